This design comes from an exercise in tuning for small area on the open sky130 flow, not from production work. Where RTL was checked, it was by simulation tests only, not by an equivalence proof against the original. The runs stand in the order in which they began. Some may have run side by side, so a run need not build on the results above it, and the first need not be the original design. Not every run is shown, and edits may drop behaviour that the tests do not exercise. Only the layout flow was run in run 2; the RTL was not checked for function there. The clock cells of runs 5 to 12 come from the design's own scripts or RTL, not from TritonCTS. No driver is modelled on the clock port, so clock power and skew are understated where the tree is cut down; a real chip needs a root buffer or a tree.

==> flow/run.sh <==
#!/bin/bash
# synth_recipe.tcl (not shown) runs the flow's synth.tcl, then flattens the netlist and writes it again
# the make line also repeats each setting of config.mk as NAME=value (left out here)
make -C /OpenROAD-flow-scripts/flow DESIGN_CONFIG=/design/flow/config.mk WORK_HOME=/design/flow/orfs CLKGATE_MAP_FILE= SYNTH_SCRIPT=/design/flow/synth_recipe.tcl finish
==> flow/config.mk <==
export PLATFORM = sky130hd
export DESIGN_NAME = LEDRGBCtrl
export DESIGN_NICKNAME = LEDRGBCtrl
export VERILOG_FILES = /design/flow/design.v
export SDC_FILE = /design/flow/constraint.sdc
export NUM_CORES = 4
export LEC_CHECK = 0
export CAP_MARGIN = 20
export CORE_MARGIN = 2
export CORE_UTILIZATION = 40
export PLACE_DENSITY = 0.6
export SLEW_MARGIN = 20
==> flow/constraint.sdc <==
create_clock -name core_clock -period 6.0 [get_ports {CLK}]
set_input_delay 1.2000 -clock core_clock [delete_from_list [all_inputs] [get_ports {CLK}]]
set_output_delay 1.2000 -clock core_clock [all_outputs]
set_load 0.01 [all_outputs]
==> flow/design.v <==
module PWM
#(
    parameter PWMWidth = 16
)
(
    input   wire                    CLK,
    input   wire                    nRST,
    output  wire                    OUT,
    input   wire    [PWMWidth-1:0]  PWMUpData,
    input   wire    [PWMWidth-1:0]  PWMConData
);
    reg     [PWMWidth-1:0]  PWMCount;
    always@( posedge CLK or negedge nRST ) begin
        if( !nRST )begin
            PWMCount    <=  0;
            end
        else if ( PWMCount >= PWMUpData )begin
            PWMCount    <=  0;
            end
        else begin
            PWMCount    <=  PWMCount + 1'b1;
            end
    end
    assign  OUT = ( PWMCount <= PWMConData ) ? 1'b0 : 1'b1;
endmodule
module LEDRGBCtrl
(
    input   wire    CLK,
    input   wire    nRST,
    output  wire    [2:0]    LEDs
);
    reg [31:0]  Count_LED;
    always@( posedge CLK or negedge nRST ) begin
        if ( !nRST ) begin
            Count_LED     <=  32'd0;
        end
        else if ( Count_LED >= 32'd768000 )begin
            Count_LED     <=  32'd0;
        end
        else begin
            Count_LED     <=  Count_LED + 1'b1;
        end
    end
    wire    [31:0]  PWM_RData;
    wire    [31:0]  PWM_GData;
    wire    [31:0]  PWM_BData;
    assign  PWM_RData[31:0]   = ( Count_LED <= 32'd256000 ) ? Count_LED[31:0] : 
                                (( Count_LED > 32'd256000)&&( Count_LED <= 32'd512000 )) ? ( 32'd512000 - Count_LED[31:0] ) : 32'b0;
    assign  PWM_GData[31:0]   = (( Count_LED >= 32'd256000 )&&( Count_LED <= 32'd512000 )) ? ( Count_LED[31:0] - 32'd256000 ) : 
                                ( Count_LED > 32'd512000 ) ? ( 32'd768000 - Count_LED[31:0] ) : 32'b0;
    assign  PWM_BData[31:0]   = ( Count_LED <= 32'd256000 ) ? ( 32'd256000 - Count_LED[31:0] ) : 
                                ( Count_LED > 32'd512000 ) ? ( Count_LED[31:0] - 32'd512000 ) : 32'b0;
    PWM
    #(
       .PWMWidth( 16 )
    )
    R_PWM
    (
        .CLK        (   CLK         ),
        .nRST       (   nRST        ),
        .OUT        (   LEDs[0]     ),
        .PWMUpData  (   16'd1000    ),
        .PWMConData (   PWM_RData[23:8]   )
    );
    PWM
    #(
       .PWMWidth( 16 )
    )
    G_PWM
    (
        .CLK        (   CLK         ),
        .nRST       (   nRST        ),
        .OUT        (   LEDs[1]     ),
        .PWMUpData  (   16'd1000    ),
        .PWMConData (   PWM_GData[23:8]   )
    );
    PWM
    #(
       .PWMWidth( 16 )
    )
    B_PWM
    (
        .CLK        (   CLK         ),
        .nRST       (   nRST        ),
        .OUT        (   LEDs[2]     ),
        .PWMUpData  (   16'd1000    ),
        .PWMConData (   PWM_BData[23:8]   )
    );
endmodule
==> flow_summary.json, run 1 <==
{
  "async_reset_ff_share_pct": 100.0,
  "worst_ep_required_time_ns": 4.80,
  "avgSynthCellArea_um2": 8.822,
  "floorplan.die.width_um": 125.0,
  "critical_path.endpoint_type": "output port",
  "cts_sinks": 80,
  "power.combinational.fraction_pct": 5.0,
  "synth-seq-cells": 80,
  "fp.coreArea_um2": 14420,
  "critPathBufInv": 4,
  "final_sum_of_negative_setup_slack_ns": 0,
  "floorplan.die.height_um": 125.0,
  "via_count_of_the_first_global_routing_pass": 4699,
  "timing.slew.headroom_pct": 43.18,
  "finalWeightedCongestion": 0.9261,
  "detail_route_antenna_nets": 0,
  "final_max_slew_viol_count": 0,
  "reg2reg_from": "Count_LED[9]",
  "setup_violations": 0,
  "synth-edff-count": 0,
  "critPathMaxFanout": 20,
  "overflow": 0,
  "max-clock-path-buffers": 2,
  "holdCritStartpoint": "G_PWM.PWMCount[0]",
  "hold_path_end": "G_PWM.PWMCount[0]",
  "vdd.ir_drop.worst_mv": 0.1372,
  "fin_nets": 768,
  "netlist_instances": 664,
  "r2r_end": "Count_LED[17]",
  "synth_warnings": 2,
  "rsz0062_at_grt": "no",
  "synth.cell_area_um2": 5858,
  "maxCapViolCount": 0,
  "synthDominantAreaCellType": "sky130_fd_sc_hd__dfrtp_1",
  "post-route-drc-count": 0,
  "power.switching_mw": 0.2550,
  "ff_latch_area_um2": 2004,
  "yosysTopAreaCellShare_pct": 34.17,
  "reg2reg_depth": 6,
  "drt-total-wl_um": 14700,
  "place_area_um2": 6201,
  "max_freq_mhz": 173.4,
  "p_seq_share_pct": 48.2,
  "nFillCells": 1379,
  "final_worst_path_cycle_share_pct": 96.11,
  "timing.hold.worst.class": "flop to flop",
  "worst_ep_arrival_time_ns": 4.57,
  "grt_first_pass_wirelength_um": 23740,
  "place.port_buffers": 4,
  "initialDrtViolationCount": 388,
  "path_cells": "inv_1, buf_4, ha_1, and3b_1, nand3_1, o211ai_4, buf_4, mux2_2, mux2i_1, ha_1, a21o_1, a21oi_1, o311ai_0, o21a_1, clkdlybuf4s50_1",
  "vias_per_cell": 5.628,
  "grt_start_max_net_pins": 81,
  "ios": 5,
  "dieArea_um2": 15630,
  "drive_gt1_share_pct": 7.813,
  "period_minus_slack_ns": 5.766,
  "netlist-cell-type-count": 68,
  "number_of_buffers_inserted_during_clock_tree_synthesis": 9,
  "starting_density_pct": 40.61,
  "hold_viol": 0,
  "total_power_mw": 1.159,
  "reg_to_reg_slack_setup_ns": 3.88,
  "postLayoutCellArea_um2": 6574,
  "p_per_area_nw_per_um2": 176.4,
  "ys_dominant_reg_cell": "sky130_fd_sc_hd__dfrtp_1",
  "status": "complete, no violations",
  "crit_path_top_delay_cell": "sky130_fd_sc_hd__dfrtp_2",
  "place.detailed.hpwl_um": 10670,
  "leakage_nw": 2.796,
  "synth.yosys.seq_area_share_pct": 34.17,
  "setup.worst_path.start_class": "flop",
  "clk_latency_ns": 0.35,
  "area_growth_syn_to_layout_pct": 12.22,
  "cts_root_buffer": "sky130_fd_sc_hd__clkbuf_16",
  "htreeDepth": 3,
  "crit_path_max_incr_delay_ns": 0.50,
  "multi_input_area_um2": 3746,
  "grt_util_all_layers_pct": 18.77,
  "number_of_antenna_repair_diodes": 0,
  "tightestPinTransition_ns": 0.8466,
  "ys_top_cells_by_area": "sky130_fd_sc_hd__dfrtp_1, sky130_fd_sc_hd__ha_1, sky130_fd_sc_hd__nor2_1, sky130_fd_sc_hd__xnor2_1, sky130_fd_sc_hd__xor2_1",
  "crit_family": "buffers and inverters",
  "path_clk_slew_ns": 0.06,
  "cp_num_cells": 15,
  "hold_path_depth": 1,
  "switching_share_pct": 21.99,
  "route.vias.total": 4998,
  "detail_route.wl_per_cell_um": 16.55,
  "path_class": "flop to output port",
  "p_clk_share_pct": 46.9,
  "antenna_found_initial": 0,
  "std_cell_rows": 44,
  "p_int_mw": 0.9043,
  "tritoncts": "done",
  "clock_skew_ns": 0.005275,
  "detailedRoute.firstPassIterationCount": 6
}
[Yosys cell counts, drive strengths merged, types with 2 or more instances]
| master | count |
|---|---|
| a211oi | 5 |
| a21boi | 6 |
| a21o | 16 |
| a21oi | 36 |
| a221oi | 2 |
| a22o | 3 |
| a22oi | 5 |
| a311oi | 2 |
| a31o | 2 |
| a31oi | 2 |
| and2 | 2 |
| and3 | 8 |
| and3b | 2 |
| and4 | 3 |
| buf | 18 |
| clkbuf | 13 |
| dfrtp | 80 |
| ha | 66 |
| inv | 25 |
| nand2 | 40 |
| nand2b | 2 |
| nand3 | 28 |
| nand4 | 27 |
| nand4b | 2 |
| nor2 | 83 |
| nor2b | 6 |
| nor3 | 16 |
| nor4 | 7 |
| o2111ai | 2 |
| o211ai | 6 |
| o21a | 4 |
| o21ai | 43 |
| o21ba | 2 |
| o21bai | 3 |
| o221ai | 4 |
| o22ai | 8 |
| o2bb2ai | 3 |
| o31ai | 7 |
| or3 | 8 |
| or4 | 3 |
| xnor2 | 27 |
| xor2 | 23 |
[power groups by stage]
stage / Clock, mW / Sequential, mW / Combinational [mW]
after global placement: 0 / 0.568 / 0.0556
after floorplan: 0 / 0.564 / 0.0378
after global routing: 0.578 / 0.559 / 0.0679
final: 0.543 / 0.558 / 0.0577
after detailed placement: 0 / 0.568 / 0.0578
after CTS: 0.554 / 0.558 / 0.0577
[area by class of cell]
cell class              count  area share, %
multi-input cells         557          56.99
flip-flops and latches     80          30.49
clock buffers              12          3.750
well taps                 184          3.502
repair buffers             26          3.140
inverters                  26          1.485
clock inverters             3         0.6471
[metal layers]
layer	up-vias	track usage, %	part of all wire [%]
met2	148	30.18	47
met5	-	0	0
met3	31	2.995	5.4
met4	0	7.386	2.7
li1	2455	-	-
met1	2364	25.47	45
[logic make-up after synthesis]
family	synth area share, %
buf+inv	4.165
flops	34.17
xor+xnor	7.475
mux	0.3631
other cells	0.06401
fa+ha+maj	14.10
compound gates	19.03
simple gates	20.63
[metrics by stage]
| step | std cells | worst slack (ns) | util [%] | hold WS (ns) |
|---|---|---|---|---|
| after CTS | 880 | 0.06207 | 44.99 | 0.5163 |
| final | 888 | 0.2336 | 45.58 | 0.5113 |
| after global routing | 888 | 0.01495 | 45.58 | 0.5522 |
| after global placement | 865 | 0.6172 | 42.99 | 0.5006 |
| after floorplan | 693 | 1.529 | - | 0.4737 |
| after detailed placement | 865 | 0.4755 | 42.99 | 0.5084 |
[cells in the final DEF, fill, tap and decap left out, types with 4 or more instances in the layout]
cell / instances
sky130_fd_sc_hd__a21oi_1: 35
sky130_fd_sc_hd__dfrtp_1: 78
sky130_fd_sc_hd__o221ai_1: 4
sky130_fd_sc_hd__a21boi_0: 5
sky130_fd_sc_hd__or3_1: 8
sky130_fd_sc_hd__o22ai_1: 8
sky130_fd_sc_hd__o31ai_1: 6
sky130_fd_sc_hd__nor2b_1: 6
sky130_fd_sc_hd__o21a_1: 4
sky130_fd_sc_hd__nor4_1: 6
sky130_fd_sc_hd__nor2_1: 82
sky130_fd_sc_hd__a211oi_1: 4
sky130_fd_sc_hd__and3_1: 8
sky130_fd_sc_hd__o21ai_0: 37
sky130_fd_sc_hd__clkbuf_16: 9
sky130_fd_sc_hd__o211ai_1: 5
sky130_fd_sc_hd__o21ai_1: 6
sky130_fd_sc_hd__a22oi_1: 5
sky130_fd_sc_hd__xnor2_1: 27
sky130_fd_sc_hd__conb_1: 30
sky130_fd_sc_hd__xor2_1: 23
sky130_fd_sc_hd__buf_4: 22
sky130_fd_sc_hd__nand4_1: 27
sky130_fd_sc_hd__nand3_1: 28
sky130_fd_sc_hd__inv_1: 25
sky130_fd_sc_hd__nor3_1: 15
sky130_fd_sc_hd__a21o_1: 16
sky130_fd_sc_hd__ha_1: 66
sky130_fd_sc_hd__nand2_1: 40
[worst max path at each step]
stage	from	to	slack, ns
2_1_floorplan	Count_LED[12]	LEDs[1]	1.53
3_3_place_gp	Count_LED[13]	LEDs[1]	0.62
3_5_place_dp	Count_LED[13]	LEDs[1]	0.48
4_1_cts	Count_LED[13]	LEDs[1]	0.06
5_1_grt	Count_LED[6]	LEDs[2]	0.01
6_report	Count_LED[12]	LEDs[1]	0.23
[timing repair]
action / CTS / global route
endpoints found under the setup margin: 0 / 3
hold buffers: 0 / 0
buffers inserted: 0 / 7
resized for setup: 0 / 4
[worst reg2reg max path, stage by stage, from the launching register on]
cell	delay [ns]
sky130_fd_sc_hd__dfrtp_1	0.65
sky130_fd_sc_hd__nand2_1	0.14
sky130_fd_sc_hd__nor4_1	0.53
sky130_fd_sc_hd__and3_1	0.32
sky130_fd_sc_hd__nand4_1	0.13
sky130_fd_sc_hd__xor2_1	0.15
sky130_fd_sc_hd__nor2_1	0.06
[flip-flops by register name, indices dropped and copies added (netlist names)]
signal and cells:
B_PWM.PWMCount 16, Count_LED 32, G_PWM.PWMCount 16, R_PWM.PWMCount 16
==> run 2: changes to the inputs <==
==> flow/design.v (replaced) <==
module PWM
(
    input   wire    [1:0]   s,
    input   wire    [9:0]   T,
    input   wire    [9:0]   M,
    input   wire            y,
    output  reg     [2:0]   OUT
);
    wire [10:0] uc;
    wire [10:0] dc;
    assign uc[0] = ~y;
    assign dc[0] = 1'b1;
    genvar i;
    generate
        for (i = 0; i < 10; i = i + 1) begin : g_cmp
            assign uc[i+1] = (T[i] & ~M[i]) | (uc[i] & (T[i] | ~M[i]));
            assign dc[i+1] = (T[i] &  M[i]) | (dc[i] & (T[i] |  M[i]));
        end
    endgenerate
    wire        up   = uc[10];
    wire        dn   = dc[10];
    wire        zero = (|T[9:4]) | T[2];                     
    always @(*) begin
        case (s)
            2'b01:   OUT = {dn,   zero, up  };    
            2'b11:   OUT = {zero, up,   dn  };    
            2'b10:   OUT = {up,   dn,   zero};    
            default: OUT = {1'b0, zero, zero};    
        endcase
    end
endmodule
module LEDRGBCtrl
(
    input   wire    CLK,
    input   wire    nRST,
    output  wire    [2:0]    LEDs
);
    localparam [1:0] S3 = 2'b00, S0 = 2'b01, S1 = 2'b11, S2 = 2'b10;
    reg [1:0]   s;
    reg [9:0]   M;
    reg [7:0]   n;
    reg [9:0]   T;
    wire [8:0]  nc;
    wire [10:0] mc;
    wire [10:0] tc;
    assign nc[0] = 1'b1;
    assign mc[0] = nc[8];
    assign tc[0] = 1'b1;
    genvar i;
    generate
        for (i = 0; i < 8; i = i + 1) begin : g_n
            assign nc[i+1] = nc[i] & n[i];
        end
        for (i = 0; i < 10; i = i + 1) begin : g_mt
            assign mc[i+1] = mc[i] & M[i];
            assign tc[i+1] = tc[i] & T[i];
        end
    endgenerate
    wire        y     = nc[8];                               
    wire        m_end = y & (&M[9:4]) & M[1] & M[0];         
    wire        t_end = (&T[9:4]) & T[1] & T[0];             
    wire        is3   = (s == S3);
    always @(posedge CLK or negedge nRST) begin
        if (!nRST) begin
            s <= S3;
            T <= 10'd11;
        end else begin
            case (s)
                S3:      s <= S0;
                S0:      s <= m_end ? S1 : S0;
                S1:      s <= m_end ? S2 : S1;
                default: s <= m_end ? S3 : S2;
            endcase
            T <= t_end ? 10'd11 : (T ^ tc[9:0]);
        end
    end
    always @(posedge CLK) begin
        n <= is3 ? 8'd0 : (n ^ nc[7:0]);
        M <= (is3 | m_end) ? 10'd12 : (M ^ mc[9:0]);
    end
    PWM u_pwm
    (
        .s      (   s       ),
        .T      (   T       ),
        .M      (   M       ),
        .y      (   y       ),
        .OUT    (   LEDs    )
    );
endmodule
==> run 2 against run 1 <==
Compared with the run above:
- routed wire length decreased by 78%
- sequential share of layout area increased by 5.1 points
- core utilization increased by 0.70 points
- still clean
- highest routed layer unchanged
==> flow_summary.json, run 2 <==
{
  "number_of_antenna_repair_diodes": 0,
  "fin_util_pct": 46.27,
  "avgSynthCellArea_um2": 9.973,
  "ctsHoldBuffers": 0,
  "critPathMaxFanout": 3,
  "place.detailed.hpwl_um": 2462,
  "path_class": "flop to output port",
  "yosysTopAreaCellShare_pct": 21.25,
  "detail_route_antenna_nets": 0,
  "drt-total-wl_um": 3171,
  "ys_dominant_reg_cell": "sky130_fd_sc_hd__dfxtp_1",
  "route.met3.wl_um": 114,
  "clock_skew_ns": 0.003858,
  "synth_warnings": 2,
  "route.vias.total": 1220,
  "netlist-cell-type-count": 46,
  "reg.largest.list": "M: 10 flops, T: 10 flops, n: 8 flops",
  "status": "complete, no violations",
  "initialDrtViolationCount": 90,
  "final_max_slew_viol_count": 0,
  "path_clk_slew_ns": 0.06,
  "max_freq_mhz": 209.6,
  "worst_ep_required_time_ns": 4.80,
  "synth-edff-count": 0,
  "hold_viol": 0,
  "floorplan.die.height_um": 69.11,
  "maxCapViolCount": 0,
  "synthDominantAreaCellType": "sky130_fd_sc_hd__dfxtp_1",
  "place.port_buffers": 4,
  "rsz0062_at_grt": "no",
  "max-clock-path-buffers": 2,
  "cts_sinks": 30,
  "ys_top_cells_by_area": "sky130_fd_sc_hd__dfxtp_1, sky130_fd_sc_hd__ha_1, sky130_fd_sc_hd__dfrtp_1, sky130_fd_sc_hd__and2_1, sky130_fd_sc_hd__dfstp_2",
  "starting_density_pct": 42.08,
  "drive_gt1_share_pct": 11.80,
  "setup.worst_path.start_class": "flop",
  "setup_violations": 0,
  "highest_layer": "met4",
  "vias_per_cell": 5.351,
  "timing.hold.worst.class": "flop to flop",
  "dieArea_um2": 4776,
  "area_growth_syn_to_layout_pct": 9.963,
  "timing.critical_path.from": "n[0]",
  "htreeDepth": 2,
  "synth.cell_area_um2": 1695,
  "fp.coreArea_um2": 4029,
  "grt_first_pass_wirelength_um": 5520,
  "final_sum_of_negative_setup_slack_ns": 0,
  "wl_met1_um": 1517,
  "post-route-drc-count": 0,
  "timing.slew.headroom_pct": 64.56,
  "synth.most_common_cell": "sky130_fd_sc_hd__ha_1",
  "grt_util_all_layers_pct": 14.53,
  "detail_route.wl_per_cell_um": 13.91,
  "tritoncts": "done",
  "worst_ep_arrival_time_ns": 3.57,
  "overflow": 0,
  "via_count_of_the_first_global_routing_pass": 1155,
  "critical_path.endpoint_type": "output port",
  "grt_start_max_net_pins": 13,
  "async_reset_ff_share_pct": 40.00,
  "cts_root_buffer": "sky130_fd_sc_hd__clkbuf_8",
  "fin_nets": 204,
  "layout_common_cells": "sky130_fd_sc_hd__ha_1, sky130_fd_sc_hd__dfxtp_1, sky130_fd_sc_hd__nor2_1, sky130_fd_sc_hd__and2_1, sky130_fd_sc_hd__dfrtp_1",
  "ios": 5,
  "r2r_end": "M[9]",
  "holdCritStartpoint": "n[0]",
  "final_worst_path_cycle_share_pct": 79.52,
  "std_cell_rows": 23,
  "floorplan.die.width_um": 69.11,
  "number_of_gates_resized_after_cts": 0,
  "dr_wl_met2_um": 1493,
  "finalWeightedCongestion": 0.7689,
  "antenna_found_initial": 0,
  "synth-seq-cells": 30,
  "detailedRoute.firstPassIterationCount": 4,
  "layout_commonest_cell": "sky130_fd_sc_hd__ha_1",
  "crit_path_end": "LEDs[2]",
  "number_of_buffers_inserted_during_clock_tree_synthesis": 5,
  "reg2reg_depth": 18,
  "period_minus_slack_ns": 4.771,
  "reg2reg_from": "n[0]",
  "netlist_instances": 170,
  "clk_latency_ns": 0.27,
  "synth.yosys.seq_area_share_pct": 39.19,
  "tightestPinTransition_ns": 0.5300,
  "netlist_top_cells_count": "sky130_fd_sc_hd__ha_1, sky130_fd_sc_hd__dfxtp_1, sky130_fd_sc_hd__nor2_1",
  "cts.repair_timing.setup_buffer_count": 0,
  "reg_to_reg_slack_setup_ns": 2.33
}
==> run 2: stage by stage <==
step / worst slack, ns / cells / hold WS, ns / instance area [um2]
global placement: 1.584 / 221 / 0.4052 / 1788
global route: 1.045 / 228 / 0.4500 / 1864
CTS: 1.193 / 228 / 0.4236 / 1864
finish: 1.229 / 228 / 0.4210 / 1864
detailed placement: 1.503 / 221 / 0.4152 / 1788
floorplan: 2.129 / 170 / 0.3992 / 1695
==> run 2: worst min-delay path by stage <==
stage,to,slack [ns],cells after the start
after floorplan,n[0],0.40,1
after global placement,n[0],0.41,1
after detailed placement,n[0],0.42,1
after CTS,n[0],0.42,1
after global routing,n[0],0.45,1
final,n[0],0.42,1
==> run 2: critical path, cell delays in order (launching register included) <==
cell and delay (ns):
sky130_fd_sc_hd__dfxtp_1 0.31, sky130_fd_sc_hd__ha_1 0.20, sky130_fd_sc_hd__ha_1 0.18, sky130_fd_sc_hd__ha_1 0.18
sky130_fd_sc_hd__ha_1 0.17, sky130_fd_sc_hd__ha_1 0.18, sky130_fd_sc_hd__ha_1 0.19, sky130_fd_sc_hd__ha_1 0.23
sky130_fd_sc_hd__maj3_2 0.34, sky130_fd_sc_hd__a2111oi_4 0.33, sky130_fd_sc_hd__o31a_2 0.18, sky130_fd_sc_hd__nor4bb_1 0.07
sky130_fd_sc_hd__o31ai_2 0.17, sky130_fd_sc_hd__clkdlybuf4s50_1 0.57
==> run 2: area by class of cell <==
class,instances,area (um2)
fillers,393,2165
multi-input cells,126,975.9
flip-flops and latches,30,664.4
clock buffers,7,76.32
well taps,50,62.56
repair buffers,5,47.55
inverters,10,37.54
==> run 2: layer usage <==
layer	GRT usage, %	vias up
met5	0	-
met1	18.82	575
met2	23.18	21
met4	4.575	0
li1	-	618
met3	4.386	6
==> run 2: cell families after synthesis <==
family,Yosys count,share of synthesized area [%]
and+or+nand+nor,67,22.95
adders and majority gates,26,18.97
buffers and inverters,14,3.248
AOI/OAI and AO/OA,31,14.61
DFF,30,39.19
xor gates and xnor gates,2,1.033
Power of run 2 is not shown: the default activity estimate is doubtful for this run.
==> run 3: changes to the inputs <==
--- a/flow/design.v
+++ b/flow/design.v
@@ -42,7 +42,9 @@
     reg [9:0]   T;
-    wire [8:0]  nc;
+    wire        is3   = (s == S3);
+    wire        nz    = ~|n[6:0];
+    wire        y     = n[7] & nz;                           
+    wire        n_fb  = (n[7] ^ n[5] ^ n[4] ^ n[3] ^ nz) & ~is3;
     wire [10:0] mc;
     wire [10:0] tc;
-    assign nc[0] = 1'b1;
-    assign mc[0] = nc[8];
+    assign mc[0] = y;
     assign tc[0] = 1'b1;
@@ -50,5 +52,2 @@
     generate
-        for (i = 0; i < 8; i = i + 1) begin : g_n
-            assign nc[i+1] = nc[i] & n[i];
-        end
         for (i = 0; i < 10; i = i + 1) begin : g_mt
@@ -58,6 +57,4 @@
     endgenerate
-    wire        y     = nc[8];                               
     wire        m_end = y & (&M[9:4]) & M[1] & M[0];         
     wire        t_end = (&T[9:4]) & T[1] & T[0];             
-    wire        is3   = (s == S3);
     always @(posedge CLK or negedge nRST) begin
@@ -65,2 +62,3 @@
             s <= S3;
+            n <= 8'd0;
             T <= 10'd11;
@@ -73,2 +71,3 @@
             endcase
+            n <= {n[6:0], n_fb};
             T <= t_end ? 10'd11 : (T ^ tc[9:0]);
@@ -77,3 +76,2 @@
     always @(posedge CLK) begin
-        n <= is3 ? 8'd0 : (n ^ nc[7:0]);
         M <= (is3 | m_end) ? 10'd12 : (M ^ mc[9:0]);
--- a/flow/config.mk
+++ b/flow/config.mk
@@ -10,2 +10,4 @@
 export CORE_UTILIZATION = 40
+export CTS_CLUSTER_DIAMETER = 500
+export CTS_CLUSTER_SIZE = 40
 export PLACE_DENSITY = 0.6
==> run 3 against run 2 <==
Compared with the run above:
- still clean
- synthesized cell count fell by 8.8%
- via count fell by 2.5%
- maximum frequency rose by 25%
- worst setup slack improved by 0.95 ns
- critical endpoint is now LEDs[0]
- core utilization fell by 0.70 points
==> flow_summary.json, run 3 <==
{
  "status": "complete, no violations",
  "floorplan.die.height_um": 67.48,
  "detailedRoute.firstPassIterationCount": 4,
  "overflow": 0,
  "reg.largest.list": "M: 10 flops, T: 10 flops, n: 8 flops",
  "setup.worst_path.start_class": "flop",
  "synth-seq-cells": 30,
  "critical_path.endpoint_type": "output port",
  "finalWeightedCongestion": 0.8617,
  "place.detailed.hpwl_um": 2285,
  "floorplan.die.width_um": 67.48,
  "area_growth_syn_to_layout_pct": 11.49,
  "path_clk_slew_ns": 0.06,
  "layout_common_cells": "sky130_fd_sc_hd__dfrtp_1, sky130_fd_sc_hd__ha_1, sky130_fd_sc_hd__and2_1, sky130_fd_sc_hd__nand2b_1",
  "hold_viol": 0,
  "ys_top_cells_by_area": "sky130_fd_sc_hd__dfrtp_1, sky130_fd_sc_hd__ha_1, sky130_fd_sc_hd__dfxtp_1, sky130_fd_sc_hd__and2_1, sky130_fd_sc_hd__dfstp_2",
  "grt_util_all_layers_pct": 16.00,
  "antenna_found_initial": 0,
  "cts_sinks": 30,
  "path_class": "flop to output port",
  "route.vias.total": 1189,
  "grt_first_pass_wirelength_um": 5244,
  "ctsHoldBuffers": 0,
  "timing.slew.headroom_pct": 39.43,
  "netlist_top_cells_count": "sky130_fd_sc_hd__dfrtp_1, sky130_fd_sc_hd__ha_1, sky130_fd_sc_hd__and2_1",
  "vias_per_cell": 5.479,
  "clock_skew_ns": 0.008939,
  "period_minus_slack_ns": 3.821,
  "maxCapViolCount": 0,
  "worst_ep_required_time_ns": 4.80,
  "synth-edff-count": 0,
  "nFillCells": 386,
  "tritoncts": "done",
  "detail_route_antenna_nets": 0,
  "critPathMaxFanout": 7,
  "cts_root_buffer": "sky130_fd_sc_hd__clkbuf_8",
  "rsz0062_at_grt": "no",
  "drt-total-wl_um": 3060,
  "starting_density_pct": 40.88,
  "place.port_buffers": 4,
  "std_cell_rows": 23,
  "async_reset_ff_share_pct": 66.67,
  "final_sum_of_negative_setup_slack_ns": 0,
  "worst_ep_arrival_time_ns": 2.62,
  "max_freq_mhz": 261.7,
  "setup_violations": 0,
  "synthDominantAreaCellType": "sky130_fd_sc_hd__dfrtp_1",
  "reg2reg_depth": 13,
  "synth.yosys.seq_area_share_pct": 43.71,
  "ios": 5,
  "netlist_instances": 155,
  "cts.repair_timing.setup_buffer_count": 0,
  "via_count_of_the_first_global_routing_pass": 1173,
  "post-route-drc-count": 0,
  "final_worst_path_cycle_share_pct": 63.69,
  "initialDrtViolationCount": 77,
  "max-clock-path-buffers": 2,
  "drive_gt1_share_pct": 8.982,
  "ys_dominant_reg_cell": "sky130_fd_sc_hd__dfrtp_1",
  "timing.hold.worst.class": "flop to flop",
  "number_of_gates_resized_after_cts": 0,
  "fin_nets": 185,
  "tightestPinTransition_ns": 0.9058,
  "netlist-cell-type-count": 41,
  "htreeDepth": 2,
  "number_of_buffers_inserted_during_clock_tree_synthesis": 5,
  "synth_warnings": 2,
  "synth.cell_area_um2": 1612,
  "grt_start_max_net_pins": 21,
  "yosysTopAreaCellShare_pct": 26.40,
  "hold_path_depth": 0,
  "pre_cts_ws_ns": 2.495,
  "fp.coreArea_um2": 3943,
  "avgSynthCellArea_um2": 10.40,
  "detail_route.wl_per_cell_um": 14.10,
  "final_max_slew_viol_count": 0,
  "number_of_antenna_repair_diodes": 0,
  "clk_latency_ns": 0.28,
  "dieArea_um2": 4553,
  "final.setup.worst_slack_ns": 2.179
}
## run 3: layout make-up
| cell class | count | area [um2] | area share, % |
|---|---|---|---|
| clock buffer | 6 | 72.57 | 4.039 |
| clock inverter | 2 | 10.01 | 0.5571 |
| inverter | 8 | 30.03 | 1.671 |
| multi-input combinational | 117 | 877.1 | 48.82 |
| sequential | 30 | 704.4 | 39.21 |
| tap | 50 | 62.56 | 3.482 |
| timing repair buffer | 4 | 40.04 | 2.228 |
## run 3: through the flow
step	std cells	util [%]	instance area (um2)	hold slack, ns
floorplan	155	-	1612	0.3540
global placement	209	43.48	1714	0.3592
detailed placement	209	43.48	1714	0.3656
CTS	217	45.57	1797	0.3781
global route	217	45.57	1797	0.3844
finish	217	45.57	1797	0.3752
## run 3: layer usage
layer  routed length (um)  GRT usage [%]  part of all wire (%)
met1                 1484          20.10                    48
met5                    0              0                     0
met4                   57          8.163                   1.9
met3                   77          4.500                   2.5
met2                 1441          25.00                    47
## run 3: worst max-delay path: stages, from the launching register on
cell and delay, ns:
sky130_fd_sc_hd__dfrtp_1 0.49, sky130_fd_sc_hd__nor2_2 0.06, sky130_fd_sc_hd__or3_1 0.40, sky130_fd_sc_hd__a2111oi_1 0.57, sky130_fd_sc_hd__o41ai_1 0.17, sky130_fd_sc_hd__nand3_1 0.11
sky130_fd_sc_hd__clkdlybuf4s50_1 0.54
## run 3: worst paths after layout
kind | from | end | slack [ns]
max | T[8] | LEDs[0] | 2.18
min | n[6] | n[7] | 0.38
max reg2reg | n[5] | M[9] | 3.26
min reg2reg | n[6] | n[7] | 0.38
max in group asynchronous | nRST | n[4] | 4.01
min in group asynchronous | nRST | s[0] | 1.43
## run 3: cell families after synthesis
family / synth area share, %
AO/OA/AOI/OAI: 14.52
XOR/XNOR: 2.174
adder cells (fa/ha/maj): 14.44
buffers and inverters: 1.863
flip-flops: 43.71
multiplexers: 0.6987
AND/OR/NAND/NOR: 22.59
Power of run 3 is not shown: the default activity estimate is doubtful for this run.
==> run 4: changes to the inputs <==
--- a/flow/config.mk
+++ b/flow/config.mk
@@ -10,2 +10,3 @@
 export CORE_UTILIZATION = 40
+export CTS_BUF_LIST = sky130_fd_sc_hd__clkbuf_4
 export CTS_CLUSTER_DIAMETER = 500
==> run 4 against run 3 <==
Compared with the run above:
- sequential cell count unchanged
- hold slack better by 0.0057 ns
- non-clock buffer count stayed put
- worst setup slack got worse by 0.060 ns
- count of clock-buffer cells in the layout did not move
- via count decreased by 0.76%
- routed wire length down 0.62%
- core utilization fell by 0.70 points
- first-iteration DRC count increased by 6.5%
- critical path depth unchanged
- sequential share of layout area rose by 0.61 points
==> flow_summary.json, run 4 <==
{
  "cts_sinks": 30,
  "synth-seq-cells": 30,
  "clk_latency_ns": 0.32,
  "ios": 5,
  "path_clk_slew_ns": 0.09,
  "detail_route_antenna_nets": 0,
  "grt_util_all_layers_pct": 15.44,
  "setup_violations": 0,
  "synthDominantAreaCellType": "sky130_fd_sc_hd__dfrtp_1",
  "final_worst_path_cycle_share_pct": 64.69,
  "number_of_antenna_repair_diodes": 0,
  "detail_route.wl_per_cell_um": 14.01,
  "ctsHoldBuffers": 0,
  "overflow": 0,
  "ff_latch_area_um2": 704.4,
  "area_growth_syn_to_layout_pct": 9.783,
  "tightestPinTransition_ns": 0.8982,
  "starting_density_pct": 40.88,
  "fin_nets": 185,
  "detailedRoute.firstPassIterationCount": 4,
  "timing.hold.worst.class": "flop to flop",
  "cts.repair_timing.setup_buffer_count": 0,
  "crit_family": "compound AO/OA/AOI/OAI gates",
  "antenna_found_initial": 0,
  "floorplan.die.width_um": 67.48,
  "async_reset_ff_share_pct": 66.67,
  "nFillCells": 384,
  "rsz0062_at_grt": "no",
  "place.port_buffers": 4,
  "vias_per_cell": 5.438,
  "reg.largest.list": "M: 10 flops, T: 10 flops, n: 8 flops",
  "critPathBufInv": 1,
  "clock_skew_ns": 0.01479,
  "grt_start_max_net_pins": 21,
  "finalWeightedCongestion": 0.8617,
  "multi_input_area_um2": 877.1,
  "number_of_buffers_inserted_during_clock_tree_synthesis": 5,
  "initialDrtViolationCount": 82,
  "worst_ep_arrival_time_ns": 2.68,
  "worst_ep_required_time_ns": 4.80,
  "fp.coreArea_um2": 3943,
  "drt-total-wl_um": 3041,
  "crit_path_max_incr_delay_ns": 0.57,
  "number_of_gates_resized_after_cts": 0,
  "tritoncts": "done",
  "final_cells": 217,
  "htreeDepth": 2,
  "synth-edff-count": 0,
  "layout_common_cells": "sky130_fd_sc_hd__dfrtp_1, sky130_fd_sc_hd__ha_1, sky130_fd_sc_hd__and2_1, sky130_fd_sc_hd__nand2b_1",
  "via_count_of_the_first_global_routing_pass": 1141,
  "hold_viol": 0,
  "post-route-drc-count": 0,
  "crit_path_top_delay_cell": "sky130_fd_sc_hd__a2111oi_1",
  "path_class": "flop to output port",
  "path_cells": "nor2_2, or3_1, a2111oi_1, o41ai_1, nand3_1, clkdlybuf4s50_1",
  "yosysTopAreaCellShare_pct": 26.40,
  "drive_gt1_share_pct": 9.581,
  "setup.worst_path.start_class": "flop",
  "netlist_instances": 155,
  "status": "complete, no violations",
  "cts_root_buffer": "sky130_fd_sc_hd__clkbuf_4",
  "synth_warnings": 2,
  "std_cell_rows": 23,
  "floorplan.die.height_um": 67.48,
  "maxCapViolCount": 0,
  "place.detailed.hpwl_um": 2285,
  "ys_top_cells_by_area": "sky130_fd_sc_hd__dfrtp_1, sky130_fd_sc_hd__ha_1, sky130_fd_sc_hd__dfxtp_1, sky130_fd_sc_hd__and2_1, sky130_fd_sc_hd__dfstp_2",
  "dp.cells": 209,
  "ys_dominant_reg_cell": "sky130_fd_sc_hd__dfrtp_1",
  "period_minus_slack_ns": 3.882,
  "avgSynthCellArea_um2": 10.40,
  "final_sum_of_negative_setup_slack_ns": 0,
  "max_freq_mhz": 257.6,
  "route.vias.total": 1180,
  "critical_path.endpoint_type": "output port",
  "critPathMaxFanout": 7,
  "final_max_slew_viol_count": 0,
  "dieArea_um2": 4553,
  "grt_first_pass_wirelength_um": 5099,
  "netlist-cell-type-count": 41,
  "timing.slew.headroom_pct": 39.93,
  "synth.yosys.seq_area_share_pct": 43.71,
  "netlist_top_cells_count": "sky130_fd_sc_hd__dfrtp_1, sky130_fd_sc_hd__ha_1, sky130_fd_sc_hd__and2_1",
  "synth.cell_area_um2": 1612,
  "max-clock-path-buffers": 2
}
-- run 4: cell type report --
type                       instances  area share [%]
timing repair buffer               4           2.263
sequential                        30           39.82
inverter                           8           1.697
multi-input combinational        117           49.58
tap                               50           3.536
clock buffer                       6           2.546
clock inverter                     2          0.5658
-- run 4: path summary, 6_finish.rpt --
kind	cells after the start	slack, ns	to	startpoint
max in group asynchronous	1	4.06	n[7]	nRST
max	6	2.12	LEDs[0]	T[8]
min in group asynchronous	1	1.37	s[0]	nRST
max reg2reg	13	3.26	M[9]	n[5]
min reg2reg	0	0.38	n[7]	n[6]
min	0	0.38	n[7]	n[6]
-- run 4: stage by stage --
| step | worst slack [ns] | hold slack (ns) | utilization (%) | area, um2 |
|---|---|---|---|---|
| after CTS | 2.116 | 0.3845 | 44.87 | 1769 |
| after floorplan | 3.134 | 0.3540 | - | 1612 |
| final | 2.118 | 0.3809 | 44.87 | 1769 |
| after global placement | 2.554 | 0.3592 | 43.48 | 1714 |
| after global routing | 1.873 | 0.3919 | 44.87 | 1769 |
| after detailed placement | 2.495 | 0.3656 | 43.48 | 1714 |
-- run 4: routing by layer --
metal	part of all wire, %	vias to the layer above	GRT usage [%]
li1	-	607	-
met1	50	550	20.10
met2	45	17	24.14
met3	2.8	6	4.000
met4	1.8	0	6.633
met5	0	-	0
-- run 4: logic make-up (layout without fill, tap and decap cells) --
kind of cell    Yosys count  count (layout)  share of synthesized area [%]
simple gates             64              64                          22.59
flops                    30              30                          43.71
buf+inv                   8              20                          1.863
mux                       1               1                         0.6987
fa+ha+maj                19              19                          14.44
compound gates           29              29                          14.52
xor+xnor                  4               4                          2.174
-- run 4: worst reg2reg max path, stage by stage (launching register included) --
cell and delay [ns]:
sky130_fd_sc_hd__dfrtp_1 0.42, sky130_fd_sc_hd__nor4_1 0.08, sky130_fd_sc_hd__and4b_1 0.24, sky130_fd_sc_hd__ha_1 0.19, sky130_fd_sc_hd__ha_1 0.18, sky130_fd_sc_hd__ha_1 0.17, sky130_fd_sc_hd__ha_1 0.18, sky130_fd_sc_hd__ha_1 0.20
sky130_fd_sc_hd__ha_1 0.18, sky130_fd_sc_hd__ha_1 0.18, sky130_fd_sc_hd__ha_1 0.18, sky130_fd_sc_hd__ha_1 0.21, sky130_fd_sc_hd__xnor2_1 0.13, sky130_fd_sc_hd__nor3_1 0.12
Power of run 4 is not shown: the default activity estimate is doubtful for this run.
==> run 5: changes to the inputs <==
==> flow/flow/run.sh (new file) <==
#!/bin/bash
# Own layout flow: the standard synthesis, then its combinational logic
# re-mapped for area with ABC (registers kept as they are: same instances,
# names and cells), then the standard ORFS layout with a small clock tree.
set -euo pipefail
W=$(pwd)
F=$W/flow
R=$W/orfs/results/$FLOW_PLATFORM/LEDRGBCtrl/base
PLAT=$FLOW_HOME/platforms/$FLOW_PLATFORM
LIB=$PLAT/lib/sky130_fd_sc_hd__tt_025C_1v80.lib

# 1. standard synthesis
bash standard.sh synth > log_synth_standard.log 2>&1
cp "$R/1_2_yosys.v" std_1_2_yosys.v

# 2. re-map the combinational logic, keep the smallest result
DU=$(sed -n '/DONT_USE_CELLS/,/^$/p' "$PLAT/config.mk" | grep -oE 'sky130_fd_sc_hd__[A-Za-z0-9_]+' | sed 's/^/-dont_use /' | tr '\n' ' ')
best=""
besta=""
i=0
while IFS= read -r scr; do
  [[ -z "$scr" ]] && continue
  i=$((i+1))
  echo "$scr" | tr ';' '\n' > resyn_$i.abc
  cat > resyn_$i.ys <<EOS
read_liberty -ignore_miss_func $LIB
blackbox sky130_fd_sc_hd__df*
read_verilog std_1_2_yosys.v
hierarchy -top $FLOW_TOP
flatten
opt_clean
abc -script resyn_$i.abc -liberty $LIB $DU
opt_clean -purge
hilomap -singleton -hicell sky130_fd_sc_hd__conb_1 HI -locell sky130_fd_sc_hd__conb_1 LO
insbuf -buf sky130_fd_sc_hd__buf_4 A X
splitnets
opt_clean -purge
rename -hide w:*.*
write_verilog -noattr -noexpr -nohex -nodec resyn_$i.v
design -reset
read_liberty -lib $LIB
read_verilog resyn_$i.v
hierarchy -check -top $FLOW_TOP
check -assert -mapped
stat -liberty $LIB
EOS
  if yosys -s resyn_$i.ys > log_resyn_$i.log 2>&1 < /dev/null; then
    a=$(grep "Chip area" log_resyn_$i.log | tail -1 | awk '{print $NF}')
    echo "script $i area $a: $scr"
    if [[ -z "$besta" ]] || awk -v a="$a" -v b="$besta" 'BEGIN{exit !(a<b)}'; then
      best=$i; besta=$a
    fi
  else
    echo "script $i failed: $scr"
  fi
done < "$F/abc_scripts.txt"
echo "best script $best area $besta"
cp resyn_$best.v "$R/1_2_yosys.v"
rm -f "$R/1_synth.odb" "$R/1_synth.sdc"
bash standard.sh synth > log_synth_odb.log 2>&1

# 3. placement (ports buffered with the smallest buffer)
PORTS="BUFFER_PORTS_ARGS=-buffer_cell sky130_fd_sc_hd__buf_1"
bash standard.sh "$PORTS" place > log_place.log 2>&1

# 4. clock: a few clock buffers fed by the clock port in place of the CTS
# step's tree; the smallest set whose clock-pin slew stays under the target
bestc=""
bestca=""
while read -r k cell area; do
  [[ -z "$k" ]] && continue
  d=$W/clock_${k}_$cell
  rm -rf "$d"; mkdir -p "$d"
  cp "$R/3_place.odb" "$R/3_place.sdc" "$d/"
  if RESULTS=$d CLOCK_BUF=sky130_fd_sc_hd__$cell CLOCK_GROUPS=$k CLOCK_PORT=CLK \
      openroad -no_init -exit "$F/clock_buffer.tcl" > "log_clock_${k}_$cell.log" 2>&1 < /dev/null; then
    slew=$(grep CLOCK_PIN_SLEW_PS "log_clock_${k}_$cell.log" | awk '{print $2}')
    tot=$(awk -v k="$k" -v a="$area" 'BEGIN{print k*a}')
    echo "clock $k x $cell: area $tot, slew $slew ps"
    if awk -v s="$slew" 'BEGIN{exit !(s<=100)}'; then
      if [[ -z "$bestca" ]] || awk -v a="$tot" -v b="$bestca" 'BEGIN{exit !(a<b)}'; then
        bestc=$d; bestca=$tot
      fi
    fi
  fi
done < "$F/clock_options.txt"
echo "clock choice $bestc"
cp "$bestc/4_1_cts.odb" "$bestc/4_cts.sdc" "$R/"

# 5. routing and the final layout
bash standard.sh "$PORTS" finish > log_layout.log 2>&1
==> flow/flow/abc_scripts.txt (new file) <==
strash;ifraig;dc2;dch -f;map -a;topo
strash;dc2;dc2;dch -f;map -a;topo
strash;ifraig;dc2;dch -f;amap;topo
strash;dch;map -a;topo
strash;&get -n;&deepsyn -T 10;&put;dch -f;map -a;topo
==> flow/flow/clock_buffer.tcl (new file) <==
# Clock distribution for a small design: the registers are split into
# CLOCK_GROUPS groups by position (k-means), and one clock buffer of type
# CLOCK_BUF, placed at the centre of its group, drives each group's clock pins.
# Reads 3_place.odb; writes 4_1_cts.odb and 4_cts.sdc (in place of the CTS
# step) into RESULTS, and prints the largest register clock-pin slew.
set plat $::env(FLOW_HOME)/platforms/$::env(FLOW_PLATFORM)
set R $::env(RESULTS)
set K $::env(CLOCK_GROUPS)
read_lef $plat/lef/sky130_fd_sc_hd.tlef
read_lef $plat/lef/sky130_fd_sc_hd_merged.lef
read_liberty $plat/lib/sky130_fd_sc_hd__tt_025C_1v80.lib
read_db $R/3_place.odb
read_sdc $R/3_place.sdc
source $plat/setRC.tcl

set db [ord::get_db]
set block [ord::get_db_block]
set master [$db findMaster $::env(CLOCK_BUF)]
set clknet [$block findNet $::env(CLOCK_PORT)]

# register clock pins and their positions
set pins {}
foreach it [$clknet getITerms] {
  set bb [[$it getInst] getBBox]
  lappend pins [list $it [expr {([$bb xMin] + [$bb xMax]) / 2.0}] [expr {([$bb yMin] + [$bb yMax]) / 2.0}]]
}
set n [llength $pins]
if {$K > $n} { set K $n }

# k-means, seeded with pins spread along x
set sorted [lsort -real -index 1 $pins]
set cx {}
set cy {}
for {set k 0} {$k < $K} {incr k} {
  set p [lindex $sorted [expr {int(($k + 0.5) * $n / $K)}]]
  lappend cx [lindex $p 1]
  lappend cy [lindex $p 2]
}
for {set iter 0} {$iter < 50} {incr iter} {
  set assign {}
  foreach p $pins {
    set best 0
    set bd 1e30
    for {set k 0} {$k < $K} {incr k} {
      set d [expr {abs([lindex $p 1] - [lindex $cx $k]) + abs([lindex $p 2] - [lindex $cy $k])}]
      if {$d < $bd} { set bd $d; set best $k }
    }
    lappend assign $best
  }
  set nx {}
  set ny {}
  for {set k 0} {$k < $K} {incr k} {
    set sx 0.0
    set sy 0.0
    set c 0
    foreach p $pins a $assign {
      if {$a == $k} { set sx [expr {$sx + [lindex $p 1]}]; set sy [expr {$sy + [lindex $p 2]}]; incr c }
    }
    if {$c > 0} {
      lappend nx [expr {$sx / $c}]
      lappend ny [expr {$sy / $c}]
    } else {
      lappend nx [lindex $cx $k]
      lappend ny [lindex $cy $k]
    }
  }
  set cx $nx
  set cy $ny
}

for {set k 0} {$k < $K} {incr k} {
  set leaf [odb::dbNet_create $block clknet_leaf_$k]
  $leaf setSigType CLOCK
  set buf [odb::dbInst_create $block $master clkbuf_leaf_$k]
  set c 0
  foreach p $pins a $assign {
    if {$a == $k} {
      set it [lindex $p 0]
      $it disconnect
      $it connect $leaf
      incr c
    }
  }
  [$buf findITerm A] connect $clknet
  [$buf findITerm X] connect $leaf
  $buf setLocation [expr {int([lindex $cx $k])}] [expr {int([lindex $cy $k])}]
  $buf setPlacementStatus PLACED
  puts "clock buffer $k drives $c pins"
}
detailed_placement
check_placement

set_propagated_clock [all_clocks]
estimate_parasitics -placement
set mx 0
foreach it [$clknet getITerms] {
  set inst [$it getInst]
  if {[string match clkbuf_leaf_* [$inst getName]]} {
    set out [[$inst findITerm X] getNet]
    foreach pin [get_pins -of_objects [get_nets [$out getName]]] {
      set s [expr {[get_property $pin slew_max] * 1000.0}]
      if {$s > $mx} { set mx $s }
    }
  }
}
puts "CLOCK_PIN_SLEW_PS $mx"
report_clock_skew
report_worst_slack -max
report_worst_slack -min
write_db $R/4_1_cts.odb
write_sdc $R/4_cts.sdc
==> flow/flow/clock_options.txt (new file) <==
1 clkbuf_16 25.024
2 clkbuf_8 13.7632
3 clkbuf_8 13.7632
4 clkbuf_4 7.5072
3 clkbuf_4 7.5072
2 clkbuf_16 25.024
==> flow/standard.sh (new file) <==
#!/bin/bash
# synth_recipe.tcl (not shown) runs the flow's synth.tcl, then flattens the netlist and writes it again
# the make line also repeats each setting of config.mk as NAME=value (left out here)
make -C /OpenROAD-flow-scripts/flow DESIGN_CONFIG=/design/flow/config.mk WORK_HOME=/design/flow/orfs CLKGATE_MAP_FILE= SYNTH_SCRIPT=/design/flow/synth_recipe.tcl "${@:-finish}"
--- a/flow/config.mk
+++ b/flow/config.mk
@@ -10,5 +10,2 @@
 export CORE_UTILIZATION = 40
-export CTS_BUF_LIST = sky130_fd_sc_hd__clkbuf_4
-export CTS_CLUSTER_DIAMETER = 500
-export CTS_CLUSTER_SIZE = 40
 export PLACE_DENSITY = 0.6
removed: flow/run.sh
==> run 5 against run 4 <==
Compared with the run above:
- hold slack better by 0.0058 ns
- global-route usage is 0.99 points lower
- core utilization is 0.083 points lower
- via count grew 3.4%
- die area down 12%
- design area down 15%
- critical endpoint unchanged
==> flow_summary.json, run 5 <==
{
  "status": "complete, no violations",
  "cp_num_cells": 14,
  "number_of_antenna_repair_diodes": 0,
  "timing.hold.worst.class": "flop to flop",
  "reg2reg_from": "n[0]",
  "starting_density_pct": 41.70,
  "dieArea_um2": 3996,
  "path_cells": "nor4_1, nand3_1, nor2_1, nand2_1, clkinv_1, o22ai_1, a222oi_1, a2111oi_0, a211oi_1, o21ai_0, a31oi_1, o32a_1, o21ai_0, buf_1",
  "final_sum_of_negative_setup_slack_ns": 0,
  "fp.coreArea_um2": 3363,
  "clock_skew_ns": 0.02016,
  "drive_gt1_share_pct": 4.571,
  "via_count_of_the_first_global_routing_pass": 1165,
  "critPathBufInv": 2,
  "crit_path_top_delay_cell": "sky130_fd_sc_hd__dfrtp_1",
  "synth.cell_area_um2": 1403,
  "path_clk_slew_ns": 0.09,
  "antenna_found_initial": 0,
  "tightestPinTransition_ns": 0.5475,
  "dr_wl_met2_um": 1375,
  "grt_util_all_layers_pct": 14.45,
  "r2r_end": "M[9]",
  "place.detailed.hpwl_um": 2126,
  "grt_first_pass_wirelength_um": 4933,
  "hold_viol": 0,
  "postLayoutCellArea_um2": 1506,
  "critical_path.endpoint_type": "output port",
  "maxCapViolCount": 0,
  "grt_start_max_net_pins": 21,
  "nFillCells": 364,
  "fin_nets": 179,
  "clk_latency_ns": 0.15,
  "layout_common_cells": "sky130_fd_sc_hd__nor2_1, sky130_fd_sc_hd__clkinv_1, sky130_fd_sc_hd__dfrtp_1, sky130_fd_sc_hd__nand2_1, sky130_fd_sc_hd__o21ai_0",
  "critical_path.most_common_cell": "sky130_fd_sc_hd__o21ai_0",
  "crit_path_end": "LEDs[0]",
  "drt-total-wl_um": 2756,
  "detail_route.wl_per_cell_um": 12.47,
  "reg2reg_depth": 12,
  "finalWeightedCongestion": 0.8363,
  "initialDrtViolationCount": 49,
  "final_max_slew_viol_count": 0,
  "synth_warnings": 2,
  "post-route-drc-count": 0,
  "avgSynthCellArea_um2": 8.399,
  "highest_layer": "met4",
  "timing.slew.headroom_pct": 63.16,
  "area_growth_syn_to_layout_pct": 7.404,
  "std_cell_rows": 21,
  "ios": 5,
  "overflow": 0,
  "place_area_um2": 1475,
  "detailedRoute.firstPassIterationCount": 4,
  "worst_ep_arrival_time_ns": 2.72,
  "setup.worst_path.start_class": "flop",
  "reg.largest.list": "M: 10 flops, T: 10 flops, n: 8 flops",
  "max_freq_mhz": 255.3,
  "path_class": "flop to output port",
  "route.met3.wl_um": 97,
  "wl_met1_um": 1242,
  "rsz0062_at_grt": "no",
  "crit_path_max_incr_delay_ns": 0.39,
  "timing.critical_path.from": "n[0]",
  "vias_per_cell": 5.520,
  "route.vias.total": 1220,
  "critPathMaxFanout": 3,
  "period_minus_slack_ns": 3.916,
  "floorplan.die.width_um": 63.22,
  "place.port_buffers": 4,
  "worst_ep_required_time_ns": 4.80,
  "setup_violations": 0,
  "crit_family": "compound AO/OA/AOI/OAI gates",
  "layout_commonest_cell": "sky130_fd_sc_hd__nor2_1",
  "final_worst_path_cycle_share_pct": 65.27,
  "reg_to_reg_slack_setup_ns": 3.28,
  "netlist_instances": 167,
  "detail_route_antenna_nets": 0,
  "floorplan.die.height_um": 63.22
}
run 5: layout make-up:
type	instances	area, um2	share of cell area (%)
Buffer	4	30.03	1.993
Tap cell	46	57.56	3.821
Inverter	29	108.9	7.226
Timing Repair Buffer	4	16.27	1.080
Sequential cell	30	704.4	46.76
Multi-Input combinational cell	108	589.3	39.12
run 5: metal layers:
| layer | track usage, % | vias to the layer above |
|---|---|---|
| li1 | - | 613 |
| met1 | 18.36 | 584 |
| met2 | 26.46 | 17 |
| met3 | 1.786 | 6 |
| met4 | 2.717 | 0 |
| met5 | 0 | - |
run 5: stage by stage:
| stage | utilization, % | cells | hold slack [ns] | worst slack [ns] |
|---|---|---|---|---|
| floorplan | - | 167 | 0.3540 | 2.588 |
| global placement | 43.86 | 217 | 0.3663 | 2.269 |
| detailed placement | 43.86 | 217 | 0.3712 | 2.250 |
| global route | 44.79 | 221 | 0.4000 | 1.794 |
| finish | 44.79 | 221 | 0.3867 | 2.084 |
run 5: worst min path at each step:
stage	from	end	slack, ns	depth (start not counted)
finish	n[3]	n[4]	0.39	0
global route	n[6]	n[7]	0.40	0
detailed placement	n[3]	n[4]	0.37	0
global placement	n[6]	n[7]	0.37	0
floorplan	n[0]	n[1]	0.35	0
Power of run 5 is not shown: the default activity estimate is doubtful for this run.
==> run 6: changes to the inputs <==
--- a/flow/design.v
+++ b/flow/design.v
@@ -46,13 +46,2 @@
     wire        n_fb  = (n[7] ^ n[5] ^ n[4] ^ n[3] ^ nz) & ~is3;
-    wire [10:0] mc;
-    wire [10:0] tc;
-    assign mc[0] = y;
-    assign tc[0] = 1'b1;
-    genvar i;
-    generate
-        for (i = 0; i < 10; i = i + 1) begin : g_mt
-            assign mc[i+1] = mc[i] & M[i];
-            assign tc[i+1] = tc[i] & T[i];
-        end
-    endgenerate
     wire        m_end = y & (&M[9:4]) & M[1] & M[0];         
@@ -72,3 +61,3 @@
             n <= {n[6:0], n_fb};
-            T <= t_end ? 10'd11 : (T ^ tc[9:0]);
+            T <= t_end ? 10'd11 : T + 1'b1;
         end
@@ -76,3 +65,3 @@
     always @(posedge CLK) begin
-        M <= (is3 | m_end) ? 10'd12 : (M ^ mc[9:0]);
+        M <= (is3 | m_end) ? 10'd12 : M + y;
     end
==> flow/flow/abc_scripts.txt (replaced) <==
strash;ifraig;dc2;dch -f;map -a;topo
strash;dc2;dc2;dch -f;map -a;topo
strash;ifraig;dc2;dch -f;amap;topo
strash;ifraig;dc2;dch -f;amap -m;topo
strash;dch;map -a;topo
strash;&get -n;&deepsyn -T 10;&put;dch -f;map -a;topo
strash;&get -n;&deepsyn -T 30;&put;dch -f;amap -m;topo
strash;&get -n;&deepsyn -T 30 -S 7;&put;dch -f;amap -m;topo
==> run 6 against run 5 <==
Compared with the run above:
- routed wire length down 0.91%
- via count down 4.3%
- worst setup slack worse by 0.41 ns
- first-iteration DRC count down 16%
- hold slack worse by 0.0052 ns
- global-route usage down 0.053 points
- core utilization down 0.083 points
- die area down 1.7%
- highest routed layer unchanged
- cell count down 4.1%
- critical endpoint is now LEDs[2]
- synthesized cell count down 5.4%
==> flow_summary.json, run 6 <==
{
  "synth_warnings": 2,
  "critical_path.endpoint_type": "output port",
  "reg.largest.list": "M: 10 flops, T: 10 flops, n: 8 flops",
  "path_clk_slew_ns": 0.09,
  "hold_path_depth": 0,
  "crit_path_max_incr_delay_ns": 0.39,
  "initialDrtViolationCount": 41,
  "synth.cell_area_um2": 1376,
  "crit_path_top_delay_cell": "sky130_fd_sc_hd__dfrtp_1",
  "fp.coreArea_um2": 3311,
  "nFillCells": 341,
  "timing.hold.worst.class": "flop to flop",
  "detail_route_antenna_nets": 0,
  "setup.worst_path.start_class": "flop",
  "grt_util_all_layers_pct": 14.40,
  "floorplan.die.height_um": 62.66,
  "worst_ep_required_time_ns": 4.80,
  "r2r_end": "M[9]",
  "critical_path.most_common_cell": "sky130_fd_sc_hd__o21ai_0",
  "area_growth_syn_to_layout_pct": 7.545,
  "place.detailed.hpwl_um": 2124,
  "ios": 5,
  "rsz0062_at_grt": "no",
  "status": "complete, no violations",
  "std_cell_rows": 21,
  "route.vias.total": 1167,
  "vias_per_cell": 5.505,
  "hold_path_end": "n[4]",
  "tightestPinTransition_ns": 0.4782,
  "drive_gt1_share_pct": 4.819,
  "setup_violations": 0,
  "overflow": 0,
  "hold_viol": 0,
  "ff_latch_area_um2": 704.4,
  "reg2reg_from": "n[0]",
  "holdCritStartpoint": "n[3]",
  "floorplan.die.width_um": 62.66,
  "multi_input_area_um2": 585.6,
  "final_sum_of_negative_setup_slack_ns": 0,
  "worst_ep_arrival_time_ns": 3.12,
  "critPathBufInv": 1,
  "place.port_buffers": 4,
  "crit_family": "compound AO/OA/AOI/OAI gates",
  "maxCapViolCount": 0,
  "reg_to_reg_slack_setup_ns": 3.58,
  "timing.slew.headroom_pct": 67.82,
  "avgSynthCellArea_um2": 8.711,
  "drt-total-wl_um": 2731,
  "grt_start_max_net_pins": 21,
  "clock_skew_ns": 0.01642,
  "wl_met1_um": 1286,
  "path_class": "flop to output port",
  "reg2reg_depth": 14,
  "starting_density_pct": 41.57,
  "netlist_instances": 158,
  "antenna_found_initial": 0,
  "critPathMaxFanout": 3,
  "detail_route.wl_per_cell_um": 12.88,
  "route.met3.wl_um": 112,
  "layout_common_cells": "sky130_fd_sc_hd__nor2_1, sky130_fd_sc_hd__clkinv_1, sky130_fd_sc_hd__dfrtp_1, sky130_fd_sc_hd__o21ai_0, sky130_fd_sc_hd__nand2_1",
  "max_freq_mhz": 231.3,
  "highest_layer": "met4",
  "number_of_antenna_repair_diodes": 0,
  "fin_nets": 170,
  "detailedRoute.firstPassIterationCount": 6,
  "final_worst_path_cycle_share_pct": 72.04,
  "final_max_slew_viol_count": 0,
  "path_cells": "nor4_1, nand3_1, nor2_1, nor2_1, o221ai_1, a222oi_1, a211oi_1, a221o_1, o21ai_0, o21ai_0, o221a_1, a21oi_1, a21oi_1, o21bai_1, o21a_1, o21bai_1, o32a_1, o21ai_0, buf_1",
  "grt_first_pass_wirelength_um": 4767,
  "layout_commonest_cell": "sky130_fd_sc_hd__nor2_1",
  "clk_latency_ns": 0.15,
  "post-route-drc-count": 0,
  "dr_wl_met2_um": 1298,
  "dieArea_um2": 3926,
  "finalWeightedCongestion": 0.8359,
  "via_count_of_the_first_global_routing_pass": 1105,
  "period_minus_slack_ns": 4.323
}
run 6: cell types whose count changed in the layout (fill, tap and decap cells not counted), moves of 3 or more:
cell,delta
sky130_fd_sc_hd__a21oi_1,+3
sky130_fd_sc_hd__a221oi_1,-4
sky130_fd_sc_hd__clkinv_1,-6
sky130_fd_sc_hd__nor2_1,-4
run 6: layout make-up:
| type | count | area share (%) |
|---|---|---|
| well taps | 46 | 3.888 |
| repair buffers | 4 | 1.099 |
| multi-input cells | 105 | 39.56 |
| plain buffers | 4 | 2.029 |
| inverters | 23 | 5.833 |
| flip-flops and latches | 30 | 47.59 |
run 6: stage by stage:
step / std cells / cell area (um2) / utilization [%] / setup slack (ns) / hold WS (ns)
2_1_floorplan: 158 / 1376 / - / 2.275 / 0.3540
3_3_place_gp: 208 / 1449 / 43.76 / 1.932 / 0.3575
3_5_place_dp: 208 / 1449 / 43.76 / 1.822 / 0.3659
5_1_grt: 212 / 1480 / 44.71 / 1.312 / 0.3955
6_report: 212 / 1480 / 44.71 / 1.677 / 0.3815
run 6: layer usage:
layer	GRT usage, %	vias to the layer above
met5	0	-
met4	1.667	0
met3	1.622	3
met2	26.48	22
met1	18.71	546
li1	-	596
run 6: worst max-delay path by stage:
stage	startpoint	endpoint	slack (ns)	cells after the start
global placement	n[0]	LEDs[1]	1.93	19
floorplan	n[4]	LEDs[0]	2.28	18
finish	n[0]	LEDs[2]	1.68	19
detailed placement	n[0]	LEDs[1]	1.82	19
global route	n[0]	LEDs[2]	1.31	19
Power of run 6 is not shown: the default activity estimate is doubtful for this run.
==> run 7: changes to the inputs <==
--- a/flow/design.v
+++ b/flow/design.v
@@ -27,3 +27,3 @@
             2'b10:   OUT = {up,   dn,   zero};    
-            default: OUT = {1'b0, zero, zero};    
+            default: OUT = 3'b000;                
         endcase
@@ -37,3 +37,3 @@
 );
-    localparam [1:0] S3 = 2'b00, S0 = 2'b01, S1 = 2'b11, S2 = 2'b10;
+    localparam [1:0] R = 2'b00, S0 = 2'b01, S1 = 2'b11, S2 = 2'b10;
     reg [1:0]   s;
@@ -42,22 +42,21 @@
     reg [9:0]   T;
-    wire        is3   = (s == S3);
+    wire        isR   = (s == R);
     wire        nz    = ~|n[6:0];
-    wire        y     = n[7] & nz;                           
-    wire        n_fb  = (n[7] ^ n[5] ^ n[4] ^ n[3] ^ nz) & ~is3;
+    wire        y     = ~n[7] & nz;                          
     wire        m_end = y & (&M[9:4]) & M[1] & M[0];         
     wire        t_end = (&T[9:4]) & T[1] & T[0];             
+    wire        stall = (s == S2) & m_end;
+    wire        n_fb  = (n[7] ^ n[5] ^ n[4] ^ n[3] ^ nz) & ~stall;
     always @(posedge CLK or negedge nRST) begin
         if (!nRST) begin
-            s <= S3;
+            s <= R;
             n <= 8'd0;
-            T <= 10'd11;
         end else begin
             case (s)
-                S3:      s <= S0;
+                R:       s <= S0;
                 S0:      s <= m_end ? S1 : S0;
                 S1:      s <= m_end ? S2 : S1;
-                default: s <= m_end ? S3 : S2;
+                default: s <= m_end ? S0 : S2;
             endcase
             n <= {n[6:0], n_fb};
-            T <= t_end ? 10'd11 : T + 1'b1;
         end
@@ -65,3 +64,4 @@
     always @(posedge CLK) begin
-        M <= (is3 | m_end) ? 10'd12 : M + y;
+        T <= isR ? 10'd12 : t_end ? 10'd11 : T + 1'b1;
+        M <= isR ? 10'd12 : m_end ? ((s == S2) ? 10'd11 : 10'd12) : M + y;
     end
--- a/flow/flow/run.sh
+++ b/flow/flow/run.sh
@@ -79,3 +79,3 @@
     echo "clock $k x $cell: area $tot, slew $slew ps"
-    if awk -v s="$slew" 'BEGIN{exit !(s<=100)}'; then
+    if awk -v s="$slew" 'BEGIN{exit !(s<=112)}'; then
       if [[ -z "$bestca" ]] || awk -v a="$tot" -v b="$bestca" 'BEGIN{exit !(a<b)}'; then
==> flow/flow/clock_options.txt (replaced) <==
2 clkbuf_4 7.5072
4 clkbuf_2 5.0048
3 clkbuf_4 7.5072
1 clkbuf_16 25.024
2 clkbuf_8 13.7632
4 clkbuf_4 7.5072
3 clkbuf_8 13.7632
--- a/flow/config.mk
+++ b/flow/config.mk
@@ -10,3 +10,3 @@
 export CORE_UTILIZATION = 40
-export PLACE_DENSITY = 0.6
+export PLACE_DENSITY = 0.9
 export SLEW_MARGIN = 20
==> run 7 against run 6 <==
Compared with the run above:
- highest routed layer unchanged
- register-to-register slack lost 0.19 ns
- critical path depth is the same
- synthesized area down 1.9%
- maximum frequency increased by 0.13%
- hold slack gained 0.0078 ns
==> flow_summary.json, run 7 <==
{
  "crit_path_top_delay_cell": "sky130_fd_sc_hd__dfrtp_1",
  "route.vias.total": 1221,
  "crit_family": "compound AO/OA/AOI/OAI gates",
  "clock_skew_ns": 0.001929,
  "overflow": 0,
  "place.detailed.hpwl_um": 2078,
  "tightestPinTransition_ns": 0.5240,
  "layout_common_cells": "sky130_fd_sc_hd__clkinv_1, sky130_fd_sc_hd__nor2_1, sky130_fd_sc_hd__dfxtp_1, sky130_fd_sc_hd__nand2_1, sky130_fd_sc_hd__o21ai_0",
  "via_count_of_the_first_global_routing_pass": 1070,
  "reg2reg_depth": 12,
  "antenna_found_initial": 0,
  "worst_ep_arrival_time_ns": 3.12,
  "starting_density_pct": 41.10,
  "grt_first_pass_wirelength_um": 4464,
  "place.port_buffers": 4,
  "critPathMaxFanout": 3,
  "max_freq_mhz": 231.7,
  "path_cells": "nor3_1, nor3b_1, o22a_1, nand2_1, nor2_1, nor2_1, o221ai_1, o221ai_1, o221ai_1, o221ai_1, o221ai_1, o221ai_1, o221ai_1, o211ai_1, o221ai_1, o21ai_0, a222oi_1, clkinv_1, buf_1",
  "final_cells": 218,
  "avgSynthCellArea_um2": 8.084,
  "path_clk_slew_ns": 0.11,
  "drive_gt1_share_pct": 0.5814,
  "worst_ep_required_time_ns": 4.80,
  "grt_util_all_layers_pct": 14.85,
  "reg2reg_from": "n[0]",
  "final_worst_path_cycle_share_pct": 71.95,
  "ios": 5,
  "setup.worst_path.start_class": "flop",
  "hold_path_depth": 0,
  "floorplan.die.width_um": 62.10,
  "number_of_antenna_repair_diodes": 0,
  "path_class": "flop to output port",
  "setup_violations": 0,
  "critical_path.most_common_cell": "sky130_fd_sc_hd__o221ai_1",
  "std_cell_rows": 21,
  "fin_nets": 176,
  "drt-total-wl_um": 2698,
  "detail_route_antenna_nets": 0,
  "synth.cell_area_um2": 1350,
  "final.setup.worst_slack_ns": 1.683,
  "crit_path_max_incr_delay_ns": 0.39,
  "finalWeightedCongestion": 0.8542,
  "grt_start_max_net_pins": 31,
  "final_max_slew_viol_count": 0,
  "pre_cts_ws_ns": 1.876,
  "area_growth_syn_to_layout_pct": 7.229,
  "reg.largest.list": "M: 10 flops, T: 10 flops, n: 8 flops",
  "timing.hold.worst.class": "flop to flop",
  "hold_path_end": "n[1]",
  "period_minus_slack_ns": 4.317,
  "clk_latency_ns": 0.17,
  "dieArea_um2": 3856,
  "post-route-drc-count": 0,
  "reg_to_reg_slack_setup_ns": 3.39,
  "hold_viol": 0,
  "initialDrtViolationCount": 98,
  "dp.cells": 217,
  "detailedRoute.firstPassIterationCount": 4,
  "maxCapViolCount": 0,
  "final_sum_of_negative_setup_slack_ns": 0,
  "floorplan.die.height_um": 62.10,
  "rsz0062_at_grt": "no",
  "vias_per_cell": 5.601,
  "r2r_end": "M[2]",
  "holdCritStartpoint": "n[0]",
  "critPathBufInv": 2,
  "timing.slew.headroom_pct": 64.74,
  "status": "complete, no violations",
  "detail_route.wl_per_cell_um": 12.38,
  "fp.coreArea_um2": 3284,
  "critical_path.endpoint_type": "output port",
  "synth_warnings": 2,
  "netlist_instances": 167
}
[run 7: how the worst max path moves through the flow]
| stage | slack (ns) | cells past startpoint | from | endpoint |
|---|---|---|---|---|
| 2_1_floorplan | 2.25 | 18 | n[0] | LEDs[2] |
| 3_3_place_gp | 1.96 | 19 | n[0] | LEDs[2] |
| 3_5_place_dp | 1.88 | 19 | n[0] | LEDs[1] |
| 5_1_grt | 1.33 | 19 | n[0] | LEDs[1] |
| 6_report | 1.68 | 19 | n[0] | LEDs[1] |
[run 7: per-layer routing]
layer,global-route usage [%],up-vias,share of wire (%)
met5,0,-,0
met4,3.647,0,2.7
met3,0.8282,10,4.0
met2,27.23,33,48
met1,18.90,564,45
li1,-,614,-
[run 7: final cells by class]
type / count / area (um2)
plain buffers: 1 / 25.02
fillers: 335 / 1837
inverters: 31 / 116.4
multi-input cells: 106 / 583.1
flip-flops and latches: 30 / 650.6
well taps: 46 / 57.56
repair buffers: 4 / 15.01
[run 7: per-stage QoR]
step / hold WS (ns) / util [%] / cell area (um2)
floorplan: 0.3545 / - / 1350
finish: 0.3893 / 44.08 / 1448
global route: 0.4064 / 44.08 / 1448
detailed placement: 0.3706 / 43.31 / 1423
global placement: 0.3620 / 43.31 / 1423
Power of run 7 is not shown: the default activity estimate is doubtful for this run.
==> run 8: changes to the inputs <==
--- a/flow/flow/run.sh
+++ b/flow/flow/run.sh
@@ -79,3 +79,3 @@
     echo "clock $k x $cell: area $tot, slew $slew ps"
-    if awk -v s="$slew" 'BEGIN{exit !(s<=112)}'; then
+    if awk -v s="$slew" 'BEGIN{exit !(s<=117)}'; then
       if [[ -z "$bestca" ]] || awk -v a="$tot" -v b="$bestca" 'BEGIN{exit !(a<b)}'; then
==> flow/flow/clock_options.txt (replaced) <==
1 buf_12 20.0192
3 buf_4 7.5072
2 buf_6 11.2608
1 clkbuf_16 25.024
2 clkbuf_8 13.7632
2 buf_8 15.0144
4 clkbuf_4 7.5072
==> run 8 against run 7 <==
Compared with the run above:
- hold slack better by 0.0015 ns
- clock skew grew 0.00068 ns
- core utilization down 0.15 points
- maximum frequency grew 0.32%
- first-iteration DRC count is 4.1% lower
- still clean on timing, DRC and antenna
- global-route usage fell by 0.25 points
==> flow_summary.json, run 8 <==
{
  "synth.cell_area_um2": 1350,
  "period_minus_slack_ns": 4.303,
  "ff_latch_area_um2": 650.6,
  "timing.slew.headroom_pct": 65.15,
  "drive_gt1_share_pct": 0.5814,
  "floorplan.die.height_um": 62.10,
  "place.port_buffers": 4,
  "number_of_antenna_repair_diodes": 0,
  "detail_route_antenna_nets": 0,
  "final_worst_path_cycle_share_pct": 71.72,
  "finalWeightedCongestion": 0.8542,
  "floorplan.die.width_um": 62.10,
  "overflow": 0,
  "netlist_instances": 167,
  "vias_per_cell": 5.564,
  "final.setup.worst_slack_ns": 1.697,
  "antenna_found_initial": 0,
  "max_freq_mhz": 232.4,
  "multi_input_area_um2": 583.1,
  "reg.largest.list": "M: 10 flops, T: 10 flops, n: 8 flops",
  "status": "complete, no violations",
  "starting_density_pct": 41.10,
  "post-route-drc-count": 0,
  "via_count_of_the_first_global_routing_pass": 1073,
  "area_growth_syn_to_layout_pct": 6.858,
  "route.vias.total": 1213,
  "grt_start_max_net_pins": 31,
  "detailedRoute.firstPassIterationCount": 4,
  "detail_route.wl_per_cell_um": 12.10,
  "critical_path.endpoint_type": "output port",
  "std_cell_rows": 21,
  "worst_ep_required_time_ns": 4.80,
  "maxCapViolCount": 0,
  "tightestPinTransition_ns": 0.5180,
  "pre_cts_ws_ns": 1.876,
  "drt-total-wl_um": 2638,
  "path_class": "flop to output port",
  "clock_skew_ns": 0.002610,
  "fp.coreArea_um2": 3284,
  "grt_first_pass_wirelength_um": 4409,
  "initialDrtViolationCount": 94,
  "clk_latency_ns": 0.14,
  "synth_warnings": 2,
  "worst_ep_arrival_time_ns": 3.10,
  "ios": 5,
  "nFillCells": 336,
  "layout_common_cells": "sky130_fd_sc_hd__clkinv_1, sky130_fd_sc_hd__nor2_1, sky130_fd_sc_hd__dfxtp_1, sky130_fd_sc_hd__nand2_1, sky130_fd_sc_hd__o21ai_0",
  "final_max_slew_viol_count": 0,
  "path_clk_slew_ns": 0.11,
  "rsz0062_at_grt": "no",
  "fin_nets": 176,
  "critPathMaxFanout": 3,
  "place.detailed.hpwl_um": 2078,
  "dieArea_um2": 3856,
  "fin_util_pct": 43.92,
  "setup.worst_path.start_class": "flop",
  "setup_violations": 0,
  "avgSynthCellArea_um2": 8.084,
  "timing.hold.worst.class": "flop to flop",
  "final_sum_of_negative_setup_slack_ns": 0,
  "grt_util_all_layers_pct": 14.60,
  "hold_viol": 0
}
run 8: cell types whose count changed in the layout (fill, tap and decap cells not counted), sizes merged:
cell,delta
buf,+1
clkbuf,-1
run 8: through the flow:
stage               instance area [um2]  instances  hold WS [ns]
global placement                   1423        217        0.3620
global route                       1443        218        0.4079
detailed placement                 1423        217        0.3706
finish                             1443        218        0.3908
floorplan                          1350        167        0.3545
run 8: area by class of cell:
| type | instances | share of cell area (%) |
|---|---|---|
| repair buffers | 4 | 1.041 |
| inverters | 31 | 8.066 |
| well taps | 46 | 3.990 |
| plain buffers | 1 | 1.388 |
| flip-flops and latches | 30 | 45.10 |
| multi-input cells | 106 | 40.42 |
run 8: critical path, stage by stage, from the launching register on:
cell and delay [ns]:
sky130_fd_sc_hd__dfrtp_1 0.39, sky130_fd_sc_hd__nor3_1 0.16, sky130_fd_sc_hd__nor3b_1 0.20, sky130_fd_sc_hd__o22a_1 0.16
sky130_fd_sc_hd__nand2_1 0.07, sky130_fd_sc_hd__nor2_1 0.17, sky130_fd_sc_hd__nor2_1 0.08, sky130_fd_sc_hd__o221ai_1 0.15
sky130_fd_sc_hd__o221ai_1 0.14, sky130_fd_sc_hd__o221ai_1 0.09, sky130_fd_sc_hd__o221ai_1 0.15, sky130_fd_sc_hd__o221ai_1 0.09
sky130_fd_sc_hd__o221ai_1 0.13, sky130_fd_sc_hd__o221ai_1 0.09, sky130_fd_sc_hd__o211ai_1 0.11, sky130_fd_sc_hd__o221ai_1 0.07
sky130_fd_sc_hd__o21ai_0 0.16, sky130_fd_sc_hd__a222oi_1 0.29, sky130_fd_sc_hd__clkinv_1 0.12, sky130_fd_sc_hd__buf_1 0.14
run 8: layer usage:
layer	vias to the layer above	track usage [%]	routed length [um]
li1	613	-	-
met1	558	18.93	1212
met2	32	26.34	1230
met3	10	0.8282	118
met4	0	3.647	76
met5	-	0	0
run 8: final timing paths:
path / startpoint / end / slack, ns / cells past startpoint
hold reg to reg: n[0] / n[1] / 0.39 / 0
min in group asynchronous: nRST / n[4] / 0.98 / 1
setup reg to reg: n[0] / M[2] / 3.38 / 12
setup / recovery: n[0] / LEDs[1] / 1.70 / 19
max in group asynchronous: nRST / n[3] / 4.69 / 1
hold / removal: n[0] / n[1] / 0.39 / 0
Power of run 8 is not shown: the default activity estimate is doubtful for this run.
==> run 9: changes to the inputs <==
--- a/flow/flow/run.sh
+++ b/flow/flow/run.sh
@@ -3,3 +3,6 @@
 # re-mapped for area with ABC (registers kept as they are: same instances,
-# names and cells), then the standard ORFS layout with a small clock tree.
+# names and cells), then the standard ORFS layout, with the ports buffered by
+# the smallest buffer and the clock distributed by one level of clock buffers
+# (clock_buffer.tcl) in place of the CTS step. Each tool's output goes to a
+# log_*.log file in the folder the flow runs in.
 set -euo pipefail
@@ -57,3 +60,7 @@
 echo "best script $best area $besta"
-cp resyn_$best.v "$R/1_2_yosys.v"
+if [[ -n "$best" ]]; then
+  cp resyn_$best.v "$R/1_2_yosys.v"
+else
+  cp std_1_2_yosys.v "$R/1_2_yosys.v"
+fi
 rm -f "$R/1_synth.odb" "$R/1_synth.sdc"
@@ -86,2 +93,13 @@
 done < "$F/clock_options.txt"
+if [[ -z "$bestc" ]]; then
+  # none under the target: the option with the smallest slew
+  bests=""
+  for lg in log_clock_*.log; do
+    sl=$(grep CLOCK_PIN_SLEW_PS "$lg" | awk '{print $2}')
+    [[ -z "$sl" ]] && continue
+    if [[ -z "$bests" ]] || awk -v a="$sl" -v b="$bests" 'BEGIN{exit !(a<b)}'; then
+      bests=$sl; bestc=$W/$(basename "$lg" .log | sed 's/^log_//')
+    fi
+  done
+fi
 echo "clock choice $bestc"
--- a/flow/flow/abc_scripts.txt
+++ b/flow/flow/abc_scripts.txt
@@ -8 +8,3 @@
 strash;&get -n;&deepsyn -T 30 -S 7;&put;dch -f;amap -m;topo
+strash;&get -n;&deepsyn -T 30;&put;&get -n;&if -K 4 -a;&mfs;&st;&put;dch -f;amap -m;topo
+strash;&get -n;&deepsyn -T 30;&put;dch -f;&get -n;&nf -a -R 1000;&put;topo
==> run 9 against run 8 <==
Compared with the run above:
- still clean on timing, DRC and antenna
- sequential share of layout area is 0.16 points higher
- design area is 0.35% lower
- cell count is 1.8% lower
- register-to-register slack worse by 0.30 ns
- sequential cell count stayed put
- core utilization is 0.15 points lower
- first-iteration DRC count is 13% lower
- critical endpoint unchanged
==> flow_summary.json, run 9 <==
{
  "place.detailed.hpwl_um": 1972,
  "ios": 5,
  "path_cells": "nor3_1, nor3b_1, o22ai_1, nor3_1, a222oi_1, a21oi_1, o21ai_0, a222oi_1, a221o_1, o221ai_1, o211ai_1, o221ai_1, o21ai_0, o21ai_0, nand2_1, o22a_1, o21ai_0, buf_1",
  "status": "complete, no violations",
  "place.port_buffers": 4,
  "setup_violations": 0,
  "path_clk_slew_ns": 0.12,
  "max_freq_mhz": 230.8,
  "period_minus_slack_ns": 4.333,
  "dp.cells": 213,
  "detailedRoute.firstPassIterationCount": 5,
  "floorplan.die.height_um": 61.99,
  "critPathMaxFanout": 3,
  "route.vias.total": 1154,
  "avgSynthCellArea_um2": 8.252,
  "fin_util_pct": 43.77,
  "path_class": "flop to output port",
  "drive_gt1_share_pct": 0.5952,
  "floorplan.die.width_um": 61.99,
  "timing.slew.headroom_pct": 41.26,
  "worst_ep_required_time_ns": 4.80,
  "highest_layer": "met4",
  "critical_path.endpoint_type": "output port",
  "netlist_instances": 163,
  "final_worst_path_cycle_share_pct": 72.22,
  "std_cell_rows": 21,
  "setup.worst_path.start_class": "flop",
  "antenna_found_initial": 0,
  "drt-total-wl_um": 2568,
  "final.hold.worst_slack_ns": 0.3948,
  "dieArea_um2": 3842,
  "final_cells": 214,
  "final_max_slew_viol_count": 0,
  "grt_start_max_net_pins": 31,
  "grt_util_all_layers_pct": 14.34,
  "synth.cell_area_um2": 1345,
  "crit_path_top_delay_cell": "sky130_fd_sc_hd__dfrtp_1",
  "grt_first_pass_wirelength_um": 4395,
  "wl_met1_um": 1280,
  "finalWeightedCongestion": 0.9305,
  "worst_ep_arrival_time_ns": 3.13,
  "post-route-drc-count": 0,
  "fp.coreArea_um2": 3284,
  "synth_warnings": 2,
  "reg_to_reg_slack_setup_ns": 3.08,
  "clock_skew_ns": 0.009611,
  "initialDrtViolationCount": 82,
  "detail_route_antenna_nets": 0,
  "layout_common_cells": "sky130_fd_sc_hd__nor2_1, sky130_fd_sc_hd__clkinv_1, sky130_fd_sc_hd__dfxtp_1, sky130_fd_sc_hd__nand2_1, sky130_fd_sc_hd__o21ai_0",
  "reg.largest.list": "M: 10 flops, T: 10 flops, n: 8 flops",
  "tightestPinTransition_ns": 0.8719,
  "overflow": 0,
  "fin_nets": 172,
  "starting_density_pct": 40.95,
  "route.met3.wl_um": 82,
  "final_sum_of_negative_setup_slack_ns": 0,
  "number_of_antenna_repair_diodes": 0,
  "vias_per_cell": 5.393,
  "detail_route.wl_per_cell_um": 12.00,
  "dr_wl_met2_um": 1196,
  "critical_path.most_common_cell": "sky130_fd_sc_hd__o21ai_0",
  "clk_latency_ns": 0.15,
  "rsz0062_at_grt": "no",
  "crit_path_max_incr_delay_ns": 0.40,
  "maxCapViolCount": 0,
  "hold_viol": 0,
  "via_count_of_the_first_global_routing_pass": 1022,
  "timing.hold.worst.class": "flop to flop",
  "area_growth_syn_to_layout_pct": 6.884,
  "layout_commonest_cell": "sky130_fd_sc_hd__nor2_1"
}
run 9: path summary, 6_finish.rpt:
path / cells after the start / startpoint / end
max in group asynchronous: 1 / nRST / n[7]
hold / removal: 0 / n[5] / n[6]
setup / recovery: 18 / n[0] / LEDs[1]
setup reg to reg: 16 / n[0] / M[9]
hold reg to reg: 0 / n[5] / n[6]
min in group asynchronous: 1 / nRST / n[2]
run 9: layer usage:
layer	global-route usage [%]	vias to the layer above
met3	1.242	2
met5	0	-
met4	2.128	0
met2	24.70	23
li1	-	605
met1	19.90	524
run 9: layout make-up:
class,instances,area [um2]
plain buffers,1,20.02
repair buffers,4,15.01
multi-input cells,110,608.1
flip-flops and latches,30,650.6
inverters,23,86.33
fillers,312,1847
well taps,46,57.56
run 9: worst max-delay path, delay by kind of cell, from the launching register on:
kind	cells	cell delay [ns]
compound gates	13	1.68
buf+inv	1	0.14
flops	1	0.40
simple gates	4	0.79
run 9: stage by stage:
stage | worst slack (ns) | instance area, um2
floorplan | 2.339 | 1345
global placement | 1.977 | 1418
detailed placement | 1.921 | 1418
global route | 1.221 | 1438
finish | 1.667 | 1438
Power of run 9 is not shown: the default activity estimate is doubtful for this run.
==> run 10: changes to the inputs <==
--- a/flow/design.v
+++ b/flow/design.v
@@ -6,3 +6,4 @@
     input   wire            y,
-    output  reg     [2:0]   OUT
+    input   wire            p0,      
+    output  wire    [2:0]   OUT
 );
@@ -21,11 +22,12 @@
     wire        dn   = dc[10];
-    wire        zero = (|T[9:4]) | T[2];                     
+    reg  [2:0]  sel;
     always @(*) begin
         case (s)
-            2'b01:   OUT = {dn,   zero, up  };    
-            2'b11:   OUT = {zero, up,   dn  };    
-            2'b10:   OUT = {up,   dn,   zero};    
-            default: OUT = 3'b000;                
+            2'b01:   sel = {dn,   1'b1, up  };    
+            2'b11:   sel = {1'b1, up,   dn  };    
+            2'b10:   sel = {up,   dn,   1'b1};    
+            default: sel = 3'b000;                
         endcase
     end
+    assign OUT = p0 ? 3'b000 : sel;
 endmodule
@@ -43,8 +45,10 @@
     wire        isR   = (s == R);
+    wire        isS2  = (s == S2);
     wire        nz    = ~|n[6:0];
     wire        y     = ~n[7] & nz;                          
-    wire        m_end = y & (&M[9:4]) & M[1] & M[0];         
-    wire        t_end = (&T[9:4]) & T[1] & T[0];             
-    wire        stall = (s == S2) & m_end;
-    wire        n_fb  = (n[7] ^ n[5] ^ n[4] ^ n[3] ^ nz) & ~stall;
+    wire        m_hi  = &M[9:4];
+    wire        end1  = y & m_hi & M[1] & M[0];              
+    wire        end2  = y & m_hi & M[2];                     
+    wire        t_end = (&T[9:4]) & T[2];                    
+    wire        n_fb  = (n[7] ^ n[5] ^ n[4] ^ n[3] ^ nz) & ~(isS2 & end1);
     always @(posedge CLK or negedge nRST) begin
@@ -56,5 +60,5 @@
                 R:       s <= S0;
-                S0:      s <= m_end ? S1 : S0;
-                S1:      s <= m_end ? S2 : S1;
-                default: s <= m_end ? S0 : S2;
+                S0:      s <= end1 ? S1 : S0;
+                S1:      s <= end1 ? S2 : S1;
+                default: s <= end2 ? S0 : S2;
             endcase
@@ -64,4 +68,4 @@
     always @(posedge CLK) begin
-        T <= isR ? 10'd12 : t_end ? 10'd11 : T + 1'b1;
-        M <= isR ? 10'd12 : m_end ? ((s == S2) ? 10'd11 : 10'd12) : M + y;
+        T <= (isR | t_end) ? 10'd12 : T + 1'b1;
+        M <= (isR | end2 | (end1 & ~isS2)) ? 10'd12 : M + y;
     end
@@ -73,2 +77,3 @@
         .y      (   y       ),
+        .p0     (   t_end   ),
         .OUT    (   LEDs    )
--- a/flow/flow/abc_scripts.txt
+++ b/flow/flow/abc_scripts.txt
@@ -10 +10,2 @@
 strash;&get -n;&deepsyn -T 30;&put;dch -f;&get -n;&nf -a -R 1000;&put;topo
+strash;ifraig;dc2;dch -f;&get -n;&nf -a -R 1000;&put;topo
==> run 10 against run 9 <==
Compared with the run above:
- still clean on timing, DRC and antenna
- sequential share of layout area is 0.64 points higher
- routed wire length down 1.6%
- global-route usage down 0.61 points
- die area decreased by 1.2%
- via count fell by 2.3%
- maximum frequency is 7.1% higher
- worst setup slack improved by 0.29 ns
- register-to-register slack better by 0.09 ns
- critical endpoint is now LEDs[2]
- highest routed layer unchanged
==> flow_summary.json, run 10 <==
{
  "route.vias.total": 1128,
  "grt_start_max_net_pins": 31,
  "avgSynthCellArea_um2": 9.031,
  "status": "complete, no violations",
  "clk_latency_ns": 0.15,
  "final_max_slew_viol_count": 0,
  "netlist_instances": 147,
  "reg2reg_depth": 11,
  "post-route-drc-count": 0,
  "critical_path.endpoint_type": "output port",
  "detailedRoute.firstPassIterationCount": 4,
  "place.detailed.hpwl_um": 1784,
  "place.port_buffers": 4,
  "worst_ep_arrival_time_ns": 2.85,
  "path_clk_slew_ns": 0.11,
  "r2r_end": "M[8]",
  "path_cells": "xnor2_1, xnor2_1, a21oi_1, nor3_1, and2_0, clkinv_1, a221oi_1, o22ai_1, a21oi_1, a221oi_1, o21ai_0, a22oi_1, o221a_1, buf_1",
  "reg_to_reg_slack_setup_ns": 3.17,
  "nFillCells": 308,
  "crit_path_end": "LEDs[2]",
  "maxCapViolCount": 0,
  "synth_warnings": 2,
  "clock_skew_ns": 0.007199,
  "rsz0062_at_grt": "no",
  "layout_common_cells": "sky130_fd_sc_hd__dfxtp_1, sky130_fd_sc_hd__a21oi_1, sky130_fd_sc_hd__nor2_1, sky130_fd_sc_hd__clkinv_1, sky130_fd_sc_hd__dfrtp_1",
  "floorplan.die.height_um": 61.61,
  "cp_num_cells": 14,
  "detail_route_antenna_nets": 0,
  "timing.hold.worst.class": "flop to flop",
  "starting_density_pct": 42.78,
  "layout_commonest_cell": "sky130_fd_sc_hd__dfxtp_1",
  "critPathMaxFanout": 3,
  "fin_nets": 156,
  "worst_ep_required_time_ns": 4.80,
  "drt-total-wl_um": 2526,
  "crit_family": "compound AO/OA/AOI/OAI gates",
  "overflow": 0,
  "synth.cell_area_um2": 1328,
  "tightestPinTransition_ns": 0.6270,
  "via_count_of_the_first_global_routing_pass": 1004,
  "crit_path_max_incr_delay_ns": 0.42,
  "setup_violations": 0,
  "fp.coreArea_um2": 3103,
  "crit_path_top_delay_cell": "sky130_fd_sc_hd__dfrtp_1",
  "period_minus_slack_ns": 4.045,
  "dieArea_um2": 3796,
  "number_of_antenna_repair_diodes": 0,
  "setup.worst_path.start_class": "flop",
  "reg.largest.list": "M: 10 flops, T: 10 flops, n: 8 flops",
  "timing.slew.headroom_pct": 58.20,
  "drive_gt1_share_pct": 0.6579,
  "ios": 5,
  "area_growth_syn_to_layout_pct": 6.786,
  "grt_util_all_layers_pct": 13.73,
  "final_worst_path_cycle_share_pct": 67.42,
  "critPathBufInv": 2,
  "timing.critical_path.from": "n[4]",
  "std_cell_rows": 20,
  "final_sum_of_negative_setup_slack_ns": 0,
  "initialDrtViolationCount": 94,
  "finalWeightedCongestion": 0.9143,
  "reg2reg_from": "n[4]",
  "floorplan.die.width_um": 61.61,
  "max_freq_mhz": 247.2,
  "antenna_found_initial": 0,
  "path_class": "flop to output port",
  "detail_route.wl_per_cell_um": 12.89,
  "hold_viol": 0,
  "grt_first_pass_wirelength_um": 4133,
  "vias_per_cell": 5.755
}
[run 10: final cells by class]
type                       instances  area [um2]  area share, %
multi-input combinational        105       631.9          44.57
tap                               44       55.05          3.883
timing repair buffer               4       15.01          1.059
sequential                        30       650.6          45.90
inverter                          12       45.04          3.177
buffer                             1       20.02          1.412
[run 10: per-stage QoR]
stage,hold slack (ns),instance area [um2],util [%],setup WS [ns],instances
after floorplan,0.3540,1328,-,2.415,147
after global routing,0.4232,1418,45.69,1.629,196
final,0.3982,1418,45.69,1.955,196
after global placement,0.3673,1398,45.04,2.203,195
after detailed placement,0.3602,1398,45.04,2.123,195
[run 10: per-layer routing]
| metal | up-vias | wire length, um | GRT usage, % |
|---|---|---|---|
| met5 | - | 0 | 0 |
| met4 | 0 | 54 | 4.863 |
| met3 | 8 | 126 | 1.050 |
| met2 | 37 | 1166 | 23.46 |
| met1 | 524 | 1179 | 18.14 |
| li1 | 559 | - | - |
[run 10: worst min-delay path by stage]
stage,startpoint,endpoint,cells after the start
finish,n[2],n[3],0
global route,n[6],n[7],0
detailed placement,n[2],n[3],0
global placement,n[6],n[7],0
floorplan,n[2],n[3],0
Power of run 10 is not shown: the default activity estimate is doubtful for this run.
==> run 11: changes to the inputs <==
--- a/flow/design.v
+++ b/flow/design.v
@@ -42,3 +42,5 @@
     reg [9:0]   M;
-    reg [7:0]   n;
+    reg [6:0]   nl;                  
+    reg         n7;                  
+    wire [7:0]  n = {n7, nl};
     reg [9:0]   T;
@@ -52,3 +54,3 @@
     wire        t_end = (&T[9:4]) & T[2];                    
-    wire        n_fb  = (n[7] ^ n[5] ^ n[4] ^ n[3] ^ nz) & ~(isS2 & end1);
+    wire        n_fb  = ((n[7] ^ n[5] ^ n[4] ^ n[3] ^ nz) & ~(isS2 & end1)) | isR;
     always @(posedge CLK or negedge nRST) begin
@@ -56,3 +58,3 @@
             s <= R;
-            n <= 8'd0;
+            nl <= 7'd0;
         end else begin
@@ -64,3 +66,3 @@
             endcase
-            n <= {n[6:0], n_fb};
+            nl <= {n[5:0], n_fb};
         end
@@ -68,2 +70,3 @@
     always @(posedge CLK) begin
+        n7 <= n[6];
         T <= (isR | t_end) ? 10'd12 : T + 1'b1;
==> run 11 against run 10 <==
Compared with the run above:
- maximum frequency increased by 2.2%
- clock skew about the same
- sequential share of layout area decreased by 0.11 points
- critical endpoint is now LEDs[1]
- highest routed layer is now met3
==> flow_summary.json, run 11 <==
{
  "hold_viol": 0,
  "finalWeightedCongestion": 0.8558,
  "detail_route_antenna_nets": 0,
  "dp.cells": 207,
  "avgSynthCellArea_um2": 8.302,
  "floorplan.die.height_um": 61.45,
  "place.detailed.hpwl_um": 1913,
  "post-route-drc-count": 0,
  "detailedRoute.firstPassIterationCount": 5,
  "drive_gt1_share_pct": 0.6098,
  "rsz0062_at_grt": "no",
  "synth_warnings": 2,
  "starting_density_pct": 42.54,
  "clk_latency_ns": 0.14,
  "clock_skew_ns": 0.007464,
  "layout_common_cells": "sky130_fd_sc_hd__nor2_1, sky130_fd_sc_hd__clkinv_1, sky130_fd_sc_hd__dfxtp_1, sky130_fd_sc_hd__nand2_1, sky130_fd_sc_hd__o21ai_0",
  "setup.worst_path.start_class": "flop",
  "drt-total-wl_um": 2509,
  "dr_wl_met2_um": 1200,
  "grt_start_max_net_pins": 31,
  "tightestPinTransition_ns": 0.7007,
  "pre_cts_ws_ns": 2.232,
  "timing.slew.headroom_pct": 52.67,
  "critical_path.endpoint_type": "output port",
  "worst_ep_required_time_ns": 4.80,
  "overflow": 0,
  "detail_route.wl_per_cell_um": 12.06,
  "route.met3.wl_um": 122,
  "number_of_antenna_repair_diodes": 0,
  "highest_layer": "met3",
  "grt_util_all_layers_pct": 13.17,
  "path_clk_slew_ns": 0.11,
  "final_sum_of_negative_setup_slack_ns": 0,
  "wl_met1_um": 1186,
  "vias_per_cell": 5.486,
  "fp.coreArea_um2": 3103,
  "place.port_buffers": 4,
  "status": "complete, no violations",
  "setup_violations": 0,
  "critPathMaxFanout": 4,
  "grt_first_pass_wirelength_um": 3939,
  "layout_commonest_cell": "sky130_fd_sc_hd__nor2_1",
  "final_cells": 208,
  "floorplan.die.width_um": 61.45,
  "max_freq_mhz": 252.7,
  "route.vias.total": 1141,
  "final.setup.worst_slack_ns": 2.042,
  "path_class": "flop to output port",
  "timing.hold.worst.class": "flop to flop",
  "via_count_of_the_first_global_routing_pass": 931,
  "std_cell_rows": 20,
  "worst_ep_arrival_time_ns": 2.76,
  "reg.largest.list": "M: 10 flops, T: 10 flops, nl: 7 flops",
  "ios": 5,
  "final_worst_path_cycle_share_pct": 65.96,
  "final_max_slew_viol_count": 0,
  "antenna_found_initial": 0,
  "initialDrtViolationCount": 91,
  "netlist_instances": 159,
  "dieArea_um2": 3775,
  "fin_nets": 168,
  "synth.cell_area_um2": 1320,
  "area_growth_syn_to_layout_pct": 6.824,
  "period_minus_slack_ns": 3.958,
  "maxCapViolCount": 0
}
[run 11: layout make-up]
cell class	instances	area (um2)
Fill cell	303	1693
Sequential cell	30	645.6
Multi-Input combinational cell	105	584.3
Inverter	24	90.09
Tap cell	44	55.05
Buffer	1	20.02
Timing Repair Buffer	4	15.01
[run 11: critical path, stage by stage, from the launching register on]
cell and delay (ns):
sky130_fd_sc_hd__dfrtp_1 0.41, sky130_fd_sc_hd__nor4_1 0.29, sky130_fd_sc_hd__nand3_1 0.13, sky130_fd_sc_hd__nor3_1 0.29, sky130_fd_sc_hd__nand2_1 0.16, sky130_fd_sc_hd__o221ai_1 0.10, sky130_fd_sc_hd__o211ai_1 0.11, sky130_fd_sc_hd__o221ai_1 0.08
sky130_fd_sc_hd__o211ai_1 0.11, sky130_fd_sc_hd__o221ai_1 0.08, sky130_fd_sc_hd__o221ai_1 0.13, sky130_fd_sc_hd__o221ai_1 0.09, sky130_fd_sc_hd__a222oi_1 0.08, sky130_fd_sc_hd__o21bai_1 0.20, sky130_fd_sc_hd__o221a_1 0.24, sky130_fd_sc_hd__buf_1 0.12
[run 11: worst paths after layout]
path	endpoint	slack, ns	cells past startpoint	start
hold reg to reg	n7	0.38	0	nl[6]
setup reg to reg	M[9]	3.17	14	nl[2]
setup / recovery	LEDs[1]	2.04	15	nl[2]
min in group asynchronous	nl[4]	0.97	1	nRST
hold / removal	n7	0.38	0	nl[6]
max in group asynchronous	s[1]	4.71	1	nRST
[run 11: metal layers]
| layer | track usage [%] | vias up |
|---|---|---|
| met5 | 0 | - |
| met4 | 1.520 | 0 |
| met3 | 0.8403 | 0 |
| met2 | 24.47 | 36 |
| met1 | 17.27 | 521 |
| li1 | - | 584 |
[run 11: through the flow]
stage	util, %	hold slack (ns)	cell area, um2
after floorplan	-	0.3484	1320
after global placement	44.80	0.3532	1390
after detailed placement	44.80	0.3587	1390
after global routing	45.44	0.4069	1410
final	45.44	0.3846	1410
Power of run 11 is not shown: the default activity estimate is doubtful for this run.
==> run 12: changes to the inputs <==
--- a/flow/design.v
+++ b/flow/design.v
@@ -54,3 +54,3 @@
     wire        t_end = (&T[9:4]) & T[2];                    
-    wire        n_fb  = ((n[7] ^ n[5] ^ n[4] ^ n[3] ^ nz) & ~(isS2 & end1)) | isR;
+    wire        n_fb  = ((n[7] ^ (n[2] | n[3]) ^ nz) & ~(isS2 & end1)) | isR;
     always @(posedge CLK or negedge nRST) begin
==> run 12 against run 11 <==
Compared with the run above:
- global-route usage up 0.54 points
- clock skew up 0.0020 ns
- routed wire length down 4.3%
- sequential share of layout area up 0.66 points
- worst setup slack worse by 0.45 ns
- largest cell class unchanged
==> flow_summary.json, run 12 <==
{
  "status": "complete, no violations",
  "std_cell_rows": 20,
  "worst_ep_arrival_time_ns": 3.21,
  "netlist_instances": 149,
  "drt-total-wl_um": 2400,
  "antenna_found_initial": 0,
  "final_max_slew_viol_count": 0,
  "fp.coreArea_um2": 3078,
  "rsz0062_at_grt": "no",
  "place.detailed.hpwl_um": 1802,
  "route.vias.total": 1095,
  "final.hold.worst_slack_ns": 0.3920,
  "layout_commonest_cell": "sky130_fd_sc_hd__dfxtp_1",
  "number_of_antenna_repair_diodes": 0,
  "initialDrtViolationCount": 43,
  "grt_start_max_net_pins": 31,
  "synth.cell_area_um2": 1300,
  "period_minus_slack_ns": 4.408,
  "critical_path.endpoint_type": "output port",
  "dieArea_um2": 3722,
  "overflow": 0,
  "timing.hold.worst.class": "flop to flop",
  "ff_latch_area_um2": 645.6,
  "floorplan.die.width_um": 61.01,
  "layout_common_cells": "sky130_fd_sc_hd__dfxtp_1, sky130_fd_sc_hd__nor2_1, sky130_fd_sc_hd__a21oi_1, sky130_fd_sc_hd__clkinv_1",
  "fin_nets": 158,
  "post-route-drc-count": 0,
  "place.port_buffers": 4,
  "crit_path_top_delay_cell": "sky130_fd_sc_hd__nor4_1",
  "path_cells": "nor3_1, a211oi_1, nor4_1, and2_0, a21oi_1, o21ai_0, o221ai_1, o221ai_1, a31oi_1, a221oi_1, nor2_1, a221oi_1, a2bb2oi_1, a311oi_1, buf_1",
  "drive_gt1_share_pct": 0.6494,
  "critPathMaxFanout": 4,
  "multi_input_area_um2": 609.3,
  "maxCapViolCount": 0,
  "starting_density_pct": 42.24,
  "grt_util_all_layers_pct": 13.71,
  "tightestPinTransition_ns": 0.9980,
  "clk_latency_ns": 0.14,
  "avgSynthCellArea_um2": 8.725,
  "detail_route_antenna_nets": 0,
  "grt_first_pass_wirelength_um": 4091,
  "path_class": "flop to output port",
  "final_worst_path_cycle_share_pct": 73.46,
  "worst_ep_required_time_ns": 4.80,
  "setup_violations": 0,
  "clock_skew_ns": 0.009437,
  "synth_warnings": 2,
  "area_growth_syn_to_layout_pct": 6.929,
  "nFillCells": 304,
  "finalWeightedCongestion": 0.8584,
  "max_freq_mhz": 226.9,
  "final_sum_of_negative_setup_slack_ns": 0,
  "crit_path_max_incr_delay_ns": 0.49,
  "ios": 5,
  "detailedRoute.firstPassIterationCount": 4,
  "detail_route.wl_per_cell_um": 12.12,
  "floorplan.die.height_um": 61.01,
  "vias_per_cell": 5.530,
  "reg.largest.list": "M: 10 flops, T: 10 flops, nl: 7 flops",
  "hold_viol": 0,
  "path_clk_slew_ns": 0.11,
  "timing.slew.headroom_pct": 33.46,
  "setup.worst_path.start_class": "flop",
  "via_count_of_the_first_global_routing_pass": 949
}
==> run 12: stage by stage <==
step	std cells	util (%)	setup slack (ns)	cell area, um2
2_1_floorplan	149	-	2.353	1300
3_3_place_gp	197	44.51	1.981	1370
3_5_place_dp	197	44.51	1.852	1370
5_1_grt	198	45.16	1.214	1390
6_report	198	45.16	1.592	1390
==> run 12: metal layers <==
layer / track usage (%) / share of wire [%]
met5: 0 / 0
met4: 1.863 / 0.54
met3: 1.261 / 2.4
met2: 24.73 / 48
met1: 18.32 / 49
==> run 12: worst paths after layout <==
path	start	cells after the start	endpoint	slack, ns
worst min register to register	nl[0]	0	nl[1]	0.39
min in group asynchronous	nRST	1	nl[4]	0.96
worst max register to register	nl[1]	9	M[9]	3.41
max in group asynchronous	nRST	1	s[0]	4.73
worst max-delay path	nl[1]	15	LEDs[1]	1.59
worst min-delay path	nl[0]	0	nl[1]	0.39
==> run 12: critical path: cells and delay by family, from the launching register on <==
kind | cells | cell delay [ns]
flops | 1 | 0.40
buf+inv | 1 | 0.17
compound gates | 10 | 1.45
simple gates | 4 | 1.04
==> run 12: layout make-up <==
class / count / share of cell area (%)
Multi-Input combinational cell: 107 / 43.83
Sequential cell: 30 / 46.44
Buffer: 1 / 1.440
Timing Repair Buffer: 4 / 1.080
Inverter: 12 / 3.240
Tap cell: 44 / 3.960
Power of run 12 is not shown: the default activity estimate is doubtful for this run.

re-timing with driven ports:
The results above use ideal ports. As a check the final layouts listed here were re-extracted and re-timed, cells and wires unchanged. Step 1 (the two cells are an assumption about what drives the block):
set clk [get_ports {CLK}]
set_driving_cell -lib_cell sky130_fd_sc_hd__clkbuf_16 $clk
set_driving_cell -lib_cell sky130_fd_sc_hd__buf_2 [delete_from_list [all_inputs] $clk]
Step 2 also shifts input and output timing later by t, the mid clock arrival at the registers, as if the neighbouring blocks saw the same clock. a / b / c = ideal / step 1 / step 2; a / b = the first two.
run | shift t [ns] | setup slack, ns | hold slack, ns
run 1 | 0.387 | 0.234 / 0.194 / 0.581 | 0.511 / 0.511 / 0.511
run 2 | 0.298 | 1.229 / 1.203 / 1.502 | 0.421 / 0.421 / 0.421
run 3 | 0.296 | 2.179 / 2.154 / 2.451 | 0.375 / 0.375 / 0.375
run 4 | 0.339 | 2.118 / 2.096 / 2.434 | 0.381 / 0.381 / 0.381
run 5 | 0.185 | 2.084 / 2.040 / 2.226 | 0.387 / 0.387 / 0.387
run 6 | 0.187 | 1.677 / 1.634 / 1.821 | 0.382 / 0.382 / 0.382
run 7 | 0.196 | 1.683 / 1.653 / 1.849 | 0.389 / 0.389 / 0.389
run 8 | 0.172 | 1.697 / 1.665 / 1.837 | 0.391 / 0.391 / 0.391
run 9 | 0.177 | 1.667 / 1.634 / 1.811 | 0.395 / 0.395 / 0.395
run 10 | 0.174 | 1.955 / 1.923 / 2.097 | 0.398 / 0.398 / 0.398
run 11 | 0.169 | 2.042 / 2.011 / 2.181 | 0.385 / 0.385 / 0.385
run 12 | 0.171 | 1.592 / 1.560 / 1.731 | 0.392 / 0.392 / 0.392
After both steps every run listed still meets setup and hold.
